This design comes from an exercise in tuning for small area on the open sky130 flow, not from production work.
Function was checked by simulation only, so behaviour that the tests miss may differ from the original.
Runs are listed by start time; runs that overlapped did not see each other's results, and the first one shown may already differ from the original design.
Some runs may be left out. An edit can pass the tests and still lose a function that they never use.
The clock port is modelled as an ideal driver, which makes a skipped or thinned clock tree look cheaper than it is; a real chip needs a root buffer or a tree.
No activity file was given, so power comes from the tool's default toggle rates.

==> design/flow/design.v <==
module	generic_arbiter_full(busreq,hlock,hclk,hreset,hmaster_lock,hgrant,hready,hwdata,data_out,haddr,addr_out,hburst,htrans,htrans_out,hburst_out,hmaster);
	parameter size=9;
	parameter size_out=4;
	integer i;
	input [8*size-1:0]hwdata;
	input [8*size-1:0]haddr;
	input [3*size-1:0]hburst;
	input [2*size-1:0]htrans;
	input hclk;
	input hreset;
	input hready;
	input  [size-1:0]busreq;
	input [size-1:0]hlock;
	output reg [2:0]hburst_out;
	output reg [1:0]htrans_out;
	output reg hmaster_lock;
	output reg  [size_out-1:0]hgrant;
	output reg [7:0]data_out;
	output reg [7:0]addr_out;
	output reg [size_out-1:0]hmaster;
	reg [8*size-1:0]data1;
	reg [8*size-1:0]addr1;
	reg [8*size-1:0]data2;
	reg [8*size-1:0]addr2;
	reg [3*size-1:0]hburst1;
	reg [2*size-1:0]htrans1;
	reg [3*size-1:0]hburst2;
	reg [2*size-1:0]htrans2;
	reg  [size_out-1:0]w_hgrant;
	reg  w_hlock;
	reg hmasterlock;
	reg hlock3;
	reg [size_out-1:0]j;
	reg [size_out-1:0]inter;
	reg inter1;
	reg [size_out-1:0]hmaster_pre;
	reg hlock_c;
	reg [4:0]count;
	reg [4:0]counter;
	reg hlock_out;
	reg hlock_bus;
	reg [4:0]count_n;
	reg [4:0]counter_n;
	reg hmaster_lock_n;
always@(posedge hclk)
	begin
		hmaster_pre<=hmaster;
	end
always@*
	begin
		hlock_out=hlock>>hgrant;
		if(hmaster_lock)
			begin
				hlock_bus=hlock_out;
			end
		else
			begin
				hlock_bus=hlock3;
			end
	end
always @*
        begin
        	inter=4'b1000;inter1=0;
		w_hgrant=inter;w_hlock=inter1;
			for (j = size; j >= 1; j = j - 1)
				begin
					if (busreq[j-1]==1)
						begin
							w_hgrant = j-1;
							inter=j-1;
							w_hlock=hlock[j-1];
							inter1=hlock[j-1];
						end
					else
						begin
							w_hgrant=inter;
							w_hlock=inter1;
						end
				end
	end
always@(posedge hclk)
	begin
		if(!hreset)
			begin
				hgrant<=1'b0;
				hlock3<=1'b0;
			end
		else    if(!hmasterlock)
			begin
				hgrant<=w_hgrant;
				hlock3<=w_hlock;
			end
	end
always@*
	begin
		hmasterlock=hmaster_lock;
	end
always@(posedge hclk)
	begin
		if(!hreset)
			begin
				hmaster<=1'b0;
				hlock_c <=1'b0;
			end
		else    if(hready)
			begin
				hmaster<=hgrant;
				hlock_c<=hlock_bus;
			end
	end
always@*
	begin
		addr_out=addr2>>8*hmaster;
		htrans_out=htrans2>>2*hmaster;
		hburst_out=hburst2>>3*hmaster;
	end
always@*
	begin
		data_out=data2>>8*hmaster_pre;
	end
always@(posedge hclk)
	begin
		if(hready)
			begin
				data2<=data1;addr2<=addr1;htrans2<=htrans1;hburst2<=hburst1;
			end
	end
always@(posedge hclk)
	begin
		data1<=hwdata;addr1<=haddr;htrans1<=htrans;hburst1<=hburst;
	end
always@*
	begin
		hmaster_lock_n=hmaster_lock;
		counter_n=counter;
		count_n=count;
		case(hburst_out)
			3'b000,3'b001:begin
				if(counter_n==5'b00000)
					begin
						counter_n=5'b00000;
						hmaster_lock_n=hlock_c;
					end
			end
			3'b010,3'b011:begin
				if(counter_n==5'b00000)
					begin
						counter_n=5'b00100;
						hmaster_lock_n=1'b1;
						count_n=5'b00000;
					end
			end
			3'b100,3'b101:begin
				if(counter_n==5'b00000)
					begin
						counter_n=5'b01000;
						hmaster_lock_n=1'b1;
						count_n=5'b00000;
					end
			end
			3'b110,3'b111:begin
				if(counter_n==5'b00000)
					begin
						counter_n=5'b10000;
						hmaster_lock_n=1'b1;
						count_n=5'b00000;
					end
			end
		endcase
		case(htrans_out)
			2'b00 ,2'b01 :begin
				if ((count_n+3)<=counter_n)
					begin
						count_n=count_n+1;
					end
				else if ((count_n+3)>counter_n && ((count_n+1)<counter_n) )
					begin
						hmaster_lock_n=hlock_c;
						count_n=count_n+1;
					end
				else
					begin
						counter_n=5'b00000;
						hmaster_lock_n=hlock_c;
						count_n=5'b0000;
					end
			end
			default: count_n=count_n;
		endcase
	end
always@(posedge hclk)
	begin
		if(!hreset)
			begin
				hmaster_lock<=1'b0;
				counter<=5'b00000;
				count<=5'b00000;
			end
		else
			begin
				hmaster_lock<=hmaster_lock_n;
				counter<=counter_n;
				count<=count_n;
			end
	end
endmodule
==> design/flow/run.sh <==
#!/bin/bash
# synth_recipe.tcl (not shown) runs the flow's synth.tcl, then flattens the netlist and writes it again
# the make line also repeats each setting of config.mk as NAME=value (left out here)
make -C /OpenROAD-flow-scripts/flow DESIGN_CONFIG=/design/flow/config.mk WORK_HOME=/design/flow/orfs CLKGATE_MAP_FILE= SYNTH_SCRIPT=/design/flow/synth_recipe.tcl finish
==> design/flow/config.mk <==
export PLATFORM = sky130hd
export DESIGN_NAME = generic_arbiter_full
export DESIGN_NICKNAME = generic_arbiter_full
export VERILOG_FILES = /design/flow/design.v
export SDC_FILE = /design/flow/constraint.sdc
export NUM_CORES = 4
export LEC_CHECK = 0
export CAP_MARGIN = 20
export CORE_MARGIN = 2
export CORE_UTILIZATION = 40
export SLEW_MARGIN = 20
==> design/flow/constraint.sdc <==
create_clock -name core_clock -period 5.0 [get_ports {hclk}]
set_input_delay 1.0000 -clock core_clock [delete_from_list [all_inputs] [get_ports {hclk}]]
set_output_delay 1.0000 -clock core_clock [all_outputs]
set_load 0.01 [all_outputs]
==> results of run 1 <==
-- flip-flops by register name, summed over array words and instances (netlist names), 5 cells and up --
signal and flops:
count 5, addr1 72, htrans2 18, hburst1 27, data2 72, htrans1 18, addr2 72, data1 72
hburst2 27, counter 5
-- routing by layer --
metal | vias to the layer above | global-route usage [%]
li1 | 3117 | -
met3 | 43 | 5.78
met2 | 254 | 24.1
met5 | - | 0
met4 | 6 | 4.29
met1 | 3012 | 18.8
-- final timing paths --
check / startpoint / endpoint / slack (ps) / cells after the start
worst max-delay path: hmaster[1] / count[4] / 600 / 18
worst min-delay path: addr1[32] / addr2[32] / 400 / 0
worst max register to register: hmaster[1] / count[4] / 600 / 18
worst min register to register: addr1[32] / addr2[32] / 400 / 0
-- worst register-to-register path: cells and delay by family, from the launching register on --
kind,cells,cell delay (ps)
AOI/OAI and AO/OA,8,1860
and+or+nand+nor,5,680
muxes,1,530
adders and majority gates,2,520
DFF,1,500
xor gates and xnor gates,1,120
buffers and inverters,1,60
-- cell usage after synthesis (3+ instances only) --
library cell	number
nand3_1	4
a32oi_1	3
nor2b_1	10
nand2_1	33
a31oi_1	3
ha_1	11
xor2_1	6
a21oi_1	8
nand2b_1	4
a21boi_0	3
buf_2	5
edfxtp_1	189
o21ai_0	25
buf_1	5
clkbuf_1	12
mux4_2	42
nor2_1	21
dfxtp_1	214
inv_1	10
nor3_1	5
mux2i_1	28
o211ai_1	5
-- where the power goes --
group	switching (uW)	leakage (uW)	internal [uW]	total, uW
Sequential	66.8	0.00365	3640	3710
Clock	1180	0.000659	1800	2990
Combinational	197	0.00169	296	493
Total	1450	0.00600	5740	7190
-- area by class of cell --
class                   count  area, um2  area share, %
flip-flops and latches    403       9960           59.5
repair buffers            252       2490           14.9
multi-input cells         251       2370           14.2
clock buffers              63       1190           7.11
well taps                 396        495           2.96
clock inverters            11        169           1.01
inverters                  10       37.5          0.224
diodes                      4       10.0         0.0598
-- stage by stage --
stage	worst slack (ps)	hold slack (ps)	power (uW)	instance area, um2	instances
3_3_place_gp	769	385	4270	15400	1312
5_1_grt	277	402	7470	16700	1388
6_report	598	400	7190	16700	1390
3_5_place_dp	598	389	4280	15400	1312
2_1_floorplan	1050	386	3960	12500	687
4_1_cts	589	397	7280	16700	1386
-- logic make-up (layout without fill, tap and decap cells) --
kind of cell    after synthesis  count (layout)  share of synthesized area [%]
xor+xnor                      8               8                          0.563
compound gates               72              72                           3.94
mux                          70              70                           9.85
fa+ha+maj                    11              11                           1.11
simple gates                 90              90                           3.48
flops                       403             403                           80.0
other cells                   0               4                              0
buf+inv                      33             336                           1.08
==> key figures, run 1 <==
Placement
  • Port buffer count: 239
  • Routability Congestion: around 0.84
  • Final HPWL DP: 16,700 um

STA
  • Tcrit/Tclk final: 88.0%
  • TNS Setup: 0 ps
  • Worst slew pin tran: a little over 1000 ps
  • Rel. slew slack: roughly 33%
  • Final setup viols: 0
  • Highest clock rate: roughly 230 MHz
  • Count of final hold-check violations: 0
  • Tmin final: about 4400 ps
  • Final Skew: 12.1 ps
  • RSZ-0062 raised after global routing: no
  • Slew Viols, Final: 0

Drt
  • Wirelength per Cell: roughly 17 um
  • Post-route DRC: 0
  • Initial drt markers: 380
  • Post-route antenna net violation count: 0
  • Via Count: ~6,400
  • WL final: around 24,000 um
  • DRT Pass-1 Iters: 5
  • DR top layer: met5
  • Met1 WL: 10,100 um
  • Vias per Instance: about 4.6
  • Met3 routed WL: 2250 um
  • Met2 routed WL: approximately 11,000 um

Critical path
  • Cell family with most CP delay: compound AO/OA/AOI/OAI gates
  • Critical Path End Type: flop
  • Worst Path Required: between 5000 and 6000 ps
  • Bufs and invs on worst path: 1
  • CP max FO: 11
  • Crit-path max cell delay: ~530 ps
  • Arrival @ worst endpoint: 4810 ps
  • Critical path, cell by cell: mux4_2, nand2b_1, a22o_1, o21ai_2, and2_1, inv_1, ha_1, nor2_1, xnor2_1, nor2_1, ha_1, a21o_1, a211oi_1, o32ai_1, o31ai_1, a32o_1, o21ai_4, nor3_1
  • CP startpoint kind: flop
  • Worst setup path class: flop to flop
  • CP max-delay cell: mux4_2

Synth
  • Main area contributors after synthesis: edfxtp_1 (46%), dfxtp_1 (34%), mux4_2 (7.6%), mux2i_1 (2.3%), ha_1 (1.1%)
  • Post-synth top area share: 45.6%
  • Post-synthesis area per instance: ~18 um2
  • FFs w/ async S/R, synth: 0%
  • Synth Flop Type: dfxtp_1
  • Seq/Total Area, Yosys: between 70% and 80%
  • Yosys cell types: 53
  • Seq cells post-synth: approximately 400
  • Post-synth EDFFs: ~190
  • Syn Nets: 908
  • Post-synth top area cell: edfxtp_1
  • Mapped Area: ~12,000 um2
  • Synth Instances: between 600 and 700
  • Synth warn: 1

Global routing
  • First-pass GRT wire length: around 37,000 um
  • Vias in the first global route: 6,791
  • Largest net degree at the start of global routing: around 110
  • Initial antenna violation count: 7
  • GRT Util Overall: between 10% and 20%
  • Remaining global-route overflow: 0

Clock tree
  • Hold_buf cts: 0
  • Post-CTS Resized: 0
  • Num CTS Buffers: 40
  • Setup bufs post-CTS: 0
  • Clk buf depth: 3
  • CTS tree: yes
  • Clock root cell: clkbuf_16
  • Worst-path clk slew: roughly 60 ps
  • Htree depth: 2
  • Clk latency of the worst-skew pair: roughly 540 ps
  • CTS Sinks: just over 400

Finish
  • Fillers: ~2,500
  • Most frequent cells in the layout: clkdlybuf4s50_1 (238), dfxtp_1 (212), edfxtp_1 (189)
  • Most common cell after layout, fill and taps aside: clkdlybuf4s50_1
  • Fin util: roughly 55%
  • Layout cell share with drive strength beyond 1: 12.4%
  • Nets@finish: 1,179
  • Area growth, synth to finish: 34.4%

Die
  • Ports: 240
  • Core box area: approximately 30,000 um2
  • Die Y: approximately 180 um
  • Die Area: ~33,000 um2
  • Initial Utilization: between 40% and 50%
  • Die W: between 150 and 200 um
  • Core Rows: 64

Pwr
  • Pwr dens: 430 nW/um2
  • Peak supply drop: ~0.24 mV
  • Lkg Pwr: 0.00600 uW

Worst hold path
  • Hold crit path type: flop to flop

Run status
  • Status: finished clean

Job
  • Max cap viols: 0
==> inputs of run 2 (changes only) <==
==> design/flow/design.v (replaced) <==
module	generic_arbiter_full(busreq,hlock,hclk,hreset,hmaster_lock,hgrant,hready,hwdata,data_out,haddr,addr_out,hburst,htrans,htrans_out,hburst_out,hmaster);
	parameter size=9;
	parameter size_out=4;
	input [8*size-1:0]hwdata;
	input [8*size-1:0]haddr;
	input [3*size-1:0]hburst;
	input [2*size-1:0]htrans;
	input hclk;
	input hreset;
	input hready;
	input  [size-1:0]busreq;
	input [size-1:0]hlock;
	output reg [2:0]hburst_out;
	output reg [1:0]htrans_out;
	output reg hmaster_lock;
	output reg  [size_out-1:0]hgrant;
	output reg [7:0]data_out;
	output reg [7:0]addr_out;
	output reg [size_out-1:0]hmaster;
	integer i;
	reg [size_out-1:0]w_hgrant;
	reg w_hlock;
	always @*
		begin
			w_hgrant=4'd8;
			w_hlock=1'b0;
			for (i=size-1; i>=0; i=i-1)
				if (busreq[i])
					begin
						w_hgrant=i;
						w_hlock=hlock[i];
					end
		end
	reg hlock3;
	reg hlock_c;
	reg [4:0]rem;
	wire [size_out-1:0]ng = !hreset ? 4'd0 : (hmaster_lock ? hgrant : w_hgrant);
	wire [size_out-1:0]nm = !hreset ? 4'd0 : (hready ? hgrant : hmaster);
	always@(posedge hclk)
		begin
			hgrant<=ng;
			if(!hreset)
				hlock3<=1'b0;
			else if(!hmaster_lock)
				hlock3<=w_hlock;
		end
	always@(posedge hclk)
		begin
			hmaster<=nm;
			if(!hreset)
				hlock_c<=1'b0;
			else if(hready)
				hlock_c<=hmaster_lock ? hlock[hgrant] : hlock3;
		end
	reg [7:0]a1g,a1z,d1g,d1m,d1z;
	reg [1:0]t1g,t1z;
	reg [2:0]b1g,b1z;
	reg [7:0]a_ng,d_ng,d_nm;
	reg [1:0]t_ng;
	reg [2:0]b_ng;
	always @*
		begin
			a_ng=8'd0;d_ng=8'd0;t_ng=2'd0;b_ng=3'd0;d_nm=8'd0;
			for (i=0; i<size; i=i+1)
				begin
					if (ng==i)
						begin
							a_ng=haddr[8*i+:8];d_ng=hwdata[8*i+:8];
							t_ng=htrans[2*i+:2];b_ng=hburst[3*i+:3];
						end
					if (nm==i)
						d_nm=hwdata[8*i+:8];
				end
		end
	always@(posedge hclk)
		begin
			a1g<=a_ng;t1g<=t_ng;b1g<=b_ng;d1g<=d_ng;d1m<=d_nm;
			a1z<=haddr[7:0];t1z<=htrans[1:0];b1z<=hburst[2:0];d1z<=hwdata[7:0];
		end
	reg [7:0]a2z,d2m,d2z;
	reg [1:0]t2z;
	reg [2:0]b2z;
	wire [7:0]a2z_n = hready ? a1z : a2z;
	wire [1:0]t2z_n = hready ? t1z : t2z;
	wire [2:0]b2z_n = hready ? b1z : b2z;
	wire [7:0]d2z_n = hready ? d1z : d2z;
	always@(posedge hclk)
		begin
			a2z<=a2z_n;t2z<=t2z_n;b2z<=b2z_n;d2z<=d2z_n;
			data_out<=hready ? d1m : d2m;
			if(!hreset)
				begin
					addr_out<=a2z_n;htrans_out<=t2z_n;hburst_out<=b2z_n;d2m<=d2z_n;
				end
			else if(hready)
				begin
					addr_out<=a1g;htrans_out<=t1g;hburst_out<=b1g;d2m<=d1g;
				end
		end
	reg [4:0]rem_n;
	reg hml_n;
	always @*
		begin
			rem_n=rem;
			hml_n=hmaster_lock;
			if (rem==5'd0)
				begin
					case (hburst_out[2:1])
						2'b00: hml_n=hlock_c;
						2'b01: begin rem_n=5'd4; hml_n=1'b1; end
						2'b10: begin rem_n=5'd8; hml_n=1'b1; end
						2'b11: begin rem_n=5'd16; hml_n=1'b1; end
					endcase
				end
			if (!htrans_out[1])
				begin
					if (rem_n<5'd3)
						hml_n=hlock_c;
					if (rem_n!=5'd0)
						rem_n=rem_n-5'd1;
				end
		end
	always@(posedge hclk)
		begin
			if(!hreset)
				begin
					hmaster_lock<=1'b0;
					rem<=5'd0;
				end
			else
				begin
					hmaster_lock<=hml_n;
					rem<=rem_n;
				end
		end
endmodule
==> run 2 against run 1 <==
Compared with the run above:
- fmax up 19%
- final cell count down 15%
- register-to-register slack better by 1300 ps
- critical path type is now input pin to flop
- largest power group unchanged
==> key figures, run 2 <==
Worst hold path
  • HP Start: b2z[1]
  • Hold Path End: b2z[1]
  • WHS Path Cells: 1
  • Hold crit path type: flop to flop

Job
  • Max cap viols: 0

Die
  • Core box area: roughly 17,000 um2
  • Die W: around 130 um
  • Die Area: around 18,000 um2
  • Core Rows: 47
  • Die Y: ~130 um
  • Ports: between 200 and 250
  • Initial Utilization: approximately two fifths

Critical path
  • CP max FO: 20
  • Arrival @ worst endpoint: roughly 4000 ps
  • Reg-to-Reg End: a1g[5]
  • Critical Path End Type: flop
  • Worst setup path class: input pin to flop
  • Reg2reg setup slack: 1850 ps
  • RR Startpoint: hmaster_lock
  • R2R depth: 7
  • CP startpoint kind: input pin
  • Worst Path Required: 5290 ps

Synth
  • Synth Instances: 734
  • Syn Nets: about 950
  • Seq/Total Area, Yosys: 37.0%
  • Seq cells post-synth: roughly 120
  • Post-synth top area share: 27.8%
  • Synth warn: 1
  • Post-synthesis area per instance: between 9 and 10 um2
  • Synth Flop Type: dfxtp_1
  • Most frequent cells after synthesis: dfxtp_1 (95), a21oi_1 (68), mux2_2 (53), nor2_1 (52), nand4_1 (41)
  • Mapped Area: just under 7000 um2
  • Yosys cell types: 69
  • Post-synth EDFFs: 21
  • Top-count cell post-synth: dfxtp_1
  • Main area contributors after synthesis: dfxtp_1 (28%), edfxtp_1 (9.2%), mux2_2 (8.7%), a21oi_1 (5.0%), mux2i_1 (3.9%)
  • FFs w/ async S/R, synth: 0%
  • Post-synth top area cell: dfxtp_1

Pwr
  • Pwr dens: around 350 nW/um2
  • Peak supply drop: around 0.22 mV
  • Clock Power Share: approximately 35%
  • Switching pwr: ~1100 uW
  • Comb pwr share: 29.5%
  • Pint: 2330 uW
  • Switch share: 31.8%
  • Lkg Pwr: ~0.0037 uW
  • Reg power frac: a little over a third

Clock tree
  • Setup bufs post-CTS: 0
  • Clk latency of the worst-skew pair: between 400 and 500 ps
  • Clock root cell: clkbuf_16
  • CTS tree: yes
  • Hold_buf cts: 0
  • CTS Sinks: around 120
  • Worst-path clk slew: roughly 60 ps
  • Post-CTS Resized: 0
  • Num CTS Buffers: 17
  • Htree depth: 4
  • Clk buf depth: 2

Run status
  • Status: finished clean

STA
  • Tmin final: around 3700 ps
  • RSZ-0062 raised after global routing: no
  • Rel. slew slack: 25.5%
  • TNS Setup: 0 ps
  • Slew Viols, Final: 0
  • Tcrit/Tclk final: 74.0%
  • Final setup viols: 0
  • Highest clock rate: ~270 MHz
  • Count of final hold-check violations: 0
  • Worst slew pin tran: around 1100 ps
  • Final worst setup slack: around 1300 ps
  • Final Skew: about 11 ps

Global routing
  • Remaining global-route overflow: 0
  • Vias in the first global route: slightly below 7,000
  • Initial antenna violation count: 1
  • First-pass GRT wire length: roughly 39,000 um
  • Largest net degree at the start of global routing: between 40 and 50
  • GRT Util Overall: between 20% and 30%

Drt
  • Post-route DRC: 0
  • DRT Pass-1 Iters: 6
  • Initial drt markers: 942
  • Post-route antenna net violation count: 0
  • Vias per Instance: between 6 and 7
  • Via Count: a little over 7,000
  • WL final: between 20,000 and 30,000 um
  • Wirelength per Cell: 22.2 um

Placement
  • Setup WS pre-CTS: 884 ps
  • Final HPWL DP: 19,500 um
  • Port buffer count: ~240
  • Routability Congestion: approximately 1

Finish
  • Nets@finish: around 1,200
  • Fin util: 59.6%
  • Most frequent cells in the layout: clkdlybuf4s50_1 (238), dfxtp_1 (95), a21oi_1 (68)
  • Most common cell after layout, fill and taps aside: clkdlybuf4s50_1
  • Area growth, synth to finish: 44.9%
  • # diodes: 0
  • Layout cell share with drive strength beyond 1: 14.9%
run 2: metrics by stage:
stage               std cells  power (uW)  hold slack (ps)  instance area, um2
floorplan                 734        1790              433                6850
global route             1175        3590              483                9920
finish                   1175        3430              469                9920
global placement         1143        2220              449                9340
CTS                      1175        3430              470                9920
detailed placement       1143        2240              458                9340
run 2: metal layers:
| layer | up-vias | wire, um | track usage, % |
|---|---|---|---|
| met2 | 505 | 11700 | 43.5 |
| met4 | 0 | 568 | 8.71 |
| met5 | - | 0 | 0 |
| li1 | 3286 | - | - |
| met1 | 3346 | 11500 | 40.6 |
| met3 | 54 | 2420 | 5.74 |
run 2: logic make-up (layout without fill, tap and decap cells):
logic type / count (synthesis) / after routing / synth area share [%]
fa+ha+maj: 2 / 2 / 0.365
compound gates: 278 / 278 / 28.4
flops: 116 / 116 / 37.0
mux: 88 / 88 / 15.3
simple gates: 164 / 164 / 13.1
buf+inv: 86 / 307 / 5.94
run 2: worst max-delay path: stages:
cell and delay [ps]:
clkdlybuf4s50_1 950, buf_4 320, nand2_1 140, inv_1 680
nor2_2 230, o2bb2ai_1 190, a222oi_1 330, o21ai_0 120
run 2: area by class of cell:
class | instances | area (um2)
fill | 1428 | 6720
multi-input combinational | 532 | 3930
timing repair buffer | 262 | 2560
sequential | 116 | 2530
clock buffer | 18 | 439
tap | 220 | 275
clock inverter | 14 | 140
inverter | 13 | 48.8
run 2: how the worst max path moves through the flow:
stage                start  cells after the start           to
floorplan           hready                      4  addr_out[0]
global placement    hreset                      8       d1m[6]
detailed placement  hreset                      8       d1m[5]
CTS                 hreset                      8       d1m[3]
global route        hreset                      8       d1m[5]
finish              hreset                      8       d1m[5]
run 2: power groups by stage:
| stage | logic, uW | registers [uW] | clock network [uW] |
|---|---|---|---|
| 3_5_place_dp | 995 | 1250 | 0 |
| 3_3_place_gp | 975 | 1240 | 0 |
| 5_1_grt | 1090 | 1250 | 1250 |
| 4_1_cts | 1000 | 1230 | 1200 |
| 6_report | 1010 | 1230 | 1180 |
| 2_1_floorplan | 590 | 1200 | 0 |
==> inputs of run 3 (changes only) <==
--- a/design/flow/design.v
+++ b/design/flow/design.v
@@ -57,2 +57,3 @@
 	reg [2:0]b1g,b1z;
+	reg [size-1:0]g_oh,m_oh,pri_oh,hg_oh,hm_oh;
 	reg [7:0]a_ng,d_ng,d_nm;
@@ -62,13 +63,50 @@
 		begin
-			a_ng=8'd0;d_ng=8'd0;t_ng=2'd0;b_ng=3'd0;d_nm=8'd0;
 			for (i=0; i<size; i=i+1)
 				begin
-					if (ng==i)
-						begin
-							a_ng=haddr[8*i+:8];d_ng=hwdata[8*i+:8];
-							t_ng=htrans[2*i+:2];b_ng=hburst[3*i+:3];
-						end
-					if (nm==i)
-						d_nm=hwdata[8*i+:8];
+					hg_oh[i]=(hgrant==i);
+					hm_oh[i]=(hmaster==i);
 				end
+			pri_oh[0]=busreq[0];
+			for (i=1; i<size-1; i=i+1)
+				pri_oh[i]=busreq[i] & ~|(busreq & ((9'd1<<i)-9'd1));
+			pri_oh[size-1]=~|busreq[size-2:0];
+			g_oh = !hreset ? 9'd1 : (hmaster_lock ? hg_oh : pri_oh);
+			m_oh = !hreset ? 9'd1 : (hready ? hg_oh : hm_oh);
+		end
+	wire [size*21-1:0]gin;
+	wire [size*8-1:0]min;
+	genvar k,b;
+	generate
+		for (k=0; k<size; k=k+1)
+			begin : tr
+				assign gin[21*k+:21]={hburst[3*k+:3],htrans[2*k+:2],hwdata[8*k+:8],haddr[8*k+:8]};
+			end
+		for (b=0; b<21; b=b+1)
+			begin : mg
+				wire [size-1:0]v;
+				for (k=0; k<size; k=k+1)
+					begin : s
+						assign v[k]=gin[21*k+b];
+					end
+				wire o;
+				sel9 u(.v(v),.s(g_oh),.o(o));
+			end
+		for (b=0; b<8; b=b+1)
+			begin : mm
+				wire [size-1:0]v;
+				for (k=0; k<size; k=k+1)
+					begin : s
+						assign v[k]=hwdata[8*k+b];
+					end
+				wire o;
+				sel9 u(.v(v),.s(m_oh),.o(o));
+			end
+	endgenerate
+	always @*
+		begin
+			a_ng={mg[7].o,mg[6].o,mg[5].o,mg[4].o,mg[3].o,mg[2].o,mg[1].o,mg[0].o};
+			d_ng={mg[15].o,mg[14].o,mg[13].o,mg[12].o,mg[11].o,mg[10].o,mg[9].o,mg[8].o};
+			t_ng={mg[17].o,mg[16].o};
+			b_ng={mg[20].o,mg[19].o,mg[18].o};
+			d_nm={mm[7].o,mm[6].o,mm[5].o,mm[4].o,mm[3].o,mm[2].o,mm[1].o,mm[0].o};
 		end
@@ -136 +174,16 @@
 endmodule
+module sel9(v,s,o);
+	input [8:0]v;
+	input [8:0]s;
+	output o;
+	wire n0,n1,n2;
+	aoi222 g0(.a(v[0]),.b(s[0]),.c(v[1]),.d(s[1]),.e(v[2]),.f(s[2]),.y(n0));
+	aoi222 g1(.a(v[3]),.b(s[3]),.c(v[4]),.d(s[4]),.e(v[5]),.f(s[5]),.y(n1));
+	aoi222 g2(.a(v[6]),.b(s[6]),.c(v[7]),.d(s[7]),.e(v[8]),.f(s[8]),.y(n2));
+	assign o=~(n0&n1&n2);
+endmodule
+module aoi222(a,b,c,d,e,f,y);
+	input a,b,c,d,e,f;
+	output y;
+	assign y=~((a&b)|(c&d)|(e&f));
+endmodule
==> design/flow/flow/run.sh (new file) <==
#!/bin/bash
set -euo pipefail
export BUFFER_PORTS_ARGS="-buffer_cell sky130_fd_sc_hd__buf_1"
export CTS_ARGS="-sink_clustering_enable -repair_clock_nets -dont_use_dummy_load -buf_list sky130_fd_sc_hd__clkbuf_4"
bash standard.sh > standard.log 2>&1
==> design/flow/standard.sh (new file) <==
#!/bin/bash
# synth_recipe.tcl (not shown) runs the flow's synth.tcl, then flattens the netlist and writes it again
# the make line also repeats each setting of config.mk as NAME=value (left out here)
make -C /OpenROAD-flow-scripts/flow DESIGN_CONFIG=/design/flow/config.mk WORK_HOME=/design/flow/orfs CLKGATE_MAP_FILE= SYNTH_SCRIPT=/design/flow/synth_recipe.tcl "${@:-finish}"
--- a/design/flow/config.mk
+++ b/design/flow/config.mk
@@ -9,3 +9,4 @@
 export CORE_MARGIN = 2
-export CORE_UTILIZATION = 40
+export CORE_UTILIZATION = 60
 export SLEW_MARGIN = 20
+export SYNTH_HIERARCHICAL = 1
removed: design/flow/run.sh
==> run 3 against run 2 <==
Compared with the run above:
- clock-buffer cell count decreased by 1
- non-clock buffer count fell by 18
- die area decreased by 48%
- first-iteration DRC count up 14%
- clock skew up 41 ps
- largest cell class unchanged
- final cell count shrank 31%
==> key figures, run 3 <==
Global routing
  • Initial antenna violation count: 0
  • First-pass GRT wire length: between 20,000 and 30,000 um
  • Largest net degree at the start of global routing: 28
  • Vias in the first global route: between 5,000 and 6,000
  • GRT Util Overall: ~37%
  • Remaining global-route overflow: 0

Die
  • Ports: 240
  • Core Rows: 33
  • Die Area: 9390 um2
  • Core box area: between 8000 and 9000 um2
  • Die W: roughly 97 um
  • Die Y: slightly below 100 um
  • Initial Utilization: between 60 and 70%

Synth
  • Syn Nets: about 670
  • Mux cell area share after synthesis: between 10% and 20%
  • Seq/Total Area, Yosys: 48.9%
  • Top-count cell post-synth: dfxtp_1
  • Post-synthesis compound-gate area fraction: 24.2%
  • Yosys cell types: 48
  • Post-synth EDFFs: 21
  • Mapped Area: 5180 um2
  • Post-synth top area share: 36.7%
  • Synth Instances: approximately 460
  • Post-synthesis area per instance: 11.3 um2
  • Synth Flop Type: dfxtp_1
  • Synth Area in XOR/XNOR: 0%
  • FFs w/ async S/R, synth: 0%
  • Adder-cell share of the synthesized area: less than 1%
  • Largest family of logic cells by synthesized area: compound AO/OA/AOI/OAI gates
  • Main area contributors after synthesis: dfxtp_1 (37%), a222oi_1 (17%), edfxtp_1 (12%), mux2_2 (11%), nand3_1 (3.5%)
  • Post-synth top area cell: dfxtp_1
  • Seq cells post-synth: between 100 and 150
  • Synth warn: 7
  • Simple-gate share of the synthesized area: around 11%
  • Most frequent cells after synthesis: dfxtp_1 (95), a222oi_1 (87), mux2_2 (52), nand3_1 (36), nor2_1 (26)

Drt
  • Met3 routed WL: around 2200 um
  • Post-route DRC: 0
  • DRT Pass-1 Iters: 12
  • Via Count: between 5,000 and 6,000
  • Wirelength per Cell: about 22 um
  • Vias per Instance: roughly 6.9
  • Post-route antenna net violation count: 0
  • Met2 routed WL: 8640 um
  • WL final: ~18,000 um
  • Met1 WL: 6230 um
  • DR top layer: met4
  • Initial drt markers: between 1,000 and 1,500

STA
  • Tcrit/Tclk final: roughly two thirds
  • Final worst setup slack: 1740 ps
  • TNS Setup: 0 ps
  • Count of final hold-check violations: 0
  • Tmin final: between 3000 and 4000 ps
  • Final Skew: between 50 and 60 ps
  • Final setup viols: 0
  • RSZ-0062 raised after global routing: no
  • Worst slew pin tran: approximately 1200 ps
  • Highest clock rate: a little over 300 MHz
  • Slew Viols, Final: 0
  • Min Hold Slack: 458 ps
  • Rel. slew slack: 16.9%

Finish
  • Area growth, synth to finish: 22.8%
  • Nets@finish: 915
  • Most frequent cells in the layout: buf_1 (238), dfxtp_1 (95), a222oi_1 (87)
  • # diodes: 0
  • Most common cell after layout, fill and taps aside: buf_1
  • Layout cell share with drive strength beyond 1: around an eighth
  • Non-filler cells, final: 806
  • Fillers: 634

Clock tree
  • Setup bufs post-CTS: 0
  • Clock root cell: clkbuf_4
  • CTS Sinks: approximately 120
  • Worst-path clk slew: 120 ps
  • Hold_buf cts: 0
  • Num CTS Buffers: 17
  • Clk buf depth: 2
  • CTS tree: yes
  • Htree depth: 4
  • Clk latency of the worst-skew pair: 500 ps
  • Post-CTS Resized: 0

Critical path
  • Bufs and invs on worst path: 1
  • Critical Path End Type: flop
  • CP max FO: 21
  • R2R depth: 6
  • WP depth: 7
  • Critical path, cell by cell: buf_1, nor3_1, nor3b_1, a32oi_1, nor2_2, a222oi_1, nand3_1
  • CP startpoint kind: input pin
  • CP max-delay cell: nor2_2
  • Crit-path max cell delay: roughly 960 ps
  • Worst setup path class: input pin to flop
  • Arrival @ worst endpoint: 3700 ps
  • Reg2reg setup slack: roughly 1800 ps
  • Worst Path Required: 5440 ps
  • Cell family with most CP delay: simple AND/OR/NAND/NOR gates

Worst hold path
  • Hold crit path type: flop to flop
  • WHS Path Cells: 1

Pwr
  • Switch share: 31.7%
  • Reg power frac: approximately 53%
  • Tot Pwr: 2280 uW
  • Comb pwr share: between 20% and 30%
  • Lkg Pwr: ~0.0022 uW
  • Pint: 1560 uW
  • Clock Power Share: a little under a fifth
  • Peak supply drop: ~0.19 mV
  • Pwr dens: between 300 and 400 nW/um2
  • Switching pwr: about 720 uW

Placement
  • Routability Congestion: between 0.9 and 1
  • Placed cells: between 700 and 800
  • Final HPWL DP: between 10,000 and 15,000 um
  • Port buffer count: between 200 and 250
  • Setup WS pre-CTS: around 1400 ps

Run status
  • Status: finished clean

Job
  • Max cap viols: 0
==> run 3: changes by cell type after synthesis, sizes merged, moves of 32 or more <==
| cell | change |
|---|---|
| o21ai | -41 |
| nand4 | -39 |
| a222oi | +82 |
| buf | -39 |
| nand3 | +32 |
| a21oi | -55 |
==> run 3: logic make-up (layout without fill, tap and decap cells) <==
kind of cell	count (synthesis)	in the layout
multiplexers	59	59
flip-flops	116	116
AND/OR/NAND/NOR	105	105
AO/OA/AOI/OAI	146	146
buffers and inverters	29	273
adder cells (fa/ha/maj)	2	2
==> run 3: layout make-up <==
| cell class | instances | area (um2) | share of cell area [%] |
|---|---|---|---|
| clock buffers | 17 | 128 | 2.01 |
| inverters | 12 | 45.0 | 0.708 |
| multi-input cells | 312 | 2580 | 40.6 |
| flip-flops and latches | 116 | 2530 | 39.8 |
| well taps | 105 | 131 | 2.07 |
| repair buffers | 244 | 943 | 14.8 |
==> run 3: Yosys stat by module, one instance, submodules excluded <==
module	flip-flops and latches	area, um2	copies in the design	cells
generic_arbiter_full	116	4160	1	341
sel9	0	5.00	29	1
aoi222	0	10.0	87	1
==> run 3: routing by layer <==
metal	up-vias	global-route usage, %
li1	2445	-
met1	2552	43.5
met2	469	62.8
met3	61	9.47
met4	0	15.9
met5	-	0
==> run 3: path summary, 6_finish.rpt <==
check | from | endpoint
setup / recovery | busreq[1] | d1g[1]
hold / removal | d1z[7] | d2z[7]
setup reg to reg | hmaster_lock | d1g[1]
hold reg to reg | d1z[7] | d2z[7]
==> run 3: through the flow <==
step | util (%) | cell area [um2]
detailed placement | 74.6 | 6190
global placement | 74.4 | 6180
CTS | 76.1 | 6320
finish | 76.6 | 6360
global route | 76.6 | 6360
floorplan | - | 5180
==> run 3: power groups by stage <==
stage	Clock (uW)	Sequential [uW]	Combinational [uW]
floorplan	0	1200	433
global placement	0	1230	590
detailed placement	0	1230	615
CTS	435	1220	619
global route	477	1230	688
finish	427	1220	637
==> run 3: worst reg2reg max path: cells and delay by family, from the launching register on <==
family	cells	cell delay [ps]
flops	1	480
simple gates	4	2150
compound gates	2	500
==> inputs of run 4 (changes only) <==
--- a/design/flow/design.v
+++ b/design/flow/design.v
@@ -35,3 +35,2 @@
 	reg hlock_c;
-	reg [4:0]rem;
 	wire [size_out-1:0]ng = !hreset ? 4'd0 : (hmaster_lock ? hgrant : w_hgrant);
@@ -57,3 +56,3 @@
 	reg [2:0]b1g,b1z;
-	reg [size-1:0]g_oh,m_oh,pri_oh,hg_oh,hm_oh;
+	reg [size-1:0]g_oh,m_oh;
 	reg [7:0]a_ng,d_ng,d_nm;
@@ -61,18 +60,12 @@
 	reg [2:0]b_ng;
+	integer j;
 	always @*
-		begin
-			for (i=0; i<size; i=i+1)
-				begin
-					hg_oh[i]=(hgrant==i);
-					hm_oh[i]=(hmaster==i);
-				end
-			pri_oh[0]=busreq[0];
-			for (i=1; i<size-1; i=i+1)
-				pri_oh[i]=busreq[i] & ~|(busreq & ((9'd1<<i)-9'd1));
-			pri_oh[size-1]=~|busreq[size-2:0];
-			g_oh = !hreset ? 9'd1 : (hmaster_lock ? hg_oh : pri_oh);
-			m_oh = !hreset ? 9'd1 : (hready ? hg_oh : hm_oh);
-		end
+		for (j=0; j<size; j=j+1)
+			begin
+				g_oh[j]=(ng==j);
+				m_oh[j]=(nm==j);
+			end
 	wire [size*21-1:0]gin;
-	wire [size*8-1:0]min;
+	wire [20:0]gsel;
+	wire [7:0]msel;
 	genvar k,b;
@@ -90,4 +83,3 @@
 					end
-				wire o;
-				sel9 u(.v(v),.s(g_oh),.o(o));
+				sel9 u(.v(v),.s(g_oh),.o(gsel[b]));
 			end
@@ -100,4 +92,3 @@
 					end
-				wire o;
-				sel9 u(.v(v),.s(m_oh),.o(o));
+				sel9 u(.v(v),.s(m_oh),.o(msel[b]));
 			end
@@ -106,7 +97,4 @@
 		begin
-			a_ng={mg[7].o,mg[6].o,mg[5].o,mg[4].o,mg[3].o,mg[2].o,mg[1].o,mg[0].o};
-			d_ng={mg[15].o,mg[14].o,mg[13].o,mg[12].o,mg[11].o,mg[10].o,mg[9].o,mg[8].o};
-			t_ng={mg[17].o,mg[16].o};
-			b_ng={mg[20].o,mg[19].o,mg[18].o};
-			d_nm={mm[7].o,mm[6].o,mm[5].o,mm[4].o,mm[3].o,mm[2].o,mm[1].o,mm[0].o};
+			{b_ng,t_ng,d_ng,a_ng}=gsel;
+			d_nm=msel;
 		end
@@ -120,40 +108,50 @@
 	reg [2:0]b2z;
-	wire [7:0]a2z_n = hready ? a1z : a2z;
-	wire [1:0]t2z_n = hready ? t1z : t2z;
-	wire [2:0]b2z_n = hready ? b1z : b2z;
-	wire [7:0]d2z_n = hready ? d1z : d2z;
+	wire s_g = hreset & hready;	 
+	wire s_h = hreset & !hready;	 
+	wire s_z = !hreset & hready;	 
+	wire s_o = !hreset & !hready;	 
+	wire [20:0]own_g = {b1g,t1g,a1g,d1g};
+	wire [20:0]own_h = {hburst_out,htrans_out,addr_out,d2m};
+	wire [20:0]own_z = {b1z,t1z,a1z,d1z};
+	wire [20:0]own_o = {b2z,t2z,a2z,d2z};
+	wire [20:0]own_n;
+	genvar q;
+	generate
+		for (q=0; q<21; q=q+1)
+			begin : s2
+				sel4 u(.v({own_o[q],own_z[q],own_h[q],own_g[q]}),.s({s_o,s_z,s_h,s_g}),.o(own_n[q]));
+			end
+	endgenerate
 	always@(posedge hclk)
 		begin
-			a2z<=a2z_n;t2z<=t2z_n;b2z<=b2z_n;d2z<=d2z_n;
+			if(hready)
+				begin
+					a2z<=a1z;t2z<=t1z;b2z<=b1z;d2z<=d1z;
+				end
 			data_out<=hready ? d1m : d2m;
-			if(!hreset)
-				begin
-					addr_out<=a2z_n;htrans_out<=t2z_n;hburst_out<=b2z_n;d2m<=d2z_n;
-				end
-			else if(hready)
-				begin
-					addr_out<=a1g;htrans_out<=t1g;hburst_out<=b1g;d2m<=d1g;
-				end
+			{hburst_out,htrans_out,addr_out,d2m}<=own_n;
 		end
-	reg [4:0]rem_n;
-	reg hml_n;
+	reg busy;
+	reg [3:0]cnt;
+	wire idle = !htrans_out[1];
+	wire ld = !busy && (hburst_out[2:1]!=2'b00);
+	reg [3:0]cnt_n;
+	reg busy_n,hml_n;
 	always @*
 		begin
-			rem_n=rem;
+			cnt_n=cnt;
+			busy_n=busy;
 			hml_n=hmaster_lock;
-			if (rem==5'd0)
+			if (!busy)
 				begin
-					case (hburst_out[2:1])
-						2'b00: hml_n=hlock_c;
-						2'b01: begin rem_n=5'd4; hml_n=1'b1; end
-						2'b10: begin rem_n=5'd8; hml_n=1'b1; end
-						2'b11: begin rem_n=5'd16; hml_n=1'b1; end
-					endcase
+					cnt_n={hburst_out[2]&hburst_out[1],hburst_out[2],1'b1,!idle};
+					busy_n=ld;
+					hml_n=ld | hlock_c;
 				end
-			if (!htrans_out[1])
+			else if (idle)
 				begin
-					if (rem_n<5'd3)
+					cnt_n=cnt-4'd1;
+					busy_n=(cnt!=4'd0);
+					if (cnt[3:1]==3'd0)
 						hml_n=hlock_c;
-					if (rem_n!=5'd0)
-						rem_n=rem_n-5'd1;
 				end
@@ -162,2 +160,3 @@
 		begin
+			cnt<=cnt_n;
 			if(!hreset)
@@ -165,3 +164,3 @@
 					hmaster_lock<=1'b0;
-					rem<=5'd0;
+					busy<=1'b0;
 				end
@@ -170,3 +169,3 @@
 					hmaster_lock<=hml_n;
-					rem<=rem_n;
+					busy<=busy_n;
 				end
@@ -189 +188,9 @@
 endmodule
+module sel4(v,s,o);
+	input [3:0]v;
+	input [3:0]s;
+	output o;
+	wire n0;
+	aoi222 g0(.a(v[0]),.b(s[0]),.c(v[1]),.d(s[1]),.e(v[2]),.f(s[2]),.y(n0));
+	assign o=~(n0&~(v[3]&s[3]));
+endmodule
==> design/flow/flow/run.sh (replaced) <==
#!/bin/bash
set -euo pipefail
here=$(pwd)
export BUFFER_PORTS_ARGS="-buffer_cell sky130_fd_sc_hd__buf_1"
export CTS_ARGS="-sink_clustering_enable -repair_clock_nets -dont_use_dummy_load -buf_list sky130_fd_sc_hd__clkbuf_4"
export POST_CTS_TCL="$here/flow/post_cts.tcl"
bash standard.sh > standard.log 2>&1
==> design/flow/flow/post_cts.tcl (new file) <==
estimate_parasitics -placement
set changed 0
foreach inst [get_cells -filter "ref_name == sky130_fd_sc_hd__clkbuf_4"] {
  set out [get_pins -of_objects $inst -filter "direction == output"]
  set s [get_property $out slew_max]
  if { $s > 0.075 } {
    puts "post_cts: [get_full_name $inst] slew $s -> clkbuf_8"
    replace_cell $inst sky130_fd_sc_hd__clkbuf_8
    incr changed
  }
}
if { $changed > 0 } {
  detailed_placement
  check_placement -verbose
  estimate_parasitics -placement
}
--- a/design/flow/config.mk
+++ b/design/flow/config.mk
@@ -9,3 +9,3 @@
 export CORE_MARGIN = 2
-export CORE_UTILIZATION = 60
+export CORE_UTILIZATION = 45
 export SLEW_MARGIN = 20
==> run 4 against run 3 <==
Compared with the run above:
- still clean
- combinational power decreased by 41%
- die area is 26% higher
- via count is 4.9% lower
- utilization fell by 19 points
- synthesized cell count fell by 9.2%
- worst setup slack got worse by 9.0 ps
- highest routed layer unchanged
==> key figures, run 4 <==
Critical path
  • RR Startpoint: hmaster_lock
  • CP max FO: 13
  • CP max-delay cell: nor3_2
  • CP startpoint kind: input pin
  • Critical Path End Type: flop
  • Critical path, cell by cell: buf_1, nor3b_1, o21ai_1, and3_4, nor3_2, buf_4, a222oi_1, nand3_1
  • Reg-to-Reg End: d1g[7]
  • Worst setup path class: input pin to flop
  • Bufs and invs on worst path: 2
  • Worst Path Required: between 5000 and 6000 ps
  • Reg2reg setup slack: around 2200 ps
  • Crit-path max cell delay: 740 ps
  • R2R depth: 8
  • Cell family with most CP delay: simple AND/OR/NAND/NOR gates
  • Arrival @ worst endpoint: approximately 3600 ps

Finish
  • Most frequent cells in the layout: buf_1 (238), a222oi_1 (108), dfxtp_1 (92)
  • Most common cell after layout, fill and taps aside: buf_1
  • Nets@finish: slightly below 900
  • Area growth, synth to finish: 26.5%
  • Fillers: 968
  • Layout cell share with drive strength beyond 1: 8.49%
  • # diodes: 0
  • Fin util: 57.9%

Drt
  • Post-route DRC: 0
  • DRT Pass-1 Iters: 12
  • WL final: between 15,000 and 20,000 um
  • Initial drt markers: slightly below 1,000
  • Post-route antenna net violation count: 0
  • Vias per Instance: 6.48
  • Wirelength per Cell: between 20 and 25 um
  • Via Count: ~5,300

Die
  • Core box area: between 10,000 and 15,000 um2
  • Core Rows: 38
  • Die Y: between 100 and 150 um
  • Die W: ~110 um
  • Die Area: 11,800 um2
  • Ports: 240
  • Initial Utilization: 45.8%

Synth
  • Main area contributors after synthesis: dfxtp_1 (37%), a222oi_1 (22%), edfxtp_1 (15%), a21bo_1 (4.3%), nand3_1 (3.4%)
  • Syn Nets: 626
  • Synth Instances: 415
  • Mapped Area: 4940 um2
  • Post-synth EDFFs: 24
  • Post-synth top area share: 37.3%
  • Post-synth top area cell: dfxtp_1
  • FFs w/ async S/R, synth: 0%
  • Yosys cell types: 51
  • Synth Flop Type: dfxtp_1
  • Post-synthesis area per instance: roughly 12 um2
  • Seq cells post-synth: 116
  • Most frequent cells after synthesis: a222oi_1 (108), dfxtp_1 (92), nand3_1 (34), edfxtp_1 (24)
  • Seq/Total Area, Yosys: 51.9%
  • Top-count cell post-synth: a222oi_1
  • Synth warn: 7

Global routing
  • GRT Max-Usage Layer: met2
  • Remaining global-route overflow: 0
  • Vias in the first global route: around 5,100
  • First-pass GRT wire length: about 27,000 um
  • GR Util met3: roughly 5.9%
  • Initial antenna violation count: 0
  • GRT Util Overall: 29.9%
  • Met2 usage: between 40% and 50%
  • Largest net degree at the start of global routing: 36
  • Met1 Usage GRT: between 30% and 40%

Run status
  • Status: finished clean

STA
  • Worst slew pin tran: 1190 ps
  • Tcrit/Tclk final: 65.4%
  • Rel. slew slack: between 20 and 25%
  • Final Skew: roughly 22 ps
  • Final worst setup slack: 1730 ps
  • TNS Setup: 0 ps
  • Count of final hold-check violations: 0
  • Slew Viols, Final: 0
  • Highest clock rate: around 310 MHz
  • Tmin final: between 3000 and 4000 ps
  • Final setup viols: 0
  • RSZ-0062 raised after global routing: no

Job
  • Max cap viols: 0

Pwr
  • Pwr dens: approximately 320 nW/um2
  • Lkg Pwr: roughly 0.0023 uW
  • Peak supply drop: 0.115 mV

Clock tree
  • CTS tree: yes
  • Clk latency of the worst-skew pair: around 390 ps
  • CTS Sinks: 116
  • Worst-path clk slew: 70 ps

Worst hold path
  • Hold Path End: d2z[3]
  • HP Start: d1z[3]
  • WHS Path Cells: 0
  • Hold crit path type: flop to flop

Placement
  • Setup WS pre-CTS: 1410 ps
  • Routability Congestion: around 0.92
  • Final HPWL DP: ~13,000 um
  • Port buffer count: approximately 240
## run 4: cell count changes in the layout (fill, tap and decap cells not counted), moves of 4 or more
cell and change:
clkbuf_8 +9, a21oi_1 -6, a32oi_1 -4, clkbuf_4 -9, buf_4 +4, a222oi_1 +21, nand2b_1 -4, mux2_2 -42
a21bo_1 +21, o22ai_1 -4, nor3_2 +5
## run 4: modules after synthesis, one instance, submodules excluded
module / cells inside / cell area, um2 / times used
aoi222: 1 / 10.0 / 108
generic_arbiter_full: 257 / 3500 / 1
sel4: 1 / 10.0 / 21
sel9: 1 / 5.00 / 29
## run 4: how the worst max path moves through the flow
stage,startpoint,end,slack (ps),depth (start not counted)
3_5_place_dp,hreset,d1g[7],1410,8
3_3_place_gp,hreset,d1g[7],1550,8
2_1_floorplan,busreq[1],a1g[0],1860,6
5_1_grt,hreset,d1g[3],1620,8
6_report,hreset,d1g[7],1730,8
## run 4: through the flow
step | cells | area, um2 | hold slack, ps | total power (uW)
2_1_floorplan | 415 | 4940 | 409 | 1330
3_3_place_gp | 793 | 6060 | 412 | 1510
3_5_place_dp | 794 | 6060 | 416 | 1510
5_1_grt | 811 | 6250 | 423 | 2120
6_report | 811 | 6250 | 420 | 2030
## run 4: layer usage
layer  up-vias  wire (um)
met4         0        227
met2       350       8630
met1      2517       7300
li1       2368          -
met3        23       1910
met5         -          0
## run 4: cell type report
cell class	count	area, um2	share of cell area, %
Tap cell	140	175	2.80
Inverter	10	40.0	0.641
Clock buffer	17	184	2.94
Timing Repair Buffer	247	956	15.3
Multi-Input combinational cell	281	2330	37.3
Sequential cell	116	2560	41.0
## run 4: worst register-to-register path: cells and delay by family (launching register included)
family	cells	cell delay (ps)
and+or+nand+nor	4	1410
DFF	1	610
buffers and inverters	2	420
AOI/OAI and AO/OA	2	280
## run 4: cell families (layout without fill, tap and decap cells)
kind of cell	after synthesis	count (layout)	share of synthesized area, %
AOI/OAI and AO/OA	160	160	30.4
xor gates and xnor gates	2	2	0.355
adders and majority gates	1	1	0.253
buffers and inverters	18	274	1.87
DFF	116	116	51.9
muxes	16	16	3.82
and+or+nand+nor	102	102	11.5
## run 4: report_power, final
part | switching (uW) | internal, uW | total (uW)
combinational | 204 | 170 | 374
sequential | 60.4 | 1070 | 1130
clock | 296 | 233 | 529
==> inputs of run 5 (changes only) <==
--- a/design/flow/design.v
+++ b/design/flow/design.v
@@ -20,4 +20,4 @@
 	integer i;
+	reg [size-1:0]g_oh,m_oh;
 	reg [size_out-1:0]w_hgrant;
-	reg w_hlock;
 	always @*
@@ -25,9 +25,5 @@
 			w_hgrant=4'd8;
-			w_hlock=1'b0;
 			for (i=size-1; i>=0; i=i-1)
 				if (busreq[i])
-					begin
-						w_hgrant=i;
-						w_hlock=hlock[i];
-					end
+					w_hgrant=i;
 		end
@@ -37,2 +33,4 @@
 	wire [size_out-1:0]nm = !hreset ? 4'd0 : (hready ? hgrant : hmaster);
+	wire hl_sel;
+	sel9 ul(.v({hlock[size-1]&(hmaster_lock|busreq[size-1]),hlock[size-2:0]}),.s(g_oh),.o(hl_sel));
 	always@(posedge hclk)
@@ -43,3 +41,3 @@
 			else if(!hmaster_lock)
-				hlock3<=w_hlock;
+				hlock3<=hl_sel;
 		end
@@ -51,3 +49,3 @@
 			else if(hready)
-				hlock_c<=hmaster_lock ? hlock[hgrant] : hlock3;
+				hlock_c<=hmaster_lock ? hl_sel : hlock3;
 		end
@@ -56,3 +54,2 @@
 	reg [2:0]b1g,b1z;
-	reg [size-1:0]g_oh,m_oh;
 	reg [7:0]a_ng,d_ng,d_nm;
@@ -192,5 +189,11 @@
 	output o;
-	wire n0;
+	wire n0,n1;
 	aoi222 g0(.a(v[0]),.b(s[0]),.c(v[1]),.d(s[1]),.e(v[2]),.f(s[2]),.y(n0));
-	assign o=~(n0&~(v[3]&s[3]));
+	nand2m g1(.a(v[3]),.b(s[3]),.y(n1));
+	nand2m g2(.a(n0),.b(n1),.y(o));
 endmodule
+module nand2m(a,b,y);
+	input a,b;
+	output y;
+	assign y=~(a&b);
+endmodule
==> run 5 against run 4 <==
Compared with the run above:
- clock skew increased by 1.7 ps
- still clean
- combinational power decreased by 2%
- flip-flop and latch count unchanged
- worst setup slack got worse by 470 ps
- hold slack got worse by 1.5 ps
- largest cell class unchanged
- sequential power about the same
- fmax decreased by 13%
- final area decreased by 3.8%
- via count decreased by 1.5%
- register-to-register slack got worse by 750 ps
- final cell count decreased by 0.62%
==> key figures, run 5 <==
Critical path
  • CP startpoint kind: input pin
  • Crit. Startpoint: busreq[3]
  • Reg2reg setup slack: about 1500 ps
  • CP max FO: 13
  • Worst setup path class: input pin to flop
  • Critical Path End Type: flop
  • Arrival @ worst endpoint: 4030 ps
  • RR Startpoint: hmaster_lock
  • Worst Path Required: roughly 5300 ps

Global routing
  • Initial antenna violation count: 0
  • GRT Util Overall: between 30 and 40%
  • Remaining global-route overflow: 0
  • Largest net degree at the start of global routing: 36
  • First-pass GRT wire length: around 26,000 um
  • Vias in the first global route: between 4,000 and 5,000

Synth
  • Most frequent cells after synthesis: a222oi_1 (111), dfxtp_1 (92), nand2_1 (51), nand3_1 (33), edfxtp_1 (24)
  • FFs w/ async S/R, synth: 0%
  • Post-synth EDFFs: 24
  • Post-synthesis area per instance: roughly 11 um2
  • Seq/Total Area, Yosys: a little under three fifths
  • Synth Instances: between 400 and 500
  • Post-synth top area share: between 30% and 40%
  • Post-synth top area cell: dfxtp_1
  • Main area contributors after synthesis: dfxtp_1 (40%), a222oi_1 (24%), edfxtp_1 (16%), nand2_1 (4.1%), nand3_1 (3.6%)
  • Mapped Area: between 4000 and 5000 um2
  • Synth Flop Type: dfxtp_1
  • Seq cells post-synth: approximately 120
  • Synth warn: 7
  • Top-count cell post-synth: a222oi_1
  • Yosys cell types: 34
  • Syn Nets: 620

Placement
  • Port buffer count: ~240
  • Routability Congestion: ~1
  • Final HPWL DP: roughly 12,000 um

STA
  • Tmin final: roughly 3700 ps
  • RSZ-0062 raised after global routing: no
  • Worst slew pin tran: approximately 1200 ps
  • Final setup viols: 0
  • Rel. slew slack: a little over a fifth
  • Highest clock rate: 267 MHz
  • Count of final hold-check violations: 0
  • Final Skew: 23.6 ps
  • Tcrit/Tclk final: 74.8%
  • TNS Setup: 0 ps
  • Slew Viols, Final: 0
  • Min Hold Slack: ~420 ps

Die
  • Core box area: between 10,000 and 15,000 um2
  • Initial Utilization: between 40 and 50%
  • Core Rows: 37
  • Ports: 240
  • Die Area: around 11,000 um2
  • Die Y: about 110 um
  • Die W: around 110 um

Finish
  • # diodes: 0
  • Nets@finish: slightly below 900
  • Most frequent cells in the layout: buf_1 (238), a222oi_1 (111), dfxtp_1 (92)
  • Most common cell after layout, fill and taps aside: buf_1
  • Layout cell share with drive strength beyond 1: just under 8%
  • Area growth, synth to finish: 29.5%

Drt
  • Initial drt markers: between 900 and 1,000
  • WL final: 17,600 um
  • Vias per Instance: around 6.4
  • Via Count: 5,180
  • Wirelength per Cell: 21.8 um
  • Post-route DRC: 0
  • Post-route antenna net violation count: 0
  • DRT Pass-1 Iters: 15

Pwr
  • Peak supply drop: ~0.16 mV
  • Lkg Pwr: 0.00215 uW
  • Pwr dens: between 300 and 400 nW/um2

Worst hold path
  • HP Start: a2z[1]
  • Hold crit path type: flop to flop

Run status
  • Status: finished clean

Clock tree
  • CTS Sinks: about 120
  • Worst-path clk slew: around 70 ps
  • Clk latency of the worst-skew pair: around 400 ps
  • CTS tree: yes

Job
  • Max cap viols: 0
[run 5: cell types whose count changed in the layout (fill, tap and decap cells not counted), sizes merged, moves of 3 or more]
cell | previous run | this run
a21bo | 21 | 0
a222oi | 108 | 111
and3 | 4 | 1
buf | 246 | 249
nand2 | 13 | 51
nor2 | 22 | 17
nor2b | 5 | 2
nor4 | 3 | 0
o211ai | 4 | 0
[run 5: cell families (layout without fill, tap and decap cells)]
family | Yosys count | count (layout) | synth area share, %
XOR/XNOR | 2 | 2 | 0.378
AND/OR/NAND/NOR | 128 | 128 | 12.5
adder cells (fa/ha/maj) | 1 | 1 | 0.270
flip-flops | 116 | 116 | 55.2
buffers and inverters | 15 | 276 | 1.27
multiplexers | 15 | 15 | 3.51
AO/OA/AOI/OAI | 132 | 132 | 26.8
[run 5: Yosys stat by module, one instance, submodules excluded, a selection]
module | cells | cell area (um2) | flip-flops and latches
aoi222 | 1 | 10.0 | 0
generic_arbiter_full | 226 | 3220 | 116
nand2m | 1 | 3.75 | 0
sel9 | 1 | 5.00 | 0
[run 5: per-layer routing]
layer  GRT usage (%)  share of wire [%]  routed length [um]
met4            13.3                3.2                 568
met3            7.61                 11                1970
met1            37.6                 39                6770
met2            50.5                 47                8260
met5               0                  0                   0
[run 5: area by class of cell]
class	count	area, um2
clock buffers	17	190
well taps	136	170
repair buffers	250	981
flip-flops and latches	116	2560
multi-input cells	278	2070
inverters	9	33.8
fillers	953	4180
[run 5: final timing paths]
| path | end | depth (start not counted) |
|---|---|---|
| max reg2reg | hlock_c | 10 |
| min | addr_out[1] | 2 |
| min reg2reg | addr_out[1] | 2 |
| max | hlock_c | 11 |
[run 5: through the flow]
step | std cells | util [%] | power (uW) | worst slack, ps | instance area, um2
after global routing | 806 | 59.0 | 2120 | 1030 | 6010
after global placement | 789 | 57.1 | 1500 | 1070 | 5810
after floorplan | 409 | - | 1330 | 1260 | 4640
final | 806 | 59.0 | 2030 | 1260 | 6010
after detailed placement | 789 | 57.1 | 1510 | 947 | 5810
[run 5: where the power goes]
part | switching [uW] | internal, uW | leakage (uW) | total, uW
sequential | 59.4 | 1070 | 0.00101 | 1130
clock | 291 | 241 | 0.000104 | 532
combinational | 207 | 159 | 0.00103 | 366
[run 5: critical path, stage by stage]
cell and delay, ps:
buf_1 100, nor3_1 340, o31ai_1 150, o2111ai_1 330
inv_1 270, nor3_2 920, buf_4 350, a222oi_1 130
nand3_1 130, mux2i_1 90, a211oi_1 230
==> inputs of run 6 (changes only) <==
==> design/flow/flow/post_cts.tcl (replaced) <==
set MAXS 14
set MAXD 60.0
set block [ord::get_db_block]
set dbu [$block getDefUnits]
estimate_parasitics -placement

proc leaf_info {block inst} {
  set net [[$inst findITerm X] getNet]
  set sinks {}
  foreach it [$net getITerms] {
    if {[$it isOutputSignal]} { continue }
    lappend sinks $it
  }
  return [list $net $sinks]
}
proc centroid {sinks} {
  set sx 0; set sy 0; set n 0
  foreach it $sinks {
    set inst [$it getInst]
    set loc [$inst getLocation]
    set sx [expr {$sx + [lindex $loc 0]}]; set sy [expr {$sy + [lindex $loc 1]}]; incr n
  }
  if {$n == 0} { return {0 0} }
  return [list [expr {$sx / $n}] [expr {$sy / $n}]]
}

# leaf buffers: clock buffers whose loads are all flip-flops
set leaves {}
foreach inst [$block getInsts] {
  set m [[$inst getMaster] getName]
  if {![string match "sky130_fd_sc_hd__clkbuf_*" $m]} { continue }
  if {![string match "clkbuf_*hclk" [$inst getName]]} { continue }
  lassign [leaf_info $block $inst] net sinks
  set allff 1
  foreach it $sinks { if {![string match "*df*" [[[$it getInst] getMaster] getName]]} { set allff 0 } }
  if {$allff && [llength $sinks] > 0} { lappend leaves $inst }
}
puts "post_cts: [llength $leaves] leaf clock buffers"

set merged 1
while {$merged} {
  set merged 0
  set best {}
  set bestd 1e18
  foreach a $leaves {
    lassign [leaf_info $block $a] na sa
    lassign [centroid $sa] ax ay
    foreach b $leaves {
      if {$a == $b} { continue }
      lassign [leaf_info $block $b] nb sb
      if {[llength $sa] + [llength $sb] > $MAXS} { continue }
      lassign [centroid $sb] bx by
      set d [expr {hypot($ax - $bx, $ay - $by) / double($dbu)}]
      if {$d < $MAXD && $d < $bestd} { set bestd $d; set best [list $a $b] }
    }
  }
  if {$best != {}} {
    lassign $best a b
    lassign [leaf_info $block $a] na sa
    lassign [leaf_info $block $b] nb sb
    foreach it $sb { $it disconnect; $it connect $na }
    set inb [$b findITerm A]
    $inb disconnect
    [$b findITerm X] disconnect
    puts "post_cts: merged [$b getName] into [$a getName] ([llength $sa]+[llength $sb] sinks, [format %.1f $bestd] um)"
    odb::dbInst_destroy $b
    odb::dbNet_destroy $nb
    set i [lsearch -exact $leaves $b]
    set leaves [lreplace $leaves $i $i]
    set merged 1
  }
}

# move each leaf buffer to the centroid of its sinks
foreach a $leaves {
  lassign [leaf_info $block $a] na sa
  lassign [centroid $sa] ax ay
  $a setLocation $ax $ay
}
detailed_placement
estimate_parasitics -placement

foreach inst [get_cells -filter "ref_name =~ sky130_fd_sc_hd__clkbuf_*"] {
  if {![string match "clkbuf_*hclk" [get_full_name $inst]]} { continue }
  set out [get_pins -of_objects $inst -filter "direction == output"]
  set s [get_property $out slew_max]
  set ref [get_property $inst ref_name]
  if { $s > 0.075 && $ref != "sky130_fd_sc_hd__clkbuf_8" && $ref != "sky130_fd_sc_hd__clkbuf_16" } {
    puts "post_cts: [get_full_name $inst] slew $s -> clkbuf_8"
    replace_cell $inst sky130_fd_sc_hd__clkbuf_8
  }
}
detailed_placement
check_placement -verbose
estimate_parasitics -placement
set mx 0
foreach p [get_pins -hierarchical */CLK] { set s [get_property $p slew_max]; if {$s > $mx} {set mx $s} }
puts "post_cts: max flip-flop clock slew (placement estimate) $mx"
==> run 6 against run 5 <==
Compared with the run above:
- still clean
- synthesized cell count stayed put
- clock power is 14% lower
- register-to-register slack better by 30 ps
- via count is 1.1% lower
- combinational power hardly changed
- hold slack better by 15 ps
- critical endpoint unchanged
- largest cell class unchanged
==> key figures, run 6 <==
Synth
  • Most frequent cells after synthesis: a222oi_1 (111), dfxtp_1 (92), nand2_1 (51), nand3_1 (33), edfxtp_1 (24)
  • Synth Instances: ~410
  • Main area contributors after synthesis: dfxtp_1 (40%), a222oi_1 (24%), edfxtp_1 (16%), nand2_1 (4.1%), nand3_1 (3.6%)
  • Synth warn: 7
  • Post-synth top area share: 39.7%
  • Seq/Total Area, Yosys: 55.2%
  • Post-synthesis area per instance: 11.3 um2
  • Post-synth top area cell: dfxtp_1
  • Syn Nets: 620
  • Synth Flop Type: dfxtp_1
  • Yosys cell types: 34
  • FFs w/ async S/R, synth: 0%
  • Post-synth EDFFs: 24
  • Seq cells post-synth: 116
  • Top-count cell post-synth: a222oi_1
  • Mapped Area: about 4600 um2

Global routing
  • Remaining global-route overflow: 0
  • Vias in the first global route: between 4,000 and 5,000
  • Largest net degree at the start of global routing: 36
  • First-pass GRT wire length: ~26,000 um
  • Initial antenna violation count: 0
  • GRT Util Overall: 30.4%

STA
  • Highest clock rate: roughly 270 MHz
  • Final Skew: 23.5 ps
  • Count of final hold-check violations: 0
  • Slew Viols, Final: 0
  • Rel. slew slack: between 20% and 30%
  • Tcrit/Tclk final: about three quarters
  • Final setup viols: 0
  • Tmin final: between 3000 and 4000 ps
  • Min Hold Slack: roughly 430 ps
  • Worst slew pin tran: between 1000 and 1500 ps
  • TNS Setup: 0 ps
  • RSZ-0062 raised after global routing: no

Critical path
  • Arrival @ worst endpoint: 3990 ps
  • Worst Path Required: between 5000 and 6000 ps
  • Critical Path End Type: flop
  • CP max FO: 13
  • CP startpoint kind: input pin
  • Reg2reg setup slack: roughly 1500 ps
  • Worst setup path class: input pin to flop

Drt
  • Wirelength per Cell: roughly 22 um
  • Post-route DRC: 0
  • WL final: 17,600 um
  • Post-route antenna net violation count: 0
  • Vias per Instance: approximately 6.4
  • DRT Pass-1 Iters: 13
  • Initial drt markers: between 900 and 1,000
  • Via Count: 5,123

Pwr
  • Peak supply drop: approximately 0.19 mV
  • Pwr dens: 328 nW/um2
  • Tot Pwr: 1960 uW
  • Lkg Pwr: 0.00211 uW

Finish
  • Most frequent cells in the layout: buf_1 (238), a222oi_1 (111), dfxtp_1 (92)
  • Fin util: ~58%
  • Area growth, synth to finish: 28.4%
  • Fillers: 951
  • Layout cell share with drive strength beyond 1: approximately 6.8%
  • Finished Cell Area: 5960 um2
  • Area of the multi-input gates: around 2100 um2
  • Most common cell after layout, fill and taps aside: buf_1
  • Nets@finish: 876
  • # diodes: 0
  • Sequential cell area: roughly 2600 um2

Placement
  • Final HPWL DP: ~12,000 um
  • Routability Congestion: approximately 0.98
  • Port buffer count: about 240
  • Dpl cell area: 5810 um2

Run status
  • Status: finished clean

Die
  • Core Rows: 37
  • Ports: 240
  • Initial Utilization: a little under half
  • Die Area: between 10,000 and 15,000 um2
  • Core box area: a little over 10,000 um2
  • Die Y: between 100 and 150 um
  • Die W: between 100 and 150 um

Clock tree
  • Worst-path clk slew: roughly 90 ps
  • CTS Sinks: approximately 120
  • Clk latency of the worst-skew pair: ~380 ps

Worst hold path
  • Hold crit path type: flop to flop

Job
  • Max cap viols: 0
[run 6: cell families after synthesis]
logic type                 count (synthesis)  synth area share [%]
AOI/OAI and AO/OA                        132                  26.8
buffers and inverters                     15                  1.27
xor gates and xnor gates                   2                 0.378
DFF                                      116                  55.2
adders and majority gates                  1                 0.270
muxes                                     15                  3.51
and+or+nand+nor                          128                  12.5
[run 6: area by class of cell]
cell class                 instances  share of cell area (%)
timing repair buffer             250                    16.5
inverter                           9                   0.567
multi-input combinational        278                    34.8
sequential                       116                    43.0
tap                              136                    2.86
clock buffer                      10                    2.31
[run 6: per-stage QoR]
stage | setup WS [ps] | std cells
after floorplan | 1260 | 409
after global placement | 1070 | 789
after detailed placement | 947 | 789
after global routing | 1010 | 799
final | 1310 | 799
[run 6: critical path: stages]
cell and delay (ps):
buf_1 100, nor3_1 340, o31ai_1 140, o2111ai_1 320
inv_1 260, nor3_2 890, buf_4 350, a222oi_1 130
nand3_1 130, mux2i_1 90, a211oi_1 230
[run 6: worst paths after layout]
| kind | start | endpoint | depth (start not counted) |
|---|---|---|---|
| setup reg to reg | hmaster_lock | hlock_c | 10 |
| hold / removal | a1z[4] | a2z[4] | 0 |
| setup / recovery | busreq[3] | hlock_c | 11 |
| hold reg to reg | a1z[4] | a2z[4] | 0 |
[run 6: Yosys stat by module (local to each module, per instance), a selection]
| module | area (um2) | flops+latches |
|---|---|---|
| nand2m | 3.75 | 0 |
| aoi222 | 10.0 | 0 |
| sel9 | 5.00 | 0 |
| generic_arbiter_full | 3220 | 116 |
[run 6: per-layer routing]
layer / track usage (%) / up-vias / routed length [um]
met4: 13.8 / 0 / 512
met5: 0 / - / 0
met2: 50.9 / 364 / 8410
met1: 37.2 / 2416 / 6730
li1: - / 2309 / -
met3: 7.24 / 34 / 1940
[run 6: power breakdown]
part,total [uW],switching (uW),internal [uW]
clock,459,279,180
sequential,1130,60.1,1070
combinational,366,207,158
total,1960,546,1410
==> inputs of run 7 (changes only) <==
--- a/design/flow/design.v
+++ b/design/flow/design.v
@@ -59,7 +59,13 @@
 	always @*
-		for (j=0; j<size; j=j+1)
-			begin
-				g_oh[j]=(ng==j);
-				m_oh[j]=(nm==j);
-			end
+		begin
+			for (j=0; j<size-1; j=j+1)
+				begin
+					g_oh[j]=(ng[2:0]==j);
+					m_oh[j]=(nm[2:0]==j);
+				end
+			g_oh[0]=g_oh[0] & !ng[3];
+			m_oh[0]=m_oh[0] & !nm[3];
+			g_oh[size-1]=ng[3];
+			m_oh[size-1]=nm[3];
+		end
 	wire [size*21-1:0]gin;
==> run 7 against run 6 <==
Compared with the run above:
- worst setup slack improved by 260 ps
- flip-flop and latch count unchanged
- critical path depth decreased by 2
- critical path type unchanged
==> key figures, run 7 <==
Run status
  • Status: finished clean

Die
  • Initial Utilization: between 40% and 50%
  • Ports: 240
  • Die Y: roughly 110 um
  • Core Rows: 37
  • Core box area: 10,100 um2
  • Die W: between 100 and 150 um
  • Die Area: between 10,000 and 15,000 um2

Finish
  • Fillers: 932
  • Most frequent cells in the layout: buf_1 (238), a222oi_1 (111), dfxtp_1 (92)
  • # diodes: 0
  • Area growth, synth to finish: 29.0%
  • Nets@finish: between 800 and 900
  • Layout cell share with drive strength beyond 1: 7.13%
  • Most common cell after layout, fill and taps aside: buf_1

Clock tree
  • Clk latency of the worst-skew pair: 390 ps
  • Worst-path clk slew: around 70 ps
  • CTS Sinks: about 120

Synth
  • Seq cells post-synth: 116
  • Seq/Total Area, Yosys: a little under three fifths
  • Top-count cell post-synth: a222oi_1
  • Synth Flop Type: dfxtp_1
  • Post-synth EDFFs: 24
  • Post-synth top area cell: dfxtp_1
  • Syn Nets: 614
  • Post-synth top area share: between 30% and 40%
  • Most frequent cells after synthesis: a222oi_1 (111), dfxtp_1 (92), nand2_1 (50), nand3_1 (31), edfxtp_1 (24)
  • Synth warn: 7
  • Post-synthesis area per instance: roughly 11 um2
  • Yosys cell types: 35
  • Synth Instances: 403
  • Mapped Area: about 4600 um2
  • FFs w/ async S/R, synth: 0%
  • Main area contributors after synthesis: dfxtp_1 (40%), a222oi_1 (24%), edfxtp_1 (16%), nand2_1 (4.1%), nand3_1 (3.3%)

Global routing
  • First-pass GRT wire length: around 26,000 um
  • GRT Util Overall: 31.1%
  • Remaining global-route overflow: 0
  • Vias in the first global route: between 4,000 and 5,000
  • Largest net degree at the start of global routing: 28
  • Initial antenna violation count: 0

Pwr
  • Reg power frac: between 50% and 60%
  • Switch share: 27.9%
  • Peak supply drop: ~0.14 mV
  • Pint: 1440 uW
  • Comb pwr share: 18.6%
  • Lkg Pwr: 0.00215 uW
  • Switching pwr: 555 uW
  • Pwr dens: 333 nW/um2
  • Clock Power Share: between 20% and 30%

Drt
  • WL final: approximately 18,000 um
  • Via Count: slightly above 5,000
  • Initial drt markers: 942
  • Post-route antenna net violation count: 0
  • DRT Pass-1 Iters: 9
  • Post-route DRC: 0
  • Wirelength per Cell: between 20 and 25 um
  • Vias per Instance: approximately 6.4

Critical path
  • Worst Path Required: 5290 ps
  • Arrival @ worst endpoint: between 3000 and 4000 ps
  • Critical path, cell by cell: buf_1, or4_1, a32o_2, nor3b_2, buf_4, a222oi_1, nand3_1, mux2i_1, a211oi_1
  • CP max FO: 13
  • RR Startpoint: hmaster_lock
  • R2R depth: 9
  • Reg2reg setup slack: 1760 ps
  • Cell family with most CP delay: simple AND/OR/NAND/NOR gates
  • Bufs and invs on worst path: 2
  • Worst setup path class: input pin to flop
  • Reg-to-Reg End: hlock_c
  • Critical Path End Type: flop
  • CP startpoint kind: input pin
  • Worst Setup EP: hlock_c
  • Crit-path max cell delay: 720 ps
  • CP max-delay cell: nor3b_2
  • WP depth: 9
  • Crit. Startpoint: busreq[4]

STA
  • Count of final hold-check violations: 0
  • Highest clock rate: slightly below 300 MHz
  • Final setup viols: 0
  • Final worst setup slack: 1570 ps
  • Rel. slew slack: approximately a quarter
  • RSZ-0062 raised after global routing: no
  • Slew Viols, Final: 0
  • TNS Setup: 0 ps
  • Final Skew: 22.0 ps
  • Tmin final: between 3000 and 4000 ps
  • Tcrit/Tclk final: 68.6%
  • Worst slew pin tran: between 1000 and 1500 ps

Worst hold path
  • Hold crit path type: flop to flop

Placement
  • Routability Congestion: 0.968
  • Port buffer count: about 240
  • Setup WS pre-CTS: 1260 ps
  • Final HPWL DP: around 12,000 um

Job
  • Max cap viols: 0
-- run 7: cell type report --
class                      instances  area, um2  area share [%]
timing repair buffer             250        988            16.5
tap                              136        170            2.85
sequential                       116       2560            42.9
multi-input combinational        271       2060            34.5
inverter                          10       37.5           0.628
clock buffer                      12        159            2.66
-- run 7: metrics by stage --
stage	util (%)	hold WS, ps	total power [uW]	instances	area, um2
3_5_place_dp	57.3	415	1510	783	5810
2_1_floorplan	-	409	1330	403	4630
6_report	59.0	426	1990	795	5980
3_3_place_gp	56.9	412	1500	780	5770
5_1_grt	59.0	442	2090	795	5980
-- run 7: cells by family after synthesis --
| logic type | after synthesis | share of synthesized area, % |
|---|---|---|
| buf+inv | 16 | 1.35 |
| simple gates | 126 | 12.4 |
| mux | 16 | 3.75 |
| xor+xnor | 2 | 0.378 |
| compound gates | 126 | 26.5 |
| fa+ha+maj | 1 | 0.270 |
| flops | 116 | 55.3 |
-- run 7: routing by layer --
| metal | vias to the layer above | wire (um) | global-route usage [%] |
|---|---|---|---|
| li1 | 2293 | - | - |
| met1 | 2411 | 7000 | 40.0 |
| met2 | 358 | 8260 | 50.2 |
| met3 | 31 | 1970 | 8.47 |
| met4 | 0 | 340 | 11.1 |
| met5 | - | 0 | 0 |
-- run 7: worst reg2reg max path: stages, from the launching register on --
cell and delay (ps):
dfxtp_1 640, nor3_1 170, o31ai_1 110, o2111a_1 420, nor3b_2 790, buf_4 370, a222oi_1 150, nand3_1 150
mux2i_1 90, a211oi_1 260
-- run 7: Yosys stat by module, one instance, submodules excluded, a selection --
| module | area [um2] | flops+latches |
|---|---|---|
| nand2m | 3.75 | 0 |
| sel9 | 5.00 | 0 |
| aoi222 | 10.0 | 0 |
| generic_arbiter_full | 3210 | 116 |
-- run 7: power by group through the flow --
| stage | Sequential [uW] | Clock (uW) | Combinational (uW) |
|---|---|---|---|
| global placement | 1150 | 0 | 351 |
| floorplan | 1140 | 0 | 187 |
| finish | 1130 | 491 | 371 |
| detailed placement | 1150 | 0 | 362 |
| global route | 1140 | 540 | 403 |
-- run 7: worst min-delay path by stage --
stage           start           to  slack, ps  cells after the start
6_report       a2z[0]  addr_out[0]        430                      2
5_1_grt        a2z[0]  addr_out[0]        440                      2
3_5_place_dp   d1z[4]       d2z[4]        420                      0
3_3_place_gp   b1z[2]       b2z[2]        410                      0
2_1_floorplan  a1z[0]       a2z[0]        410                      0
==> inputs of run 8 (changes only) <==
--- a/design/flow/design.v
+++ b/design/flow/design.v
@@ -59,13 +59,7 @@
 	always @*
-		begin
-			for (j=0; j<size-1; j=j+1)
-				begin
-					g_oh[j]=(ng[2:0]==j);
-					m_oh[j]=(nm[2:0]==j);
-				end
-			g_oh[0]=g_oh[0] & !ng[3];
-			m_oh[0]=m_oh[0] & !nm[3];
-			g_oh[size-1]=ng[3];
-			m_oh[size-1]=nm[3];
-		end
+		for (j=0; j<size; j=j+1)
+			begin
+				g_oh[j]=(ng==j);
+				m_oh[j]=(nm==j);
+			end
 	wire [size*21-1:0]gin;
--- a/design/flow/config.mk
+++ b/design/flow/config.mk
@@ -9,3 +9,3 @@
 export CORE_MARGIN = 2
-export CORE_UTILIZATION = 45
+export CORE_UTILIZATION = 55
 export SLEW_MARGIN = 20
==> run 8 against run 7 <==
Compared with the run above:
- via count is 3.0% higher
- sequential share of layout area up 0.33 points
- utilization grew 13 points
- fmax down 7.9%
==> key figures, run 8 <==
STA
  • Worst slew pin tran: about 1100 ps
  • Slew Viols, Final: 0
  • TNS Setup: 0 ps
  • Highest clock rate: 269 MHz
  • Final worst setup slack: ~1300 ps
  • Final setup viols: 0
  • Tcrit/Tclk final: 74.5%
  • Tmin final: about 3700 ps
  • Rel. slew slack: 23.3%
  • Count of final hold-check violations: 0
  • Final Skew: between 30 and 40 ps
  • RSZ-0062 raised after global routing: no

Worst hold path
  • Hold crit path type: flop to flop
  • WHS Path Cells: 0

Global routing
  • Vias in the first global route: 4,904
  • Initial antenna violation count: 0
  • GRT Util Overall: between 30% and 40%
  • Largest net degree at the start of global routing: 24
  • Remaining global-route overflow: 0
  • First-pass GRT wire length: around 25,000 um

Critical path
  • Worst Path Required: between 5000 and 6000 ps
  • Worst setup path class: input pin to flop
  • R2R depth: 9
  • CP max FO: 22
  • Arrival @ worst endpoint: around 4000 ps
  • RR Startpoint: hmaster_lock
  • Reg2reg setup slack: about 1700 ps
  • Worst Setup EP: hlock_c
  • CP startpoint kind: input pin
  • Crit. Startpoint: hreset
  • Critical Path End Type: flop
  • Reg-to-Reg End: hlock_c

Die
  • Initial Utilization: a little under three fifths
  • Die Area: a little over 9000 um2
  • Core Rows: 33
  • Die W: about 96 um
  • Ports: 240
  • Die Y: between 90 and 100 um
  • Core box area: between 8000 and 9000 um2

Pwr
  • Pwr dens: about 330 nW/um2
  • Clock Power Share: approximately 24%
  • Switching pwr: roughly 560 uW
  • Comb pwr share: between 10% and 20%
  • Lkg Pwr: about 0.0021 uW
  • Pint: 1430 uW
  • Reg power frac: 57.2%
  • Tot Pwr: between 1500 and 2000 uW
  • Switch share: 28.1%
  • Peak supply drop: between 0.15 and 0.2 mV

Clock tree
  • Clk latency of the worst-skew pair: roughly 400 ps
  • CTS Sinks: roughly 120
  • Worst-path clk slew: 80 ps

Synth
  • Main area contributors after synthesis: dfxtp_1 (40%), a222oi_1 (24%), edfxtp_1 (16%), nand2_1 (4.1%), nand3_1 (3.6%)
  • Mapped Area: approximately 4600 um2
  • Synth warn: 7
  • Post-synth top area cell: dfxtp_1
  • Synth Flop Type: dfxtp_1
  • Synth Instances: 409
  • Post-synth EDFFs: 24
  • Top-count cell post-synth: a222oi_1
  • Yosys cell types: 34
  • Post-synth top area share: a little under 40%
  • Post-synthesis area per instance: 11.3 um2
  • FFs w/ async S/R, synth: 0%
  • Seq/Total Area, Yosys: roughly 55%
  • Seq cells post-synth: between 100 and 150
  • Most frequent cells after synthesis: a222oi_1 (111), dfxtp_1 (92), nand2_1 (51), nand3_1 (33), edfxtp_1 (24)
  • Syn Nets: between 600 and 700

Drt
  • DRT Pass-1 Iters: 15
  • Post-route DRC: 0
  • Post-route antenna net violation count: 0
  • WL final: 17,500 um
  • Wirelength per Cell: about 23 um
  • Vias per Instance: ~7
  • Initial drt markers: roughly 1,000
  • Via Count: around 5,200

Job
  • Max cap viols: 0

Finish
  • Fin util: between 70 and 80%
  • Layout cell share with drive strength beyond 1: between 6 and 7%
  • Most frequent cells in the layout: buf_1 (238), a222oi_1 (111), dfxtp_1 (92)
  • # diodes: 0
  • Nets@finish: a little under 900
  • Area growth, synth to finish: 27.8%
  • Most common cell after layout, fill and taps aside: buf_1

Run status
  • Status: finished clean

Placement
  • Port buffer count: 239
  • Final HPWL DP: ~12,000 um
  • Routability Congestion: 0.941
  • Setup WS pre-CTS: 989 ps
## run 8: cell count changes in the layout (fill, tap and decap cells not counted), sizes merged, moves of 2 or more
cell and delta:
o21ai +6, nand3 +2, nor4 -4, nor3b -3, nor3 +5, and2 +2
nor2 -2
## run 8: worst min path at each step
| stage | slack [ps] | end | startpoint |
|---|---|---|---|
| 3_3_place_gp | 410 | d2z[1] | d1z[1] |
| 6_report | 420 | d2z[6] | d1z[6] |
| 3_5_place_dp | 420 | d2z[5] | d1z[5] |
| 2_1_floorplan | 410 | a2z[0] | a1z[0] |
| 5_1_grt | 430 | d2z[6] | d1z[6] |
## run 8: critical path, stage by stage
cell and delay, ps:
buf_1 370, inv_2 220, or4_1 540, o31a_1 360, and4_1 600, a222oi_1 460, nand3_1 140, mux2i_1 180
a211oi_1 90
## run 8: area by class of cell
| class | instances | area, um2 |
|---|---|---|
| clock buffers | 11 | 151 |
| inverters | 9 | 33.8 |
| flip-flops and latches | 116 | 2560 |
| fillers | 664 | 2280 |
| well taps | 105 | 131 |
| repair buffers | 249 | 981 |
| multi-input cells | 278 | 2070 |
## run 8: through the flow
stage / hold slack, ps / area, um2 / instances
floorplan: 409 / 4640 / 409
global placement: 412 / 5760 / 756
detailed placement: 418 / 5770 / 756
global route: 427 / 5930 / 768
finish: 420 / 5930 / 768
## run 8: kinds of logic (layout without fill, tap and decap cells)
| family | after synthesis | count (layout) | share of synthesized area (%) |
|---|---|---|---|
| adders and majority gates | 1 | 1 | 0.270 |
| and+or+nand+nor | 128 | 128 | 12.5 |
| DFF | 116 | 116 | 55.2 |
| buffers and inverters | 15 | 269 | 1.27 |
| xor gates and xnor gates | 2 | 2 | 0.378 |
| AOI/OAI and AO/OA | 132 | 132 | 26.8 |
| muxes | 15 | 15 | 3.51 |
## run 8: Yosys stat by module (local to each module, per instance), a selection
module | area [um2] | flip-flops and latches | times used
aoi222 | 10.0 | 0 | 111
sel9 | 5.00 | 0 | 30
generic_arbiter_full | 3220 | 116 | 1
nand2m | 3.75 | 0 | 42
## run 8: power groups by stage
stage          clock [uW]  combinational (uW)  sequential (uW)
2_1_floorplan           0                 184             1140
3_3_place_gp            0                 345             1150
3_5_place_dp            0                 356             1150
5_1_grt               524                 399             1140
6_report              482                 367             1130
## run 8: routing by layer
layer	global-route usage (%)	share of wire [%]	vias to the layer above
met5	0	0	-
met3	10.8	14	49
met4	17.3	2.4	0
li1	-	-	2306
met2	61.1	48	487
met1	44.3	35	2403
==> inputs of run 9 (changes only) <==
--- a/design/flow/design.v
+++ b/design/flow/design.v
@@ -59,7 +59,13 @@
 	always @*
-		for (j=0; j<size; j=j+1)
-			begin
-				g_oh[j]=(ng==j);
-				m_oh[j]=(nm==j);
-			end
+		begin
+			for (j=0; j<size-1; j=j+1)
+				begin
+					g_oh[j]=(ng[2:0]==j);
+					m_oh[j]=(nm[2:0]==j);
+				end
+			g_oh[0]=g_oh[0] & !ng[3];
+			m_oh[0]=m_oh[0] & !nm[3];
+			g_oh[size-1]=ng[3];
+			m_oh[size-1]=nm[3];
+		end
 	wire [size*21-1:0]gin;
==> run 9 against run 8 <==
Compared with the run above:
- still clean
- synthesized cell count fell by 1.5%
- combinational power fell by 1%
- utilization fell by 0.064 points
- synthesized area fell by 0.19%
- global-route usage fell by 1.0 points
==> key figures, run 9 <==
Synth
  • Seq cells post-synth: roughly 120
  • Syn Nets: about 610
  • Most frequent cells after synthesis: a222oi_1 (111), dfxtp_1 (92), nand2_1 (50), nand3_1 (31), edfxtp_1 (24)
  • Seq/Total Area, Yosys: approximately 55%
  • Mapped Area: 4630 um2
  • Synth Flop Type: dfxtp_1
  • Post-synth top area cell: dfxtp_1
  • Synth warn: 7
  • Top-count cell post-synth: a222oi_1
  • Post-synth EDFFs: 24
  • Yosys cell types: 35
  • Main area contributors after synthesis: dfxtp_1 (40%), a222oi_1 (24%), edfxtp_1 (16%), nand2_1 (4.1%), nand3_1 (3.3%)
  • FFs w/ async S/R, synth: 0%
  • Post-synth top area share: 39.8%
  • Synth Instances: between 400 and 500
  • Post-synthesis area per instance: around 11 um2

Finish
  • Layout cell share with drive strength beyond 1: around 6.9%
  • Most common cell after layout, fill and taps aside: buf_1
  • Area growth, synth to finish: 27.3%
  • Finished Cell Area: approximately 6000 um2
  • Fin util: between 70% and 80%
  • Nets@finish: around 870
  • # diodes: 0
  • Most frequent cells in the layout: buf_1 (238), a222oi_1 (111), dfxtp_1 (92)

STA
  • Rel. slew slack: between 20% and 30%
  • RSZ-0062 raised after global routing: no
  • Worst slew pin tran: roughly 1100 ps
  • Count of final hold-check violations: 0
  • Tmin final: around 3200 ps
  • Tcrit/Tclk final: roughly 64%
  • Final Skew: ~21 ps
  • TNS Setup: 0 ps
  • Slew Viols, Final: 0
  • Highest clock rate: 312 MHz
  • Final setup viols: 0

Global routing
  • First-pass GRT wire length: 24,500 um
  • Initial antenna violation count: 0
  • Largest net degree at the start of global routing: 30
  • GRT Util Overall: a little over a third
  • Remaining global-route overflow: 0
  • Vias in the first global route: slightly below 5,000

Drt
  • Via Count: approximately 5,200
  • Post-route DRC: 0
  • Post-route antenna net violation count: 0
  • Initial drt markers: a little over 1,000
  • Wirelength per Cell: ~22 um
  • DRT Pass-1 Iters: 13
  • WL final: roughly 17,000 um
  • Vias per Instance: just under 7

Critical path
  • Arrival @ worst endpoint: between 3000 and 4000 ps
  • CP startpoint kind: input pin
  • Critical Path End Type: flop
  • CP max FO: 22
  • Worst Path Required: 5250 ps
  • Worst setup path class: input pin to flop

Placement
  • Routability Congestion: 0.862
  • Final HPWL DP: between 10,000 and 15,000 um
  • Port buffer count: about 240
  • Dpl cell area: 5730 um2

Clock tree
  • CTS Sinks: around 120
  • Clk latency of the worst-skew pair: approximately 400 ps
  • Worst-path clk slew: around 80 ps

Job
  • Max cap viols: 0

Worst hold path
  • Hold crit path type: flop to flop

Pwr
  • Peak supply drop: 0.225 mV
  • Pwr dens: approximately 340 nW/um2
  • Lkg Pwr: around 0.0021 uW

Run status
  • Status: finished clean

Die
  • Core box area: approximately 8000 um2
  • Core Rows: 33
  • Die W: approximately 96 um
  • Die Y: ~96 um
  • Die Area: between 9000 and 10,000 um2
  • Ports: 240
  • Initial Utilization: 56.7%
==> run 9: cell count changes after synthesis, sizes merged, moves of 3 or more <==
cell   before  now
nor3       12    7
nor3b       1    4
nor4        0    4
o21ai       7    1
==> run 9: cells by family (layout without fill, tap and decap cells) <==
logic type                 Yosys count  count (layout)  synth area share [%]
AOI/OAI and AO/OA                  126             126                  26.5
xor gates and xnor gates             2               2                 0.378
adders and majority gates            1               1                 0.270
buffers and inverters               16             269                  1.35
DFF                                116             116                  55.3
muxes                               16              16                  3.75
and+or+nand+nor                    126             126                  12.4
==> run 9: per-module statistics from Yosys (local to each module, per instance), excerpt <==
module / copies in the design / cells
aoi222: 111 / 1
sel9: 30 / 1
generic_arbiter_full: 1 / 220
nand2m: 42 / 1
==> run 9: path summary, 6_finish.rpt <==
check | from | end | slack [ps] | cells after the start
worst max-delay path | hreset | hlock_c | 1800 | 7
worst min-delay path | d1z[6] | d2z[6] | 420 | 0
worst max register to register | hmaster_lock | hlock_c | 2240 | 8
worst min register to register | d1z[6] | d2z[6] | 420 | 0
==> run 9: report_power, final <==
part | switching [uW] | internal [uW]
clock | 279 | 205
sequential | 62.6 | 1070
combinational | 204 | 159
==> run 9: routing by layer <==
metal	wire (um)	global-route usage, %	vias up
met1	6250	46.8	2472
met5	0	0	-
met4	507	13.5	0
li1	-	-	2285
met3	2290	10.3	47
met2	7630	56.9	431
==> run 9: critical path, cell delays in order <==
cell and delay [ps]:
buf_1 340, inv_1 320, or3_1 880, a222oi_1 500, nand3_1 150, mux2i_1 160
a211oi_1 90
==> run 9: cell type report <==
| type | count | area (um2) |
|---|---|---|
| tap | 105 | 131 |
| fill | 650 | 2280 |
| multi-input combinational | 271 | 2050 |
| sequential | 116 | 2560 |
| timing repair buffer | 247 | 958 |
| inverter | 10 | 37.5 |
| clock buffer | 12 | 159 |
==> run 9: metrics by stage <==
| stage | worst slack [ps] | hold slack (ps) | std cells | total power [uW] |
|---|---|---|---|---|
| floorplan | 910 | 409 | 403 | 1330 |
| global placement | 1490 | 412 | 749 | 1490 |
| detailed placement | 1320 | 419 | 749 | 1510 |
| global route | 1710 | 417 | 761 | 2060 |
| finish | 1800 | 419 | 761 | 1980 |

## re-timing with driven ports
The flow's constraints put no driver on any port. The routed layouts listed below were extracted and timed again, unchanged, in two steps.
Step 1 sets driving cells, clkbuf_16 on the clock port and buf_2 on the other inputs (assumed; they add their load-dependent delay and slew).
Step 2 times the ports against the registers' clock, not the clock port: input delays grow and output delays shrink by t, the midpoint of the rising clock arrivals with the driver on.
Three values: no drivers, after step 1, after step 2; two values: the first two.
| run | shift t [ns] | slack for setup (ns) | hold slack, ns | worst slew at a driven data input, ns |
|---|---|---|---|---|
| run 1 | 0.577 | 0.598 / 0.598 / 0.598 | 0.400 / 0.400 / 0.400 | 0.09 |
| run 2 | 0.452 | 1.298 / 1.313 / 0.861 | 0.469 / 0.469 / 0.469 | 0.06 |
| run 3 | 0.512 | 1.740 / 1.746 / 1.234 | 0.458 / 0.458 / 0.458 | 0.05 |
| run 4 | 0.415 | 1.731 / 1.743 / 1.327 | 0.420 / 0.420 / 0.420 | 0.06 |
| run 5 | 0.420 | 1.262 / 1.274 / 0.854 | 0.419 / 0.419 / 0.419 | 0.07 |
| run 6 | 0.404 | 1.306 / 1.318 / 0.914 | 0.434 / 0.434 / 0.434 | 0.07 |
| run 7 | 0.413 | 1.568 / 1.584 / 1.171 | 0.426 / 0.426 / 0.426 | 0.06 |
| run 8 | 0.411 | 1.276 / 1.277 / 0.866 | 0.420 / 0.420 / 0.420 | 0.06 |
| run 9 | 0.414 | 1.799 / 1.789 / 1.374 | 0.419 / 0.419 / 0.419 | 0.07 |
After both steps setup and hold are still met in every run listed. The setup slack of run 3, which loses most, moves by +0.006 ns with the drivers and by -0.506 ns with both steps.
